From an optimization exercise on the open Yosys and OpenROAD flow, aimed at a short achievable clock period and few clock cycles; shortcuts taken in it are not production practice. At most, simulation tests tie the RTL to the original design; equivalence was not proved. The runs stand in the order in which they began. Some may have run side by side, so a run need not build on the results above it, and the first need not be the original design. Some runs may be left out. An edit can pass the tests and still lose a function that they never use. The RTL of run 1 was laid out without a check of its function.

--- design.v ---
module ysyx_25030093_IFU(
    input                 in_valid,
    input                 clock,
    input                 reset,
    output                valid,
    input                 ready,
    output  reg  [31:0]   inst_wire,
    input        [31:0]   pc,
    output  reg  [31:0]   IFU_addr,
    input        [31:0]   IFU_rdata,
    output  reg           IFU_reqValid,
    input                 IFU_respValid
);
parameter IDLE =2'b00,Prepare_data = 2'b01,Occurrence_data = 2'b10;
reg [1:0] state;
reg IFU_single;
always@(posedge clock)begin
    if(reset)begin
        state <= IDLE;
        IFU_reqValid <= 1'b0;
        IFU_single <= 1'b1;
    end
    else begin
        case(state)
        IDLE:begin
           if((ready & in_valid)||(IFU_single)) begin
                state <= Prepare_data;
                IFU_addr <= pc;
                IFU_reqValid <= 1'b1;
                IFU_single <= 1'b0;
           end
           else state <= IDLE;
        end
        Prepare_data:begin
            IFU_reqValid <= 1'b0;
            if(IFU_respValid) begin
                 inst_wire <= IFU_rdata;
                 state <= Occurrence_data;
            end
            else state <= Prepare_data;
        end
        Occurrence_data:begin
            state <= IDLE;
        end
        default:begin
            state <= IDLE;
        end
        endcase
    end
end
     assign valid = (state == Occurrence_data);
endmodule
module ysyx_25030093_imm(
    input       [31:0]        inst,
    input       [1:0]         imm_type,
    output reg  [31:0]        imm_ex
);
   always@(*)begin
    case(imm_type)
    2'b00: imm_ex =  {{21{inst[31]}},inst[30:20]};  
    2'b01: imm_ex = {inst[31:12],{12{1'b0}}};   
    2'b10: imm_ex = {{21{inst[31]}},inst[30:25],inst[11:8],inst[7]};  
    default: imm_ex =32'd0;
    endcase
   end
endmodule
module ysyx_25030093_IDU(
    output wire             out_valid,
    output wire             out_ready,
    input                   in_valid,
    input                   in_ready,
    output      [1:0]       alu_single,
    output      [1:0]       pc_single,
    output                  wen,
    output                  wen_read,
    input       [31:0]      inst_wire,
    output      [31:0]      imm_data,
    output      [4:0]       rd,
    output      [4:0]       rs1,
    output      [4:0]       rs2,
    output                  ecall_single,
    output                  wen_csr,
    output      [1:0]       imm_or_rs2_other,
    output      [1:0]       rs1_pc_other,
    input                   clock,
    input                   reset,
    output      [2:0]       LSU_single,
    output                  rd_or_LSU_single
);
reg [31:0] inst;
parameter IDLE =2'b00,Prepare_data = 2'b01,Occurrence_data = 2'b10;
reg [1:0] state;
always@(posedge clock)begin
    if(reset)begin
        state <= IDLE;
    end
    else begin
        case(state)
        IDLE:begin
           if(in_ready & in_valid) begin
                state <= Prepare_data;
           end
           else state <= IDLE;
        end
        Prepare_data:begin
            inst <= inst_wire;
            state <= Occurrence_data;
        end
        Occurrence_data:begin
            state <= IDLE;
        end
        default:begin
            state <= IDLE;
        end
        endcase
    end
end
assign out_ready = (state == IDLE);
assign out_valid = (state == Occurrence_data);
wire [1:0] imm_type;
assign rd  = inst[11:7];
assign rs1 = inst[19:15];
assign rs2 = inst[24:20];
wire RISCV_ADD_OP                               = (inst[6:0] == 7'b0110011);
wire RISCV_LUI_OP                               = (inst[6:0] == 7'b0110111);
wire RISCV_ADDI_OP                              = (inst[6:0] == 7'b0010011);
wire RISCV_JALR_OP                              = (inst[6:0] == 7'b1100111);
wire RISCV_LW_OP                                = (inst[6:0] == 7'b0000011);
wire RISCV_LBU_OP                               = (inst[6:0] == 7'b0000011);
wire RISCV_ECALL_OP                             = (inst[6:0] == 7'b1110011);
wire RISCV_MRET_OP                              = (inst[6:0] == 7'b1110011);
wire RISCV_CSRRW_OP                             = (inst[6:0] == 7'b1110011);
wire RISCV_CSRRS_OP                             = (inst[6:0] == 7'b1110011);
wire RISCV_SW_OP                                = (inst[6:0] == 7'b0100011);
wire RISCV_SB_OP                                = (inst[6:0] == 7'b0100011);
wire RISCV_ADD_FUNT3                            = (inst[14:12] == 3'b000);
wire RISCV_ADDI_FUNT3                           = (inst[14:12] == 3'b000);
wire RISCV_JALR_FUNT3                           = (inst[14:12] == 3'b000);
wire RISCV_LW_FUNT3                             = (inst[14:12] == 3'b010);
wire RISCV_LBU_FUNT3                            = (inst[14:12] == 3'b100);
wire RISCV_ECALL_FUNT3                          = (inst[14:12] == 3'b000);
wire RISCV_MRET_FUNT3                           = (inst[14:12] == 3'b000);
wire RISCV_CSRRW_FUNT3                          = (inst[14:12] == 3'b001);
wire RISCV_CSRRS_FUNT3                          = (inst[14:12] == 3'b010);
wire RISCV_SW_FUNT3                             = (inst[14:12] == 3'b010);
wire RISCV_SB_FUNT3                             = (inst[14:12] == 3'b000);
wire RISCV_ADD_FUNT7                            = (inst[31:25] == 7'b0000000);
wire RISCV_ECALL_FUNT7                          = (inst[31:25] == 7'b0000000);
wire RISCV_MRET_FUNT7                           = (inst[31:25] == 7'b0011000);
wire add                                        =(RISCV_ADD_OP & RISCV_ADD_FUNT3 & RISCV_ADD_FUNT7);
wire lui                                        = RISCV_LUI_OP;
wire addi                                       =(RISCV_ADDI_OP & RISCV_ADDI_FUNT3); 
wire jalr                                       =(RISCV_JALR_OP & RISCV_JALR_FUNT3);
wire lw                                         =(RISCV_LW_OP & RISCV_LW_FUNT3);
wire lbu                                        =(RISCV_LBU_OP & RISCV_LBU_FUNT3);
wire csrrw                                      =(RISCV_CSRRW_OP & RISCV_CSRRW_FUNT3);
wire csrrs                                      =(RISCV_CSRRS_OP & RISCV_CSRRS_FUNT3);
wire ecall                                      =(RISCV_ECALL_OP & RISCV_ECALL_FUNT3 & RISCV_ECALL_FUNT7);
wire mret                                       =(RISCV_MRET_OP & RISCV_MRET_FUNT3 & RISCV_MRET_FUNT7);
wire sw                                         =(RISCV_SW_OP & RISCV_SW_FUNT3);
wire sb                                         =(RISCV_SB_OP & RISCV_SB_FUNT3);
assign imm_or_rs2_other[0] = addi | lui | lw | sw | lbu | sb;
assign imm_or_rs2_other[1] = jalr;
assign rs1_pc_other[0] = jalr | lui;
assign rs1_pc_other[1] = lui;
assign alu_single[0] = csrrw;
assign alu_single[1] = csrrs;
assign LSU_single[0] = lw | sw;
assign LSU_single[1] = lbu | sw;
assign LSU_single[2] = sb;
assign rd_or_LSU_single                            =  lw | lbu  ;
assign wen                                         = addi | csrrw |csrrs| lui |jalr | lw |add |lbu;
assign wen_read                                    = addi |lw |csrrw|csrrs| sw  | add |lbu|sb;
assign wen_csr                                     = (csrrw | csrrs);
assign imm_type[0]                                 = lui ;
assign imm_type[1]                                 = sw | sb ;
assign pc_single[0]                                = jalr;    
assign pc_single[1]                                = ecall | mret;                
ysyx_25030093_imm u_ysyx_25030093_imm(
    .inst     	(inst      ),
    .imm_type 	(imm_type  ),
    .imm_ex   	(imm_data    )
);
assign ecall_single = ecall;
endmodule
module ysyx_25030093_alu(
    input                   alu_run,
    input      [1:0]        alu_single,
    output reg [31:0]       rd_data,
    input wire [31:0]       csr_data,
    output reg [31:0]       csr_wdata,
    input      [31:0]       alu_data2,
    input      [31:0]       alu_data1,
    input                   reset
    );
reg [31:0] t;
always@(*)begin
        rd_data = 32'd0;
        csr_wdata = 32'd0;
        t = 32'd0;
    if(reset)begin
        rd_data = 32'd0;
        csr_wdata = 32'd0;
        t = 32'd0;
    end
    else if(alu_run) begin
    case(alu_single)
    2'b00: rd_data = alu_data1 + alu_data2;
    2'b01: begin
        t = csr_data;
        rd_data = t;
        csr_wdata = alu_data1;
    end
    2'b10: begin
        t = csr_data;
        rd_data = t; 
        csr_wdata = alu_data1 | t;
    end
    default: rd_data = 32'd0;
    endcase
    end
   else begin
        rd_data = 32'd0;
        csr_wdata = 32'd0;
        t = 32'd0;
   end
end
endmodule
module ysyx_25030093_EXU(
    output wire                 out_valid,
    output wire                 out_ready,
    input                       in_valid,
    input                       in_ready,
    input                       clock,
    input                       reset,
    input      [1:0]            alu_single,
    output reg [31:0]           rd_data,
    input wire [31:0]           csr_data,
    output reg [31:0]           csr_wdata,
    input      [31:0]           alu_data2,
    input      [31:0]           alu_data1
);
parameter IDLE =2'b00,Prepare_data = 2'b01,Occurrence_data = 2'b10;
reg [1:0] state;
reg alu_run;
always@(posedge clock)begin
    if(reset)begin
        state <= IDLE;
    end
    else begin
        case(state)
        IDLE:begin
           if(in_ready & in_valid) begin
                state <= Prepare_data;
                 alu_run <= 1'b0;
           end
           else begin
            state <= IDLE;
        end
           end 
        Prepare_data:begin
            alu_run <= 1'b1;
            state <= Occurrence_data;
        end
        Occurrence_data:begin
            state <= IDLE;
        end
        default:begin
            state <= IDLE;
        end
        endcase
    end
end
assign out_ready = (state == IDLE);
assign out_valid =  (state == Occurrence_data);
ysyx_25030093_alu u_ysyx_25030093_alu(
   .alu_run     (alu_run),
    .alu_single  (alu_single),
    .rd_data      	(rd_data       ),
    .reset          (reset),
     .csr_data   (csr_data),
    .csr_wdata  (csr_wdata),
    .alu_data2  (alu_data2),
    .alu_data1  ( alu_data1)
);
endmodule
module ysyx_25030093_mux41(
    input [31:0] a,
    input [31:0] b,
    output reg [31:0] y,
    input [1:0] s
);
always @(*) begin
    case(s)
    2'b00: y = a;
    2'b01: y = b;
    2'b10: y = 32'd4;
    2'b11: y = 32'd0;
    endcase
end
endmodule
module ysyx_25030093_LSU(
    input                in_valid,
    input                in_ready,
    output               out_ready,
    output               out_valid,
    input       [31:0]   rd_data,
    input       [31:0]   rs2_data,
    output reg  [31:0]   LSU_data,
    input       [2:0]    LSU_single,
    input                clock,
    input                reset,
    output reg           lsu_reqValid,  
    output reg  [31:0]   lsu_addr,      
    output      [1:0]    lsu_size,      
    output               lsu_wen,       
    output reg  [31:0]   lsu_wdata,     
    output reg  [3:0]    lsu_wmask,     
    input                lsu_respValid, 
    input       [31:0]   lsu_rdata     
);
assign  lsu_wen = ((LSU_single == 3'b100) | (LSU_single == 3'b011)) ? 1'b1 : 1'b0;
assign  lsu_size= ((LSU_single == 3'b001) | (LSU_single == 3'b011)) ? 2'b10 : 2'b00; 
wire  UART_or_RAM_or_Flash;
assign UART_or_RAM_or_Flash = ((rd_data >= 32'h10000000) & (rd_data <= 32'h10000fff)) | ((rd_data >= 32'h80000000) & (rd_data <= 32'h81ffffff)) ? 1'b1 : 1'b0;
parameter IDLE =2'b00,Prepare_data = 2'b01,Occurrence_data = 2'b10;
reg [1:0] state;
wire [31:0] offset;
wire [3:0] wstrb;
always@(posedge clock)begin
  if(reset)begin
    state <= IDLE;
    lsu_reqValid <= 1'b0;
  end
  else begin
  case(state)
IDLE:begin
  if(in_valid & in_ready)begin
    state        <= Prepare_data;
    lsu_addr     <= (UART_or_RAM_or_Flash)&(LSU_single != 3'b000)? rd_data : {rd_data[31:2],2'b00};
    lsu_reqValid <= (LSU_single != 3'b000) ? 1'b1 : 1'b0;
    lsu_wmask    <= (LSU_single != 3'b000) ? wstrb : 4'b0;
    lsu_wdata    <= (UART_or_RAM_or_Flash) &(LSU_single != 3'b000) ? rs2_data << offset: rs2_data ;
  end
  else begin
    state <= IDLE;
  end
end
Prepare_data:begin
  lsu_reqValid <= 1'b0;
if(lsu_respValid & !lsu_wen ) begin
  case(LSU_single)
    3'b001:begin 
      LSU_data <= lsu_rdata;
      state    <= Occurrence_data;
    end
    3'b010:begin 
      case(rd_data[1:0])
    2'b00:  LSU_data <= {{24{1'b0}},lsu_rdata[7:0]};
    2'b01:  LSU_data <= {{24{1'b0}},lsu_rdata[15:8]};
    2'b10:  LSU_data <= {{24{1'b0}},lsu_rdata[23:16]};
    2'b11:  LSU_data <= {{24{1'b0}},lsu_rdata[31:24]};
    endcase
      state    <= Occurrence_data;
    end
    default:begin
      state <= Prepare_data;
    end
   endcase
end
else if(lsu_respValid & lsu_wen) begin
  state <= Occurrence_data;
end
else if(LSU_single == 3'b000)begin
  state <= Occurrence_data;
end
else begin
      state <= Prepare_data;
end
end
Occurrence_data:begin
  state <= IDLE;
end
default:begin
  state <= IDLE;
end
  endcase
  end
end
assign out_ready = (state == IDLE);
assign out_valid = (state == Occurrence_data);
assign wstrb  =   ((rd_data[1:0] == 2'b00) & (LSU_single == 3'b100)) ? 4'b0001 :
                  ((rd_data[1:0] == 2'b01) & (LSU_single == 3'b100)) ? 4'b0010 :
                  ((rd_data[1:0] == 2'b10) & (LSU_single == 3'b100)) ? 4'b0100 :
                  ((rd_data[1:0] == 2'b11) & (LSU_single == 3'b100)) ? 4'b1000 :
                  (LSU_single == 3'b011) ? 4'b1111 :
                  4'b0001;
assign offset =   ((wstrb == 4'b0001) & (LSU_single == 3'b100)) ?  32'd0 :
                  ((wstrb == 4'b0010) & (LSU_single == 3'b100)) ?  32'd8 :
                  ((wstrb == 4'b0100) & (LSU_single == 3'b100)) ?  32'd16 :
                  ((wstrb == 4'b1000) & (LSU_single == 3'b100)) ?  32'd24 :
                  (LSU_single == 3'b011) ? 32'd0 : 32'd0;
endmodule
module ysyx_25030093_Register #(ADDR_WIDTH = 5, DATA_WIDTH = 32) (
  input                   clock,
  input [DATA_WIDTH-1:0]  wdata,
  input [ADDR_WIDTH-1:0]  waddr,
  input                   wen,
  input                   wen_read,
 output [DATA_WIDTH-1:0]  rs1_data,
 input [ADDR_WIDTH-1:0]   rs1_addr,
 output [DATA_WIDTH-1:0]  rs2_data,
 input [ADDR_WIDTH-1:0]   rs2_addr,
 input                    in_valid
);
  reg [DATA_WIDTH-1:0] rf [15:0];
  always @(posedge clock) begin
     if ((wen & waddr != 0) & in_valid) begin
       rf[waddr[3:0]] <= wdata;
    end
  end
  assign rs1_data =((rs1_addr == 0)&(wen_read == 1'b1))?0:rf[rs1_addr[3:0]];
  assign rs2_data =((rs2_addr == 0)&(wen_read == 1'b1))?0:rf[rs2_addr[3:0]];
endmodule
module ysyx_25030093_CSR_REG(
  input                  clock,
  input                  reset,
  output wire [31:0]     csr_data,
  output wire [31:0]     csr_data_pc,
  input       [31:0]     imm_csr,
  input                  ecall_single,
  input       [31:0]     ecall_now_pc,
  input       [31:0]     csr_wdata,
  input                  wen_csr,
  input                  in_valid 
);
  reg [31:0] csr_mtvec, csr_mepc, csr_mcause, csr_mstatus, csr_mvendorid, csr_marchid;
  reg [2:0] position;
  localparam mtvec = 3'd0,mepc = 3'd1, mcause = 3'd2,mstatus = 3'd3;
  localparam mvendorid = 3'd4 ,marchid = 3'd5,mcycle = 3'd6,mcycleh = 3'd7;
  always@(*)begin
  case(imm_csr[11:0])
  12'h305: begin position = mtvec;end
  12'h341: begin position = mepc;end
  12'h342: begin position = mcause;end
  12'h300: begin position = mstatus;end
  12'hf11: begin position = mvendorid;end
  12'hf12: begin position = marchid;end
  12'hb00: begin position = mcycle;end
  12'hb80: begin position = mcycleh;end
  default: begin
    position = 3'd3;
  end
  endcase
end
wire csr_write = wen_csr & in_valid;
always@(posedge clock)begin
  if (reset) begin
    csr_mepc      <= 32'b0;
    csr_mcause    <= 32'b0;
    csr_mstatus   <= 32'h1800;
    csr_mvendorid <= 32'h79737978;
    csr_marchid   <= 32'd25030093;
  end else if (ecall_single & in_valid) begin
    csr_mepc   <= ecall_now_pc;
    csr_mcause <= 32'd11;
  end else if (csr_write) begin
    case (position)
      mepc:      csr_mepc      <= csr_wdata;
      mcause:    csr_mcause    <= csr_wdata;
      mstatus:   csr_mstatus   <= csr_wdata;
      mvendorid: csr_mvendorid <= csr_wdata;
      marchid:   csr_marchid   <= csr_wdata;
      default: ;
    endcase
  end
end
always@(posedge clock)begin
  if (csr_write & (position == mtvec) & ~ecall_single)
    csr_mtvec <= csr_wdata;
end
assign csr_data_pc = (ecall_single)?csr_mtvec:csr_mepc; 
assign csr_data = (position == mtvec)     ? csr_mtvec :
                  (position == mepc)      ? csr_mepc :
                  (position == mcause)    ? csr_mcause :
                  (position == mstatus)   ? csr_mstatus :
                  (position == mvendorid) ? csr_mvendorid :
                  (position == marchid)   ? csr_marchid : 32'd0;
endmodule
module ysyx_25030093_WBU(
   input                in_valid,
   output               out_valid,
   output               out_ready,
   input                reset,
   input                clock,
   input   [31:0]       rd_data,
   input   [31:0]       LSU_data,
   input                rd_or_LSU_single,
   output  [31:0]       WBU_data
);
parameter IDLE =2'b00,Prepare_data = 2'b01,Occurrence_data = 2'b10;
reg [1:0] state;
always@(posedge clock)begin
    if(reset)begin
        state <= IDLE;
    end
    else begin
        case(state)
        IDLE:begin
           if(in_valid) begin
                state <= Prepare_data;
           end
           else begin
            state <= IDLE;
           end
        end
        Prepare_data:begin
            state <= Occurrence_data;
        end
        Occurrence_data:begin
            state <= IDLE;
        end
        default:begin
            state <= IDLE;
        end
        endcase
    end
end
assign out_ready = (state == IDLE);
assign out_valid = (state == Occurrence_data);
assign WBU_data = ((rd_or_LSU_single) & out_valid ) ? LSU_data : rd_data;
endmodule
module ysyx_25030093_pc(
    input       [1:0]             pc_single,
    input       [31:0]            rs1_data,
    input       [31:0]            imm_data,
    input                         reset,
    input                         clock,
    output      [31:0]            pc,
    input       [31:0]            csr_data_pc,
    input       [31:0]            inst,
    input                         in_valid_WBU,
    output reg                    out_valid_pc
);
reg [31:0] pc_current;
always@(posedge clock)begin
    if(reset) begin
        pc_current <=32'h30000000;
    end
    else begin
      if(in_valid_WBU) begin
        case(pc_single)
      2'b00:begin
           out_valid_pc <=1'b1;
           pc_current <= pc_current + 32'd4;
       end
       2'b01:begin
            pc_current <= (rs1_data + imm_data)& (~32'h1); 
            out_valid_pc <=1'b1;
       end
       2'b10:begin
         pc_current <= csr_data_pc;
         out_valid_pc <=1'b1;
       end
        default:pc_current <= pc_current ;
        endcase
        end
        else begin
            out_valid_pc <= 1'b0;
        end
    end
    end
assign pc = pc_current;
endmodule
module ysyx_25030093(
    input                clock,
    input wire           reset,
    output               io_ifu_reqValid,
    output  [31:0]       io_ifu_addr,
    input                io_ifu_respValid, 
    input   [31:0]       io_ifu_rdata,     
    output               io_lsu_reqValid,  
    output  [31:0]       io_lsu_addr,      
    output  [1:0]        io_lsu_size,      
    output               io_lsu_wen,       
    output  [31:0]       io_lsu_wdata,     
    output  [3:0]        io_lsu_wmask,     
    input                io_lsu_respValid, 
    input   [31:0]       io_lsu_rdata     
);
wire [31:0] pc;
wire [1:0] rs1_pc_other;
wire [1:0] imm_or_rs2_other;
wire [31:0] WBU_data;
wire inst_done = out_valid_WBU;
wire [31:0] inst_wire;
wire out_valid_IFU;
wire out_valid_IDU_EXU;
wire out_ready_IDU_IFU;
wire out_ready_EXU_IDU;
wire out_valid_EXU_LSU;
wire out_valid_LSU_WBU;
wire out_ready_LSU_EXU;
wire out_ready_WBU_LSU;
wire out_valid_WBU;
wire out_valid_pc;
 ysyx_25030093_IFU IFU(
    .in_valid               (out_valid_pc),
     .clock             	(clock    ),
     .reset   	            (reset    ),
     .valid 	            (out_valid_IFU  ),
     .ready 	            (out_ready_IDU_IFU  ),
     .inst_wire  	        (inst_wire   ),
     .pc    	            (pc     ),
     .IFU_addr              (io_ifu_addr),
     .IFU_rdata             (io_ifu_rdata),
     .IFU_reqValid          (io_ifu_reqValid),
     .IFU_respValid         (io_ifu_respValid)
 );
wire [1:0] pc_single;  
wire [4:0] rd,rs1,rs2;
wire rd_or_LSU_single;
wire [2:0] LSU_single;
wire wen; 
wire wen_read; 
wire [31:0] imm_data;
wire wen_csr;
wire [31:0] csr_data;
wire [31:0] csr_data_pc;
wire [31:0] csr_wdata;
wire ecall_single;
wire [1:0] alu_single; 
ysyx_25030093_IDU 
IDU(
    .imm_or_rs2_other (imm_or_rs2_other),
    .rs1_pc_other     (rs1_pc_other),
    .out_valid        (out_valid_IDU_EXU),
    .out_ready        (out_ready_IDU_IFU),
    .in_valid         (out_valid_IFU),
    .in_ready         (out_ready_EXU_IDU),
    .alu_single       (alu_single),
    .pc_single        (pc_single),
    .wen              (wen),
    .wen_read         (wen_read),
    .inst_wire        (inst_wire),
    .imm_data 	      (imm_data  ),
    .rd               (rd),
    .rs1              (rs1),
    .rs2              (rs2),
    .ecall_single     (ecall_single),
    .wen_csr          (wen_csr),
    .clock              (clock),
    .reset              (reset),
    .LSU_single       (LSU_single),
    .rd_or_LSU_single (rd_or_LSU_single)
);
wire [31:0] rs1_data; 
wire [31:0] rs2_data; 
wire [31:0] rd_data;
wire [31:0] alu_data2;
wire [31:0] alu_data1;
ysyx_25030093_EXU EXU(
    .in_valid       (out_valid_IDU_EXU),
    .in_ready       (out_ready_LSU_EXU),
    .out_ready      (out_ready_EXU_IDU),
    .out_valid      (out_valid_EXU_LSU),
    .clock           (clock),
    .reset            (reset),
    .alu_single  (alu_single),
    .rd_data      	(rd_data       ),
     .csr_data   (csr_data),
    .csr_wdata  (csr_wdata),
    .alu_data2  (alu_data2),
    .alu_data1  ( alu_data1)
);
wire [31:0] LSU_data;
ysyx_25030093_mux41 imm_data_or_rs2_data_mux41(
    .a 	(rs2_data  ),
    .b 	(imm_data  ),
    .y 	(alu_data2  ),
    .s 	(imm_or_rs2_other  )
);
ysyx_25030093_mux41 u_ysyx_25030093_mux41(
    .a 	(rs1_data  ),
    .b 	(pc  ),
    .y 	(alu_data1  ),
    .s 	(rs1_pc_other  )
);
ysyx_25030093_LSU LSU(
    .in_valid    	  (out_valid_EXU_LSU     ),
    .in_ready         (out_ready_WBU_LSU),
    .out_ready        (out_ready_LSU_EXU),
    .out_valid        (out_valid_LSU_WBU),
    .rd_data    	  (rd_data     ),
    .rs2_data   	  (rs2_data    ),
    .LSU_data   	  (LSU_data    ),
    .LSU_single 	  (LSU_single  ),
    .clock        	  (clock         ),
    .reset              (reset),
    .lsu_addr           (io_lsu_addr),
    .lsu_rdata          (io_lsu_rdata),
    .lsu_reqValid       (io_lsu_reqValid),
    .lsu_respValid      (io_lsu_respValid),
    .lsu_size           (io_lsu_size),
    .lsu_wdata          (io_lsu_wdata),
    .lsu_wen            (io_lsu_wen),
    .lsu_wmask          (io_lsu_wmask)
);
ysyx_25030093_Register Register(
    .in_valid   (out_valid_WBU),
    .clock      	(clock       ),
    .wdata    	(WBU_data    ),
    .waddr    	(rd     ),
    .wen      	(wen       ),
    .wen_read   (wen_read),
    .rs1_data 	(rs1_data  ),
    .rs1_addr 	(rs1  ),
    .rs2_data   (rs2_data),
    .rs2_addr   (rs2)
);
ysyx_25030093_CSR_REG CSR_REG(
    .clock          	(clock           ),
    .reset              (reset),
    .csr_data     	(csr_data      ),
    .csr_data_pc  	(csr_data_pc   ),
    .imm_csr      	(imm_data      ),
    .ecall_single 	(ecall_single  ),
    .ecall_now_pc 	(pc  ),
    .csr_wdata    	(csr_wdata     ),
    .wen_csr        (wen_csr),
    .in_valid       (out_valid_WBU)
);
ysyx_25030093_WBU WBU(
    .reset            (reset),
    .clock          	(clock           ),
    .rd_data    	(rd_data     ),
    .LSU_data   	(LSU_data    ),
    .rd_or_LSU_single	(rd_or_LSU_single  ),
    .in_valid           (out_valid_LSU_WBU),
    .out_ready      (out_ready_WBU_LSU),
    .out_valid          (out_valid_WBU),
    .WBU_data           (WBU_data)
);
ysyx_25030093_pc npc(
    .in_valid_WBU   (out_valid_WBU),
    .pc_single(pc_single),
    .imm_data (imm_data),
    .rs1_data (rs1_data),
    .clock        (clock),
    .pc       	(pc      ),
    .reset        (reset),
    .csr_data_pc (csr_data_pc),
    .inst         (inst_wire),
    .out_valid_pc (out_valid_pc)
);
endmodule
--- config.mk ---
export PLATFORM = sky130hd
export DESIGN_NAME = ysyx_25030093
export DESIGN_NICKNAME = ysyx_25030093
export VERILOG_FILES = /design/flow/design.v
export SDC_FILE = /design/flow/constraint.sdc
export NUM_CORES = 4
export LEC_CHECK = 0
export CAP_MARGIN = 20
export CORE_MARGIN = 2
export CORE_UTILIZATION = 40
export SLEW_MARGIN = 20
--- run.sh ---
#!/bin/bash
# synth_recipe.tcl (not shown) runs the flow's synth.tcl, then flattens the netlist and writes it again
# the make line also repeats each setting of config.mk as NAME=value (left out here)
make -C /OpenROAD-flow-scripts/flow DESIGN_CONFIG=/design/flow/config.mk WORK_HOME=/design/flow/orfs CLKGATE_MAP_FILE= SYNTH_SCRIPT=/design/flow/synth_recipe.tcl finish
--- constraint.sdc ---
create_clock -name core_clock -period 9.0 [get_ports {clock}]
set_input_delay 1.8000 -clock core_clock [delete_from_list [all_inputs] [get_ports {clock}]]
set_output_delay 1.8000 -clock core_clock [all_outputs]
set_load 0.01 [all_outputs]
==> impl_metrics.yaml, run 1 <==
outcome:
  status: "finished clean"
synth:
  ys_seq_elements: 955
  synth_top_cell_by_area: "edfxtp_1"
  syn_inst: 3794
  synth_compound_area_frac: 0.123
  synth-adder-area-share: 0.0184
  synth_simple_gate_area_frac: 0.108
  synth-xor-area-share: 0.0105
  synthMuxAreaShare: 0.164
  synth_top_cell_area_share: 0.462
  netlist_area_um2: 48200
  ys_warn_count: 11
  ys_top_cells_by_area: "edfxtp_1, mux4_2, dfxtp_1"
  synth_top_family_by_area: "multiplexers"
  synth.most_common_cell: "edfxtp_1"
  ys_seq_area_frac: 0.551
  yosys_most_used_dff: "edfxtp_1"
  synth_async_sr_flop_share: 0
  ys_top_cells_by_count: "edfxtp_1, nand2_1, mux4_2"
  synth.avg_cell_area_um2: 12.7
  synth_cell_type_count: 96
  synth_nets: 3931
  synth_edf_count: 742
cts:
  cts_tree: "built"
  postCtsSetupBuffers: 0
  cts_buffer_depth: 3
  clk_latency_ps: 740
  cts_resized: 0
  cts_hold_buffers: 0
  cts-root-buf: "clkbuf_16"
  cts_max_level: 3
  path_clk_slew_ps: 60
  cts.sinks: 955
  cts_buffers: 101
floorplanning:
  dieArea_um2: 123000
  die_w_um: 351
  pin_count: 173
  die_y_um: 351
  design.core.area_um2: 120000
  rows: 127
  start_util: 0.403
global_routing:
  grt_start_max_net_pins: 74
  grt_overflow: 0
  grt_pass1_wl_mm: 255
  grt_pass1_vias: 34500
  grt_usage: 0.290
  antenna_found_initial: 13
route:
  drt_iter0_drc: 5267
  num_vias: 35900
  wl_mm: 180
  vias_per_cell: 6.39
  wl_per_cell_um: 32.0
  drc: 0
  drt_first_pass_iters: 8
  ant_nets: 0
worst_setup_path:
  crit_chain: "nor4bb_1 -> nand3_1 -> o211a_2 -> or4_1 -> buf_4 -> and3_1 -> a22o_1 -> ha_1 -> or3_1 -> a21oi_1 -> a21oi_1 -> o211ai_1 -> nor3_1 -> a2111oi_0 -> xnor2_1 -> a22oi_1 -> nand4_1 -> nor4b_4 -> a21oi_2 -> nand2b_1 -> o31ai_1"
  worstPathRequired_ps: 9520
  worst_path_most_repeated_cell: "a21oi_1"
  crit_path_end_kind: "flip-flop"
  slowest_stage: "nor4bb_1"
  path_class: "reg2reg"
  crit_fanout: 36
  cp-start-kind: "flip-flop"
  arrival_ps: 8370
  slowest_delay_ps: 840
  r2r_cells: 21
cells_and_area:
  nNetsFinal: 4055
  final_util: 0.463
  syn_to_final_growth_pct: 15.1
  final_area_um2: 55500
  layout-drive-gt1-share: 0.176
timing:
  skew_ps: 56.1
  hold_viol: 0
  slew_headroom: 0.241
  rsz0062_at_grt: "false"
  worstMarginPinSlew_ps: 1110
  drv_slew: 0
  fin_setup_tns_ps: 0
  fmax_ghz: 0.127
  setup_viol: 0
  period_minus_slack_ps: 7850
  fin_crit_sh: 0.872
run:
  cap_violations: 0
place:
  post_dp_cell_area_um2: 52000
  dpl.hpwl_mm: 124
  io_buffers: 171
  routabilityCongestion: 1.01
min_path:
  hp-class: "reg2reg"
  min_path_cells: 0
-- through the flow --
step	instances	hold WS, ps	setup WS, ps
after CTS	5619	422	1330
after global placement	5427	403	1410
after global routing	5619	436	664
after detailed placement	5427	409	1330
after floorplan	3794	400	1930
final	5624	418	1150
-- registers in the layout, indices dropped and copies added (netlist names), 4 cells and up, named ones only --
register and count:
Register.rf 512, CSR_REG.csr_marchid 32, CSR_REG.csr_mcause 32, CSR_REG.csr_mepc 32, CSR_REG.csr_mstatus 32, CSR_REG.csr_mtvec 32, CSR_REG.csr_mvendorid 32, IDU.inst 32
IFU.IFU_addr 32, IFU.inst_wire 32, LSU.LSU_data 32, LSU.lsu_addr 32, LSU.lsu_wdata 32, npc.pc_current 32, LSU.lsu_wmask 4
-- per-layer routing --
metal	track usage	wire (um)	up-vias
met5	0	76	-
met4	0.127	9470	12
met3	0.0702	20000	421
met2	0.445	80400	2317
met1	0.392	70200	18100
li1	-	-	15100
-- area by class of cell --
cell class	instances	area, um^2
antenna	5	12.5
timing repair buffer	277	2580
sequential	955	26600
inverter	58	218
clock inverter	69	729
fill	10600	64200
clock buffer	123	2690
tap	1612	2020
multi-input combinational	2525	20600
-- cells in the final DEF (no fill, tap or decap), drive strengths merged, types with 57 or more instances in the layout --
master | Yosys | final
clkbuf | 186 | 123
nor2 | 236 | 236
nand2 | 529 | 529
a21oi | 265 | 265
a22oi | 64 | 64
o21ai | 131 | 131
a21o | 60 | 60
nor2b | 73 | 73
clkdlybuf4s50 | 0 | 170
a22o | 57 | 57
dfxtp | 213 | 213
mux4 | 319 | 319
ha | 67 | 67
buf | 70 | 107
edfxtp | 742 | 742
inv | 58 | 61
-- path summary, 6_finish.rpt --
path | from | end | slack [ps]
max reg2reg | IDU.inst[2] | LSU.lsu_wdata[13] | 1150
max | IDU.inst[2] | LSU.lsu_wdata[13] | 1150
min reg2reg | IFU.inst_wire[30] | IDU.inst[30] | 420
min | IFU.inst_wire[30] | IDU.inst[30] | 420
-- kinds of logic (layout without fill, tap and decap cells) --
logic type,Yosys count,in the layout
AOI/OAI and AO/OA,873,873
buffers and inverters,314,527
and+or+nand+nor,1136,1136
DFF,955,955
xor gates and xnor gates,58,58
other,1,6
muxes,387,387
adders and majority gates,70,70
-- critical path, delay by kind of cell, from the launching register on --
family,cells,cell delay [ps]
fa+ha+maj,1,230
compound gates,9,3100
flops,1,420
buf+inv,1,280
simple gates,9,3460
xor+xnor,1,160
Power of run 1 is not shown: the default activity estimate is doubtful for this run.
==> inputs of run 2 (changes only) <==
==> design.v (replaced) <==
module ysyx_25030093(
    input                clock,
    input wire           reset,
    output               io_ifu_reqValid,
    output  [31:0]       io_ifu_addr,
    input                io_ifu_respValid,
    input   [31:0]       io_ifu_rdata,
    output               io_lsu_reqValid,
    output  [31:0]       io_lsu_addr,
    output  [1:0]        io_lsu_size,
    output               io_lsu_wen,
    output  [31:0]       io_lsu_wdata,
    output  [3:0]        io_lsu_wmask,
    input                io_lsu_respValid,
    input   [31:0]       io_lsu_rdata
);
integer i;
reg         f_req;       
reg         f_wait;      
reg         f_room;      
reg  [31:0] f_addr;      
reg  [31:0] f_pc;        
reg  [127:0] q_inst;
reg  [127:0] q_pc;
reg  [2:0]   q_cnt;
reg         e_valid;
reg  [31:0] e_pc;
reg  [31:0] e_a;         
reg  [31:0] e_x;         
reg  [31:0] e_sd;        
reg  [3:0]  e_rd;
reg         e_wr;        
reg         e_load, e_store, e_word, e_jalr, e_ecall, e_mret, e_cf, e_csr, e_csrrs;
reg         e_p_mtvec, e_p_mepc, e_p_mcause, e_p_mstatus, e_p_mvid, e_p_march;
reg  [511:0] rf;         
reg  [31:0] mtvec, mepc, mcause, mstatus, mvendorid, marchid;
reg         ls_req;
reg  [31:0] ls_addr;
reg  [1:0]  ls_size;
reg         ls_wen;
reg  [31:0] ls_wdata;
reg  [3:0]  ls_wmask;
reg         ls_busy;     
reg         ld_pend;     
reg         ld_we;       
reg  [3:0]  ld_rd;
reg         ld_lbu;
reg  [1:0]  ld_off;
wire        e_mem    = e_load | e_store;
wire        lsu_free = ~ls_busy | io_lsu_respValid;
wire        e_go     = e_valid & (~e_mem | lsu_free);
wire        e_busy   = e_valid & e_mem & ~lsu_free;    
wire [31:0] e_sum    = e_a + e_x;
wire [31:0] e_pc4    = e_pc + 32'd4;
wire        ls_inwin = (e_sum[31:12] == 20'h10000) | (e_sum[31:25] == 7'b1000000);
wire [31:0] csr_rv = ({32{e_p_mtvec}}   & mtvec)   |
                     ({32{e_p_mepc}}    & mepc)    |
                     ({32{e_p_mcause}}  & mcause)  |
                     ({32{e_p_mstatus}} & mstatus) |
                     ({32{e_p_mvid}}    & mvendorid) |
                     ({32{e_p_march}}   & marchid);
wire [31:0] csr_wv = e_csrrs ? (csr_rv | e_a) : e_a;
wire [31:0] e_result = e_jalr ? e_pc4 : (e_csr ? csr_rv : e_sum);
wire        e_fwd    = e_valid & e_wr & ~e_mem;        
wire [31:0] e_target = e_jalr ? {e_sum[31:1], 1'b0} : (e_ecall ? mtvec : mepc);
wire        cf_req   = e_valid & e_cf;
wire [7:0]  ld_byte = (ld_off == 2'd0) ? io_lsu_rdata[7:0] :
                      (ld_off == 2'd1) ? io_lsu_rdata[15:8] :
                      (ld_off == 2'd2) ? io_lsu_rdata[23:16] : io_lsu_rdata[31:24];
wire [31:0] ld_data = ld_lbu ? {24'd0, ld_byte} : io_lsu_rdata;
wire        ld_fwd  = ld_pend & ld_we & io_lsu_respValid;
wire        ld_kill = ld_pend & e_fwd & (e_rd == ld_rd);   
wire resp_cf = io_ifu_rdata[6] & ~io_ifu_rdata[12] & ~io_ifu_rdata[13];
wire seq_req = io_ifu_respValid & f_room & ~resp_cf;
assign io_ifu_reqValid = f_req | seq_req | cf_req;
assign io_ifu_addr     = cf_req ? e_target : f_addr;
wire        d_from_q = (q_cnt != 3'd0);
wire        d_valid  = d_from_q | io_ifu_respValid;
wire [31:0] d_inst   = d_from_q ? q_inst[31:0] : io_ifu_rdata;
wire [31:0] d_pc     = d_from_q ? q_pc[31:0]   : f_pc;
wire [6:0]  op    = d_inst[6:0];
wire [2:0]  f3    = d_inst[14:12];
wire [3:0]  d_rd  = d_inst[10:7];
wire [3:0]  d_rs1 = d_inst[18:15];
wire [3:0]  d_rs2 = d_inst[23:20];
wire d_load  = ~op[6] & ~op[5] & ~op[4];           
wire d_store = ~op[6] &  op[5] & ~op[4];           
wire d_addi  = ~op[6] & ~op[5] &  op[4];           
wire d_add   = ~op[6] &  op[5] &  op[4] & ~op[2];  
wire d_lui   = ~op[6] &  op[5] &  op[4] &  op[2];  
wire d_jalr  =  op[6] & ~op[4];                    
wire d_sys   =  op[6] &  op[4];                    
wire d_csr   = d_sys & (f3[0] | f3[1]);
wire d_csrrs = d_sys & f3[1];
wire d_priv  = d_sys & ~f3[0] & ~f3[1];            
wire d_ecall = d_priv & ~d_inst[28];
wire d_mret  = d_priv &  d_inst[28];
wire d_cf    = d_jalr | d_priv;
wire d_use1  = ~d_lui & ~d_priv;
wire d_use2  = d_add | d_store;
wire d_wr    = ~d_store & ~d_priv & (d_rd != 4'd0);
wire [31:0] imm_i = {{20{d_inst[31]}}, d_inst[31:20]};
wire [31:0] imm_s = {{20{d_inst[31]}}, d_inst[31:25], d_inst[11:7]};
wire [31:0] imm_u = {d_inst[31:12], 12'd0};
wire [11:0] d_csrn = d_inst[31:20];
wire p_mtvec  = (d_csrn == 12'h305);
wire p_mepc   = (d_csrn == 12'h341);
wire p_mcause = (d_csrn == 12'h342);
wire p_mvid   = (d_csrn == 12'hf11);
wire p_march  = (d_csrn == 12'hf12);
wire p_zero   = (d_csrn == 12'hb00) | (d_csrn == 12'hb80);
wire p_mstatus = ~(p_mtvec | p_mepc | p_mcause | p_mvid | p_march | p_zero);
reg [31:0] rf1, rf2;
always @(*) begin
    rf1 = 32'd0;
    rf2 = 32'd0;
    for (i = 1; i < 16; i = i + 1) begin
        if (d_rs1 == i) rf1 = rf[32*i +: 32];
        if (d_rs2 == i) rf2 = rf[32*i +: 32];
    end
end
wire [31:0] rs1v = (d_rs1 == 4'd0) ? 32'd0 :
                   (e_fwd  & (e_rd  == d_rs1)) ? e_result :
                   (ld_fwd & (ld_rd == d_rs1)) ? ld_data : rf1;
wire [31:0] rs2v = (d_rs2 == 4'd0) ? 32'd0 :
                   (e_fwd  & (e_rd  == d_rs2)) ? e_result :
                   (ld_fwd & (ld_rd == d_rs2)) ? ld_data : rf2;
wire haz_e = e_valid & e_load & e_wr &
             ((d_use1 & (d_rs1 == e_rd)) | (d_use2 & (d_rs2 == e_rd)));
wire haz_l = ld_pend & ld_we & ~io_lsu_respValid &
             ((d_use1 & (d_rs1 == ld_rd)) | (d_use2 & (d_rs2 == ld_rd)));
wire d_go = d_valid & ~e_busy & ~haz_e & ~haz_l;
wire        q_deq = d_from_q & d_go;
wire        q_enq = io_ifu_respValid & (d_from_q | ~d_go);
wire [2:0]  q_cnt_d = q_cnt - {2'd0, q_deq};
wire [2:0]  q_cnt_n = q_cnt_d + {2'd0, q_enq};
always @(posedge clock) begin
    if (reset) begin
        f_req  <= 1'b1;
        f_wait <= 1'b0;
        f_room <= 1'b1;
        f_addr <= 32'h30000000;
        q_cnt  <= 3'd0;
        e_valid <= 1'b0;
        ls_req  <= 1'b0;
        ls_busy <= 1'b0;
        ld_pend <= 1'b0;
        ld_we   <= 1'b0;
    end else begin
        if (io_ifu_reqValid) begin
            f_pc   <= io_ifu_addr;
            f_addr <= io_ifu_addr + 32'd4;
        end
        f_req  <= f_wait & (q_cnt_n != 3'd4);
        if (f_wait & (q_cnt_n != 3'd4))
            f_wait <= 1'b0;
        else if (io_ifu_respValid & ~resp_cf & ~f_room)
            f_wait <= 1'b1;
        f_room <= (q_cnt_n <= 3'd2);
        q_cnt <= q_cnt_n;
        e_valid <= d_go | e_busy;
        if (e_go & e_mem) begin
            ls_req  <= 1'b1;
            ls_busy <= 1'b1;
            ld_pend <= e_load;
            ld_we   <= e_load & e_wr;
        end else begin
            ls_req <= 1'b0;
            if (io_lsu_respValid) begin
                ls_busy <= 1'b0;
                ld_pend <= 1'b0;
            end
            if (ld_kill) ld_we <= 1'b0;
        end
    end
    for (i = 0; i < 4; i = i + 1) begin
        if (q_enq & (q_cnt_d == i)) begin
            q_inst[32*i +: 32] <= io_ifu_rdata;
            q_pc[32*i +: 32]   <= f_pc;
        end else if (q_deq & (i < 3)) begin
            q_inst[32*i +: 32] <= q_inst[32*(i+1) +: 32];
            q_pc[32*i +: 32]   <= q_pc[32*(i+1) +: 32];
        end
    end
    if (d_go) begin
        e_pc    <= d_pc;
        e_a     <= d_lui ? 32'd0 : rs1v;
        e_x     <= d_add ? rs2v : d_lui ? imm_u : d_store ? imm_s : imm_i;
        e_sd    <= rs2v;
        e_rd    <= d_rd;
        e_wr    <= d_wr;
        e_load  <= d_load;
        e_store <= d_store;
        e_word  <= f3[1];
        e_jalr  <= d_jalr;
        e_ecall <= d_ecall;
        e_mret  <= d_mret;
        e_cf    <= d_cf;
        e_csr   <= d_csr;
        e_csrrs <= d_csrrs;
        e_p_mtvec   <= p_mtvec;
        e_p_mepc    <= p_mepc;
        e_p_mcause  <= p_mcause;
        e_p_mstatus <= p_mstatus;
        e_p_mvid    <= p_mvid;
        e_p_march   <= p_march;
    end
    for (i = 1; i < 16; i = i + 1) begin
        if (e_fwd & (e_rd == i))
            rf[32*i +: 32] <= e_result;
        else if (ld_fwd & ~ld_kill & (ld_rd == i))
            rf[32*i +: 32] <= ld_data;
    end
    if (e_go & e_mem) begin
        ls_addr  <= ls_inwin ? e_sum : {e_sum[31:2], 2'b00};
        ls_size  <= e_word ? 2'b10 : 2'b00;
        ls_wen   <= e_store;
        ls_wmask <= e_word ? 4'b1111 : (4'b0001 << e_sum[1:0]);
        ls_wdata <= (~e_word & ls_inwin) ? (e_sd << {e_sum[1:0], 3'b000}) : e_sd;
        ld_rd    <= e_rd;
        ld_lbu   <= ~e_word;
        ld_off   <= e_sum[1:0];
    end
    if (reset) begin
        mepc      <= 32'd0;
        mcause    <= 32'd0;
        mstatus   <= 32'h1800;
        mvendorid <= 32'h79737978;
        marchid   <= 32'd25030093;
    end else if (e_valid & e_ecall) begin
        mepc   <= e_pc;
        mcause <= 32'd11;
    end else if (e_valid & e_csr) begin
        if (e_p_mepc)    mepc      <= csr_wv;
        if (e_p_mcause)  mcause    <= csr_wv;
        if (e_p_mstatus) mstatus   <= csr_wv;
        if (e_p_mvid)    mvendorid <= csr_wv;
        if (e_p_march)   marchid   <= csr_wv;
    end
    if (~reset & e_valid & e_csr & e_p_mtvec)
        mtvec <= csr_wv;
end
assign io_lsu_reqValid = ls_req;
assign io_lsu_addr     = ls_addr;
assign io_lsu_size     = ls_size;
assign io_lsu_wen      = ls_wen;
assign io_lsu_wdata    = ls_wdata;
assign io_lsu_wmask    = ls_wmask;
endmodule
==> impl_metrics.yaml, run 2 <==
outcome:
  status: "finished clean"
timing:
  drv_slew: 0
  rsz0062_at_grt: "false"
  whs_ps: 446
  setup_viol: 0
  worstMarginPinSlew_ps: 1320
  hold_viol: 0
  fin_setup_tns_ps: 0
  period_minus_slack_ps: 7610
  fin_crit_sh: 0.845
  setup_ws_ps: 1390
  skew_ps: 67.5
  slew_headroom: 0.118
  fmax_ghz: 0.131
synth:
  synth_top_cell_by_area: "edfxtp_1"
  synth.most_common_cell: "nand2_1"
  netlist_area_um2: 62800
  synth_top_cell_area_share: 0.484
  synth.avg_cell_area_um2: 9.98
  syn_inst: 6292
  synth_nets: 6398
  ys_seq_area_frac: 0.548
  ys_top_cells_by_count: "nand2_1, edfxtp_1, o21ai_0"
  synth_async_sr_flop_share: 0
  yosys_most_used_dff: "edfxtp_1"
  ys_seq_elements: 1215
  ys_top_cells_by_area: "edfxtp_1, dfxtp_1, nand2_1"
  synth_cell_type_count: 97
  ys_warn_count: 3
  synth_edf_count: 1012
route:
  num_vias: 55800
  drt_first_pass_iters: 10
  drt_iter0_drc: 10300
  drc: 0
  ant_nets: 0
  wl_mm: 274
  wl_per_cell_um: 32.2
  vias_per_cell: 6.57
cells_and_area:
  multi_input_area_um2: 26300
  nNetsFinal: 6423
  largest_reg_flops: 480
  layout-drive-gt1-share: 0.0961
  final_util: 0.462
  nFillCells: 14500
  final_cell_mix: "nand2_1, edfxtp_1, o21ai_0, a21oi_1, nor2_1"
  syn_to_final_growth_pct: 14.7
  reg_top3: "rf x480, q_pc x128, q_inst x116"
  register_area_um2: 34500
  mostFrequentLayoutCell: "nand2_1"
cts:
  cts_buffers: 138
  cts_max_level: 4
  path_clk_slew_ps: 60
  cts_resized: 0
  cts.sinks: 1215
  clk_latency_ps: 840
  cts_hold_buffers: 0
  cts_tree: "built"
  cts-root-buf: "clkbuf_16"
  postCtsSetupBuffers: 0
  cts_buffer_depth: 3
global_routing:
  grt_pass1_vias: 51700
  grt_start_max_net_pins: 77
  grt_usage: 0.330
  grt-busiest-layer: "met2"
  met1_usage: 0.402
  antenna_found_initial: 14
  grt_pass1_wl_mm: 382
  grt_util_met3: 0.108
  globalRouteMet2Util: 0.494
  grt_overflow: 0
floorplanning:
  design.core.area_um2: 156000
  die_y_um: 400
  die_w_um: 400
  pin_count: 173
  dieArea_um2: 160000
  rows: 145
  start_util: 0.403
worst_setup_path:
  slowest_stage: "nand2_4"
  path_buf_inv: 4
  crit_chain: "clkdlybuf4s50_1 -> nor4b_1 -> or2_1 -> buf_4 -> xnor2_1 -> nand4_1 -> o32a_1 -> o221ai_1 -> nand2b_1 -> clkinvlp_4 -> nand2_1 -> inv_1 -> ha_1 -> ha_1 -> xnor2_1 -> nand4_4 -> nand2_4"
  cp_top_family: "simple AND/OR/NAND/NOR gates"
  crit_fanout: 61
  slowest_delay_ps: 1030
  cp-start-kind: "primary input"
  path_class: "in2reg"
  r2r_slack_ps: 2200
  worstPathRequired_ps: 9410
  crit_path_end_kind: "flip-flop"
  arrival_ps: 8020
place:
  dpl.hpwl_mm: 177
  routabilityCongestion: 1.03
  preCtsSetupSlack_ps: 519
  io_buffers: 168
run:
  cap_violations: 0
min_path:
  hp-class: "reg2reg"
## run 2: changes by cell type after synthesis, moves of 150 or more
cell / previous run / this run
a21oi_1: 263 / 469
nand2_1: 528 / 1054
a22oi_1: 64 / 214
mux2_1: 0 / 179
nor2_1: 235 / 446
mux4_2: 319 / 2
edfxtp_1: 742 / 1012
clkbuf_1: 185 / 458
o21ai_0: 127 / 607
## run 2: layout make-up
cell class                 count  area share
antenna                        9    0.000313
clock buffer                 176      0.0512
clock inverter                75      0.0122
inverter                      89     0.00472
multi-input combinational   4436       0.366
sequential                  1215       0.478
tap                         2058      0.0357
timing repair buffer         437      0.0520
## run 2: layer usage
metal	routed length (um)	up-vias
li1	-	23500
met1	95200	26500
met5	177	-
met4	23400	16
met2	117000	4642
met3	38000	1217
## run 2: stage by stage
step	std cells	area [um^2]
after floorplan	6292	62800
after global placement	8233	67400
after detailed placement	8234	67400
after CTS	8485	72000
after global routing	8488	72000
final	8495	72000
## run 2: kinds of logic after synthesis
logic type | count (synthesis) | share of synthesized area
muxes | 302 | 0.0527
other | 1 | 0.0000597
DFF | 1215 | 0.548
AOI/OAI and AO/OA | 2031 | 0.203
xor gates and xnor gates | 85 | 0.0119
and+or+nand+nor | 1979 | 0.137
buffers and inverters | 641 | 0.0395
adders and majority gates | 38 | 0.00769
## run 2: final timing paths
| path | end | cells past startpoint | startpoint |
|---|---|---|---|
| worst max register to register | q_inst[77] | 16 | q_cnt[0] |
| worst min-delay path | f_addr[13] | 2 | f_addr[13] |
| worst max-delay path | q_inst[77] | 17 | io_ifu_rdata[23] |
| worst min register to register | f_addr[13] | 2 | f_addr[13] |
## run 2: worst min-delay path: cells and delay by family (launching register included)
family / cells / cell delay (ps)
flops: 1 / 300
simple gates: 1 / 50
compound gates: 1 / 50
Testbench counts for the RTL of run 2, summed over its fixed seeds: cycles 49,560.
Power of run 2 is not shown: the default activity estimate is doubtful for this run.
==> inputs of run 3 (changes only) <==
==> design.v (replaced) <==
module ysyx_25030093_add32(
    input  [31:0] a,
    input  [31:0] b,
    output [31:0] s
);
wire [31:0] p0 = a ^ b;
wire [31:0] g0 = a & b;
wire [31:0] g1, p1, g2, p2, g3, p3, g4, p4, g5;
genvar k;
generate
for (k = 0; k < 32; k = k + 1) begin : pfx
    if (k >= 1)  begin assign g1[k] = g0[k] | (p0[k] & g0[k-1]);  assign p1[k] = p0[k] & p0[k-1]; end
    else         begin assign g1[k] = g0[k];                      assign p1[k] = p0[k]; end
    if (k >= 2)  begin assign g2[k] = g1[k] | (p1[k] & g1[k-2]);  assign p2[k] = p1[k] & p1[k-2]; end
    else         begin assign g2[k] = g1[k];                      assign p2[k] = p1[k]; end
    if (k >= 4)  begin assign g3[k] = g2[k] | (p2[k] & g2[k-4]);  assign p3[k] = p2[k] & p2[k-4]; end
    else         begin assign g3[k] = g2[k];                      assign p3[k] = p2[k]; end
    if (k >= 8)  begin assign g4[k] = g3[k] | (p3[k] & g3[k-8]);  assign p4[k] = p3[k] & p3[k-8]; end
    else         begin assign g4[k] = g3[k];                      assign p4[k] = p3[k]; end
    if (k >= 16) begin assign g5[k] = g4[k] | (p4[k] & g4[k-16]); end
    else         begin assign g5[k] = g4[k]; end
end
endgenerate
assign s = p0 ^ {g5[30:0], 1'b0};
endmodule
module ysyx_25030093(
    input                clock,
    input wire           reset,
    output               io_ifu_reqValid,
    output  [31:0]       io_ifu_addr,
    input                io_ifu_respValid,
    input   [31:0]       io_ifu_rdata,
    output               io_lsu_reqValid,
    output  [31:0]       io_lsu_addr,
    output  [1:0]        io_lsu_size,
    output               io_lsu_wen,
    output  [31:0]       io_lsu_wdata,
    output  [3:0]        io_lsu_wmask,
    input                io_lsu_respValid,
    input   [31:0]       io_lsu_rdata
);
integer i;
localparam QW = 32 + 32 + 32 + 3*16 + 5*4 + 13 + 6;
reg         f_req;       
reg         f_wait;      
reg         f_room;      
reg         f_req_d;     
reg  [31:0] f_ad, f_ad4;   
reg  [31:0] f_s;         
reg  [31:0] f_pcr, f_pc4r;   
reg  [4*QW-1:0] q_e;
reg  [3:0]   q_fast;     
reg  [1:0]   q_rp, q_wp;
reg  [2:0]   q_cnt;
reg         x_valid;
reg  [31:0] x_a;         
reg  [31:0] x_b;         
reg  [31:0] x_sd;        
reg  [31:0] x_pc, x_pc4;
reg  [11:0] x_imm12;
reg  [15:0] x_rd_oh;
reg  [3:0]  x_rd;
reg         x_load, x_store, x_jalr, x_ecall, x_priv, x_csr, x_csrrs, x_word, x_wr, x_fast;
reg         x_p_mtvec, x_p_mepc, x_p_mcause, x_p_mstatus, x_p_mvid, x_p_march;
reg  [511:0] rf;
reg  [3:0]   lw_rd;      
reg  [31:0]  lw_val;     
reg  [31:0] mtvec, mepc, mcause, mstatus, mvendorid, marchid;
reg         ls_valid;
reg  [31:0] ls_addr;
reg  [1:0]  ls_size;
reg         ls_wen;
reg  [31:0] ls_wdata;
reg  [3:0]  ls_wmask;
reg         h_load, h_we, h_lbu;
reg  [3:0]  h_rd;
reg  [1:0]  h_off;
reg         ls_busy;
reg         ld_pend, ld_we, ld_lbu;
reg  [3:0]  ld_rd;
reg  [1:0]  ld_off;
wire        ls_send = ls_valid & (~ls_busy | io_lsu_respValid);
wire [7:0]  ld_byte = (ld_off == 2'd0) ? io_lsu_rdata[7:0] :
                      (ld_off == 2'd1) ? io_lsu_rdata[15:8] :
                      (ld_off == 2'd2) ? io_lsu_rdata[23:16] : io_lsu_rdata[31:24];
wire [31:0] ld_data = ld_lbu ? {24'd0, ld_byte} : io_lsu_rdata;
wire        ld_wb   = ld_pend & ld_we & io_lsu_respValid;
wire        h_live  = ls_valid & h_load & h_we;
wire        o_live  = ld_pend & ld_we;
wire        h_free  = ~ls_valid | ls_send;
assign io_lsu_reqValid = ls_send;
assign io_lsu_addr     = ls_addr;
assign io_lsu_size     = ls_size;
assign io_lsu_wen      = ls_wen;
assign io_lsu_wdata    = ls_wdata;
assign io_lsu_wmask    = ls_wmask;
wire        x_mem   = x_load | x_store;
wire        x_stall = x_valid & x_mem & ~h_free;
wire [31:0] x_sum;
ysyx_25030093_add32 u_add (.a(x_a), .b(x_b), .s(x_sum));
wire [31:0] csr_rv = ({32{x_p_mtvec}}   & mtvec)   |
                     ({32{x_p_mepc}}    & mepc)    |
                     ({32{x_p_mcause}}  & mcause)  |
                     ({32{x_p_mstatus}} & mstatus) |
                     ({32{x_p_mvid}}    & mvendorid) |
                     ({32{x_p_march}}   & marchid);
wire [31:0] csr_wv = x_csrrs ? (csr_rv | x_a) : x_a;
wire        x_csrw = x_valid & x_csr;
wire [31:0] x_result = x_jalr ? x_pc4 : (x_csr ? csr_rv : x_sum);
wire        x_wb     = x_valid & x_wr & ~x_mem;
wire        ld_kill = x_wb & (x_rd == ld_rd);
wire        xl_live = x_valid & x_load & x_wr;
wire        h_kill  = x_wb & (x_rd == h_rd);
wire [19:0] a_hi    = x_a[31:12];
wire [12:0] a_lo    = {1'b0, x_a[11:0]} + {1'b0, x_imm12};
wire        a_c     = a_lo[12];
wire        a_s     = x_imm12[11];
wire        a_m40   = (a_hi[19:13] == 7'b1000000);
wire        w_zero  = (a_hi == 20'h10000) | a_m40;
wire        w_plus  = (a_hi == 20'h0ffff) | (a_hi == 20'h7ffff) | (a_m40 & (a_hi[12:0] != 13'h1fff));
wire        w_minus = (a_hi == 20'h10001) | (a_hi == 20'h82000) | (a_m40 & (a_hi[12:0] != 13'h0000));
wire        x_inwin = (a_c & ~a_s) ? w_plus : (~a_c & a_s) ? w_minus : w_zero;
wire        x_redir  = x_valid & (x_jalr | x_priv) & ~x_fast;
wire [31:0] x_target = x_jalr ? {x_sum[31:1], 1'b0} : (x_ecall ? mtvec : mepc);
wire resp_cf   = io_ifu_rdata[6] & ~io_ifu_rdata[12] & ~io_ifu_rdata[13];
wire seq_req   = io_ifu_respValid & f_room & ~resp_cf;
assign io_ifu_reqValid = f_req | seq_req;
wire [31:0] seq_addr = f_req_d ? f_ad4 : f_s;
wire [31:0] cur_pc   = f_req_d ? f_ad  : f_pcr;
wire [31:0] cur_pc4  = f_req_d ? f_ad4 : f_pc4r;
assign io_ifu_addr     = seq_addr;
wire        resp_priv = resp_cf & io_ifu_rdata[4];
wire        fast_priv = io_ifu_respValid & resp_priv & (q_cnt == 3'd0);
wire        resp_jalr = io_ifu_rdata[6] & ~io_ifu_rdata[4];
wire [3:0]  j_rs      = io_ifu_rdata[18:15];
wire [31:0] j_imm     = {{20{io_ifu_rdata[31]}}, io_ifu_rdata[31:20]};
wire        j_x       = x_wb & (x_rd == j_rs);
wire        j_xalu    = j_x & ~x_jalr & ~x_csr;
wire        j_pend    = (xl_live & (x_rd == j_rs)) | (h_live & (h_rd == j_rs)) |
                        (o_live & (ld_rd == j_rs));
wire        j_lw      = (lw_rd == j_rs) & (lw_rd != 4'd0);
wire        j_ok      = j_xalu | (~j_x & ~j_pend & j_lw);
wire        fast_jalr = io_ifu_respValid & resp_jalr & (q_cnt == 3'd0) & j_ok;
wire [31:0] j_s = x_a ^ x_b ^ j_imm;
wire [31:0] j_c = (x_a & x_b) | (x_a & j_imm) | (x_b & j_imm);
wire [31:0] j_sumx, j_suml;
ysyx_25030093_add32 u_jaddx (.a(j_s), .b({j_c[30:0], 1'b0}), .s(j_sumx));
ysyx_25030093_add32 u_jaddl (.a(lw_val), .b(j_imm), .s(j_suml));
wire [31:0] j_sum = j_xalu ? j_sumx : j_suml;
wire        fast      = fast_priv | fast_jalr;
wire [31:0] mtvec_f   = (x_csrw & x_p_mtvec) ? csr_wv : mtvec;
wire [31:0] mepc_f    = (x_valid & x_ecall) ? x_pc : (x_csrw & x_p_mepc) ? csr_wv : mepc;
wire [31:0] fast_target = resp_jalr ? {j_sum[31:1], 1'b0} :
                          io_ifu_rdata[28] ? mepc_f : mtvec_f;
wire [31:0] r = io_ifu_rdata;
wire r_load  = ~r[6] & ~r[5] & ~r[4];           
wire r_store = ~r[6] &  r[5] & ~r[4];           
wire r_add   = ~r[6] &  r[5] &  r[4] & ~r[2];   
wire r_lui   = ~r[6] &  r[5] &  r[4] &  r[2];   
wire r_jalr  =  r[6] & ~r[4];                   
wire r_sys   =  r[6] &  r[4];                   
wire r_csr   = r_sys & (r[12] | r[13]);
wire r_csrrs = r_sys & r[13];
wire r_priv  = r_sys & ~r[12] & ~r[13];         
wire r_ecall = r_priv & ~r[28];
wire r_use1  = ~r_lui & ~r_priv;
wire r_use2  = r_add | r_store;
wire [3:0] r_rs1 = r_use1 ? r[18:15] : 4'd0;
wire [3:0] r_rs2 = r_use2 ? r[23:20] : 4'd0;
wire [3:0] r_rd  = (~r_store & ~r_priv) ? r[10:7] : 4'd0;
wire r_wr    = (r_rd != 4'd0);
wire [31:0] r_imm = r_lui ? {r[31:12], 12'd0} :
                    r_store ? {{20{r[31]}}, r[31:25], r[11:7]} : {{20{r[31]}}, r[31:20]};
wire [11:0] r_csrn = r[31:20];
wire rp_mtvec  = (r_csrn == 12'h305);
wire rp_mepc   = (r_csrn == 12'h341);
wire rp_mcause = (r_csrn == 12'h342);
wire rp_mvid   = (r_csrn == 12'hf11);
wire rp_march  = (r_csrn == 12'hf12);
wire rp_zero   = (r_csrn == 12'hb00) | (r_csrn == 12'hb80);
wire rp_mstatus = ~(rp_mtvec | rp_mepc | rp_mcause | rp_mvid | rp_march | rp_zero);
wire [15:0] r_rs1_oh = (16'd1 << r[18:15]) & 16'hfffe;
wire [15:0] r_rs2_oh = (16'd1 << r[23:20]) & 16'hfffe;
wire [15:0] r_rd_oh  = (16'd1 << r_rd)  & 16'hfffe;
wire [QW-1:0] r_entry = {r[18:15], r[23:20], cur_pc, cur_pc4, r_imm, r_rs1_oh, r_rs2_oh, r_rd_oh, r_rs1, r_rs2, r_rd,
        r_load, r_store, r_add, r_lui, r_jalr, r_ecall, r_priv, r_csr, r_csrrs, r[13],
        r_use1, r_use2, r_wr,
        rp_mtvec, rp_mepc, rp_mcause, rp_mstatus, rp_mvid, rp_march};
wire          d_from_q = (q_cnt != 3'd0);
wire          d_valid  = d_from_q | io_ifu_respValid;
reg  [QW-1:0] q_head;
always @(*) begin
    case (q_rp)
    2'd0:    q_head = q_e[QW-1:0];
    2'd1:    q_head = q_e[2*QW-1:QW];
    2'd2:    q_head = q_e[3*QW-1:2*QW];
    default: q_head = q_e[4*QW-1:3*QW];
    endcase
end
wire [QW-1:0] d_entry  = d_from_q ? q_head : r_entry;
wire          d_fast   = d_from_q ? q_fast[q_rp] : fast;
wire [3:0]    q_head_rs1 = q_head[QW-1:QW-4];
wire [3:0]    q_head_rs2 = q_head[QW-5:QW-8];
wire [31:0] d_pc, d_pc4, d_imm;
wire [15:0] d_rs1_oh, d_rs2_oh, d_rd_oh;
wire [3:0]  d_rs1, d_rs2, d_rd;
wire d_load, d_store, d_add, d_lui, d_jalr, d_ecall, d_priv, d_csr, d_csrrs, d_word;
wire d_use1, d_use2, d_wr;
wire p_mtvec, p_mepc, p_mcause, p_mstatus, p_mvid, p_march;
wire [3:0] d_rs1x, d_rs2x;
assign {d_rs1x, d_rs2x, d_pc, d_pc4, d_imm, d_rs1_oh, d_rs2_oh, d_rd_oh, d_rs1, d_rs2, d_rd,
        d_load, d_store, d_add, d_lui, d_jalr, d_ecall, d_priv, d_csr, d_csrrs, d_word,
        d_use1, d_use2, d_wr,
        p_mtvec, p_mepc, p_mcause, p_mstatus, p_mvid, p_march} = d_entry;
reg [31:0] rf1q, rf2q, rf1r, rf2r;
always @(*) begin
    rf1q = 32'd0;
    rf2q = 32'd0;
    rf1r = 32'd0;
    rf2r = 32'd0;
    for (i = 1; i < 16; i = i + 1) begin
        rf1q = rf1q | ({32{d_rs1_oh[i]}} & rf[32*i +: 32]);
        rf2q = rf2q | ({32{d_rs2_oh[i]}} & rf[32*i +: 32]);
        rf1r = rf1r | ({32{r_rs1_oh[i]}} & rf[32*i +: 32]);
        rf2r = rf2r | ({32{r_rs2_oh[i]}} & rf[32*i +: 32]);
    end
end
wire [31:0] rf1 = d_from_q ? rf1q : rf1r;
wire [31:0] rf2 = d_from_q ? rf2q : rf2r;
wire [3:0]  d_rs1raw = d_from_q ? q_head_rs1 : r[18:15];
wire [3:0]  d_rs2raw = d_from_q ? q_head_rs2 : r[23:20];
wire x_hit1r = x_wb & (x_rd == d_rs1raw);
wire x_hit2r = x_wb & (x_rd == d_rs2raw);
wire x_hit1  = x_hit1r & d_use1;
wire x_hit2  = x_hit2r & d_use2;
wire [31:0] rs1v = x_hit1r ? x_result : rf1;
wire [31:0] rs2v = x_hit2r ? x_result : rf2;
wire haz1 = ~x_hit1 & ((xl_live & (x_rd == d_rs1)) |
                       (h_live & (h_rd == d_rs1)) | (o_live & (ld_rd == d_rs1)));
wire haz2 = ~x_hit2 & ((xl_live & (x_rd == d_rs2)) |
                       (h_live & (h_rd == d_rs2)) | (o_live & (ld_rd == d_rs2)));
wire d_go = d_valid & ~haz1 & ~haz2 & ~x_stall;
wire            q_deq  = d_from_q & d_go;
wire            q_enq  = io_ifu_respValid & (d_from_q | ~d_go);
wire [2:0]      q_cnt_p = q_cnt + 3'd1;
wire [2:0]      q_cnt_m = q_cnt - 3'd1;
wire [2:0]      q_cnt_n = (q_enq & ~q_deq) ? q_cnt_p : (~q_enq & q_deq) ? q_cnt_m : q_cnt;
wire            room_n  = (q_enq & ~q_deq) ? (q_cnt <= 3'd1) :
                          (~q_enq & q_deq) ? (q_cnt <= 3'd3) : (q_cnt <= 3'd2);
wire            owed_go = f_wait & (~q_cnt[2] | q_deq);
always @(posedge clock) begin
    if (reset) begin
        f_req   <= 1'b1;
        f_wait  <= 1'b0;
        f_room  <= 1'b1;
        f_s     <= 32'h30000000;
        f_req_d <= 1'b0;
        q_cnt   <= 3'd0;
        q_rp    <= 2'd0;
        q_wp    <= 2'd0;
        x_valid <= 1'b0;
        ls_valid <= 1'b0;
        ls_busy <= 1'b0;
        ld_pend <= 1'b0;
        ld_we   <= 1'b0;
    end else begin
        f_req_d <= io_ifu_reqValid;
        if (x_redir)
            f_s <= x_target;
        else if (fast)
            f_s <= fast_target;
        else if (f_req_d)
            f_s <= f_ad4;
        f_req  <= owed_go | x_redir | fast;
        if (owed_go)
            f_wait <= 1'b0;
        else if (io_ifu_respValid & ~resp_cf & ~f_room)
            f_wait <= 1'b1;
        f_room <= room_n;
        q_cnt <= q_cnt_n;
        if (q_enq) q_wp <= q_wp + 2'd1;
        if (q_deq) q_rp <= q_rp + 2'd1;
        x_valid <= d_go | x_stall;
        if (x_valid & x_mem & h_free)
            ls_valid <= 1'b1;
        else if (ls_send)
            ls_valid <= 1'b0;
        if (ls_send) begin
            ls_busy <= 1'b1;
            ld_pend <= h_load;
            ld_we   <= h_load & h_we & ~h_kill;
        end else begin
            if (io_lsu_respValid) begin
                ls_busy <= 1'b0;
                ld_pend <= 1'b0;
            end
            if (ld_kill) ld_we <= 1'b0;
        end
    end
    f_ad  <= seq_addr;
    f_ad4 <= seq_addr + 32'd4;
    if (f_req_d) begin
        f_pcr  <= f_ad;
        f_pc4r <= f_ad4;
    end
    for (i = 0; i < 4; i = i + 1) begin
        if (io_ifu_respValid & (q_wp == i)) begin
            q_e[QW*i +: QW] <= r_entry;
            q_fast[i]       <= fast;
        end
    end
    if (~x_stall) begin
        x_a     <= rs1v & {32{~d_lui}};
        x_b     <= d_add ? rs2v : d_imm;
        x_sd    <= rs2v;
        x_pc    <= d_pc;
        x_pc4   <= d_pc4;
        x_imm12 <= d_imm[11:0];
        x_rd_oh <= d_rd_oh;
        x_rd    <= d_rd;
        x_load  <= d_load;
        x_store <= d_store;
        x_jalr  <= d_jalr;
        x_ecall <= d_ecall;
        x_priv  <= d_priv;
        x_csr   <= d_csr;
        x_csrrs <= d_csrrs;
        x_word  <= d_word;
        x_wr    <= d_wr;
        x_fast  <= d_fast;
        x_p_mtvec   <= p_mtvec;
        x_p_mepc    <= p_mepc;
        x_p_mcause  <= p_mcause;
        x_p_mstatus <= p_mstatus;
        x_p_mvid    <= p_mvid;
        x_p_march   <= p_march;
    end
    if (reset)
        lw_rd  <= 4'd0;
    else if (x_wb) begin
        lw_rd  <= x_rd;
        lw_val <= x_result;
    end else if (ld_wb) begin
        lw_rd  <= ld_rd;
        lw_val <= ld_data;
    end
    for (i = 1; i < 16; i = i + 1) begin
        if (x_wb & x_rd_oh[i])
            rf[32*i +: 32] <= x_result;
        else if (ld_wb & ~ld_kill & (ld_rd == i))
            rf[32*i +: 32] <= ld_data;
    end
    if (x_valid & x_mem & h_free) begin
        ls_addr  <= {x_sum[31:2], x_sum[1:0] & {2{x_inwin}}};
        ls_size  <= x_word ? 2'b10 : 2'b00;
        ls_wen   <= x_store;
        ls_wmask <= x_word ? 4'b1111 : (4'b0001 << x_sum[1:0]);
        ls_wdata <= (~x_word & x_inwin) ? {4{x_sd[7:0]}} : x_sd;
        h_load   <= x_load;
        h_we     <= x_load & x_wr;
        h_rd     <= x_rd;
        h_lbu    <= ~x_word;
        h_off    <= x_sum[1:0];
    end else if (h_kill)
        h_we     <= 1'b0;
    if (ls_send) begin
        ld_rd    <= h_rd;
        ld_lbu   <= h_lbu;
        ld_off   <= h_off;
    end
    if (reset) begin
        mepc      <= 32'd0;
        mcause    <= 32'd0;
        mstatus   <= 32'h1800;
        mvendorid <= 32'h79737978;
        marchid   <= 32'd25030093;
    end else if (x_valid & x_ecall) begin
        mepc   <= x_pc;
        mcause <= 32'd11;
    end else if (x_csrw) begin
        if (x_p_mepc)    mepc      <= csr_wv;
        if (x_p_mcause)  mcause    <= csr_wv;
        if (x_p_mstatus) mstatus   <= csr_wv;
        if (x_p_mvid)    mvendorid <= csr_wv;
        if (x_p_march)   marchid   <= csr_wv;
    end
    if (~reset & x_csrw & x_p_mtvec)
        mtvec <= csr_wv;
end
endmodule
--- a/config.mk
+++ b/config.mk
@@ -10,2 +10,3 @@
 export CORE_UTILIZATION = 40
+export SETUP_SLACK_MARGIN = 5
 export SLEW_MARGIN = 20
==> impl_metrics.yaml, run 3 <==
route:
  wl_per_cell_um: 39.3
  num_vias: 84000
  drt_iter0_drc: 15400
  drc: 0
  vias_per_cell: 6.95
  wl_mm: 475
  ant_nets: 0
  drt_first_pass_iters: 9
timing:
  fin_setup_tns_ps: 0
  fin_crit_sh: 0.482
  skew_ps: 85.9
  setup_ws_ps: 4660
  period_minus_slack_ps: 4340
  rsz0062_at_grt: "true"
  fmax_ghz: 0.231
  worstMarginPinSlew_ps: 1230
  setup_viol: 0
  drv_slew: 0
  slew_headroom: 0.178
  hold_viol: 0
global_routing:
  grt_usage: 0.382
  antenna_found_initial: 37
  grt_pass1_wl_mm: 637
  grt_overflow: 0
  grt_pass1_vias: 77800
  grt_start_max_net_pins: 115
floorplanning:
  pin_count: 173
  die_y_um: 490
  start_util: 0.402
  design.core.area_um2: 235000
  rows: 178
  die_w_um: 490
  dieArea_um2: 240000
worst_setup_path:
  crit_fanout: 2
  path_class: "in2out"
  crit_path_end_kind: "output pin"
  cp-start-kind: "primary input"
  r2r_cells: 13
  worstPathRequired_ps: 7200
  arrival_ps: 2540
synth:
  ys_warn_count: 1
  ys_seq_area_frac: 0.568
  synth.most_common_cell: "edfxtp_1"
  ys_top_cells_by_area: "edfxtp_1, dfxtp_1, a22oi_1"
  synth_async_sr_flop_share: 0
  ys_seq_elements: 1899
  synth_edf_count: 1561
  syn_inst: 8519
  synth_nets: 8739
  synth_cell_type_count: 92
  synth_top_cell_by_area: "edfxtp_1"
  netlist_area_um2: 94400
  ys_top_cells_by_count: "edfxtp_1, nand2_1, o21ai_0"
  synth.avg_cell_area_um2: 11.1
  yosys_most_used_dff: "edfxtp_1"
  synth_top_cell_area_share: 0.497
place:
  io_buffers: 168
  dpl.hpwl_mm: 281
  routabilityCongestion: 0.996
  preCtsSetupSlack_ps: 2440
min_path:
  hp-class: "reg2reg"
  min_path_cells: 0
cts:
  cts-root-buf: "clkbuf_16"
  cts_tree: "built"
  cts_buffers: 201
  cts_max_level: 4
  cts_buffer_depth: 3
  cts.sinks: 1899
  path_clk_slew_ps: 60
  clk_latency_ps: 970
run:
  cap_violations: 0
cells_and_area:
  nFillCells: 20800
  final_cell_mix: "edfxtp_1, nand2_1, a22oi_1, o21ai_0, buf_4"
  reg_top3: "q_e x720, rf x480"
  nNetsFinal: 8961
  syn_to_final_growth_pct: 20.5
  largest_reg_flops: 720
  mostFrequentLayoutCell: "edfxtp_1"
  layout-drive-gt1-share: 0.176
outcome:
  status: "finished clean"
run 3: cell types whose count changed after synthesis, sizes merged, moves of 130 or more:
cell / before / now
o211a: 5 / 135
a22oi: 214 / 686
a222oi: 39 / 197
edfxtp: 1012 / 1561
a21o: 26 / 176
a221oi: 48 / 199
dfxtp: 203 / 338
run 3: kinds of logic (layout without fill, tap and decap cells):
logic type	Yosys count	in the layout	synth area share
AO/OA/AOI/OAI	3100	3100	0.232
adder cells (fa/ha/maj)	152	152	0.0228
buffers and inverters	913	1306	0.0378
multiplexers	215	217	0.0253
XOR/XNOR	135	135	0.0125
AND/OR/NAND/NOR	2104	2105	0.101
flip-flops	1899	1899	0.568
other	1	24	0.0000397
run 3: per-layer routing:
| metal | wire [um] | global-route usage | up-vias |
|---|---|---|---|
| met3 | 61300 | 0.115 | 1874 |
| met4 | 42800 | 0.279 | 18 |
| met5 | 252 | 0.00382 | - |
| li1 | - | - | 33700 |
| met1 | 171000 | 0.480 | 41500 |
| met2 | 200000 | 0.557 | 7011 |
run 3: repair_timing:
item                       4_1_cts  5_1_grt
resized for setup              759      233
setup endpoints to repair      528      268
hold buffers                     0        0
buffers inserted               156      102
cloned                          21        6
pin swaps                       90       99
run 3: final cells by class:
| cell class | count | area (um^2) | share of cell area |
|---|---|---|---|
| flip-flops and latches | 1899 | 53700 | 0.472 |
| diodes | 23 | 57.6 | 0.000506 |
| clock buffers | 261 | 5440 | 0.0478 |
| inverters | 174 | 708 | 0.00622 |
| repair inverters | 1 | 8.76 | 0.0000770 |
| repair buffers | 754 | 7970 | 0.0701 |
| well taps | 3150 | 3940 | 0.0346 |
| clock inverters | 116 | 1570 | 0.0138 |
| multi-input cells | 5710 | 40400 | 0.355 |
run 3: worst max-delay path, cell delays in order:
cell and delay, ps:
buf_12 100, nor2_4 40, a21boi_4 190, a21o_1 230, buf_2 160
run 3: worst paths after layout:
check | from | end | slack (ps)
worst max register to register | q_rp[1] | x_b[4] | 4840
worst max-delay path | io_ifu_rdata[12] | io_ifu_reqValid | 4660
worst min register to register | h_off[1] | ld_off[1] | 440
worst min-delay path | h_off[1] | ld_off[1] | 440
run 3: stage by stage:
stage	area, um^2	std cells	util	hold WS [ps]
after detailed placement	101000	11400	0.429	417
after floorplan	94900	8519	-	400
after global placement	101000	11400	0.429	407
after global routing	114000	12100	0.484	454
after CTS	112000	12000	0.476	445
final	114000	12100	0.484	444
Testbench counts for the RTL of run 3, summed over its fixed seeds: cycles 48,179.
Power of run 3 is not shown: the default activity estimate is doubtful for this run.

static timing again, ports no longer ideal:
Ports are ideal in the flow. The routed layouts listed here were re-timed in OpenROAD.
Step 1, drivers: a clkbuf_16 drives clock and a buf_2 each remaining input, both assumed.
Step 2, shift: input delay + t, output delay - t, t = (earliest + latest rising clock arrival at the registers) / 2. This alone moves slack from input paths to output paths.
Three values: ideal, step 1, step 2; two values: the first two.
run | shift t [ns] | setup slack, ns | worst data-port slew with drivers (ns)
run 1 | 0.794 | 1.150 / 1.150 / 1.150 | 0.04
run 2 | 0.912 | 1.394 / 1.465 / 0.561 | 0.08
run 3 | 1.012 | 4.664 / 4.530 / 3.784 | 0.15
After both steps setup and hold are still met in every run listed. For run 3, which loses most, drivers alone change the setup slack by -0.134 ns; drivers and shift together by -0.880 ns.
